Background: an optimization exercise with open tools, aiming at small area. Do not read the settings as production practice.
Where RTL was checked, it was by simulation tests only, not by an equivalence proof against the original.
Order is by start time. A run may have started before the one above it ended, and the first run may already hold edits.
Not every run is shown, and edits may drop behaviour that the tests do not exercise.
The RTL of runs 1 and 3 was laid out without a check of its function.

--- flow/design.v ---
`timescale 1ns / 1ps
module bcdSubDigit(
    input  [3:0] a,
    input  [3:0] b,
    input  borrowIn,
    output reg [3:0] result,
    output reg     borrowOut
);
    wire [4:0] tempSubBinary = a - b - (borrowIn ? 1'b1 : 1'b0); 
    always @(*) begin
        if (tempSubBinary[4] == 1) begin
            borrowOut = 1;
            result = tempSubBinary + 10; 
        end else begin
            borrowOut = 0;
            result = tempSubBinary[3:0];
        end
    end
endmodule
`timescale 1ns / 1ps
module buttonSyncPulse(
    input  clk,
    input  resetPulse,
    input  button,
    output buttonPulse
);
    parameter DEBOUNCE_CLKS = 240000;
    reg [$clog2(DEBOUNCE_CLKS)-1:0] debounceCounter; 
    reg debouncedButton; 
    always @(posedge clk) begin
        if (~resetPulse) begin 
            debounceCounter <= 0;
            debouncedButton <= 1; 
        end else begin
            if (button != debouncedButton) begin
                if (debounceCounter == (DEBOUNCE_CLKS - 1)) begin
                    debouncedButton <= button; 
                    debounceCounter <= 0; 
                end else begin
                    debounceCounter <= debounceCounter + 1;
                end
            end else begin
                debounceCounter <= 0;
            end
        end
    end
    reg debouncedButtonSync1;
    reg debouncedButtonSync2; 
    always @(posedge clk) begin
        if (~resetPulse) begin 
            debouncedButtonSync1 <= 1;
            debouncedButtonSync2 <= 1;
        end else begin
            debouncedButtonSync1 <= debouncedButton;       
            debouncedButtonSync2 <= debouncedButtonSync1; 
        end
    end
    reg debouncedButtonSync2Delayed; 
    always @(posedge clk) begin
        if (~resetPulse) begin 
            debouncedButtonSync2Delayed <= 1;
        end else begin
            debouncedButtonSync2Delayed <= debouncedButtonSync2; 
        end
    end
    assign buttonPulse = !debouncedButtonSync2 && debouncedButtonSync2Delayed;
endmodule
`timescale 1ns / 1ps
module systemResetHandler(
    input  clk,
    input  reset,
    output resetPulse
);
    parameter DEBOUNCE_CLKS = 240000;
    reg [$clog2(DEBOUNCE_CLKS)-1:0] debounceCounter;
    reg debouncedReset;
    always @(posedge clk) begin 
        if (reset != debouncedReset) begin
            if (debounceCounter == (DEBOUNCE_CLKS - 1)) begin
                debouncedReset <= reset;
                debounceCounter <= 0;
            end else begin
                debounceCounter <= debounceCounter + 1;
            end
        end else begin
            debounceCounter <= 0;
        end
    end
    assign resetPulse = ~debouncedReset; 
endmodule
`timescale 1ns / 1ps
module SevenSegmentALU(
    input clk, 
    input reset,
    input onesBtn, 
    input tensBtn, 
    input hundredsBtn, 
    input sign, 
    input enter, 
    output [6:0] seg,
    output [3:0] anode 
);
    parameter DEBOUNCE_CLKS = 1000;
    wire resetPulse;
    systemResetHandler #(.DEBOUNCE_CLKS(DEBOUNCE_CLKS)) resetHandlerInstance (
        .clk(clk),
        .reset(reset),
        .resetPulse(resetPulse)
    );
    wire onesBtnPulse;
    buttonSyncPulse #(.DEBOUNCE_CLKS(DEBOUNCE_CLKS)) onesBtnGen (
        .clk(clk),
        .resetPulse(resetPulse), 
        .button(onesBtn),
        .buttonPulse(onesBtnPulse)
    );
    wire tensBtnPulse;
    buttonSyncPulse #(.DEBOUNCE_CLKS(DEBOUNCE_CLKS)) tensBtnGen (
        .clk(clk),
        .resetPulse(resetPulse), 
        .button(tensBtn),
        .buttonPulse(tensBtnPulse)
    );
    wire hundredsBtnPulse;
    buttonSyncPulse #(.DEBOUNCE_CLKS(DEBOUNCE_CLKS)) hundredsBtnGen (
        .clk(clk),
        .resetPulse(resetPulse), 
        .button(hundredsBtn),
        .buttonPulse(hundredsBtnPulse)
    );
    wire signPulse;
    buttonSyncPulse #(.DEBOUNCE_CLKS(DEBOUNCE_CLKS)) signBtnGen (
        .clk(clk),
        .resetPulse(resetPulse), 
        .button(sign),
        .buttonPulse(signPulse)
    );
    wire enterPulse;
    buttonSyncPulse #(.DEBOUNCE_CLKS(DEBOUNCE_CLKS)) enterBtnGen (
        .clk(clk),
        .resetPulse(resetPulse), 
        .button(enter),
        .buttonPulse(enterPulse)
    );
    reg [3:0] bcdOnes;
    reg [3:0] bcdTens;
    reg [3:0] bcdHundreds;
    reg [3:0] bcdThousands;
    wire numberOn; 
    wire finished; 
    reg [15:0] firstNumber;
    reg [15:0] secondNumber;
    reg [15:0] sum;
    reg [16:0] carry;
    reg [2:0] state;
    localparam STATE_INPUT_1        = 3'd0;
    localparam STATE_WAIT_1         = 3'd1;
    localparam STATE_INPUT_2        = 3'd2;
    localparam STATE_WAIT_2         = 3'd3;
    localparam STATE_CALC           = 3'd4;
    localparam STATE_UPDATE_DISPLAY = 3'd5;
    localparam STATE_DONE           = 3'd6;
    assign numberOn = (state == STATE_INPUT_2);
    assign finished = (state == STATE_DONE);
    wire [3:0] firstNumberThousandsVal  = firstNumber[15:12];
    wire [3:0] firstNumberHundredsVal = firstNumber[11:8];
    wire [3:0] firstNumberTensVal     = firstNumber[7:4];
    wire [3:0] firstNumberOnesVal     = firstNumber[3:0];
    wire [3:0] secondNumberThousandsVal = secondNumber[15:12];
    wire [3:0] secondNumberHundredsVal  = secondNumber[11:8];
    wire [3:0] secondNumberTensVal      = secondNumber[7:4];
    wire [3:0] secondNumberOnesVal      = secondNumber[3:0];
    reg [3:0] addResultOnes;
    reg [3:0] addResultTens;
    reg [3:0] addResultHundreds;
    reg carryOneAdd;
    reg carryTenAdd;
    reg carryHundredAdd;
    wire [15:0] sameSignCalculatedSum = {firstNumberThousandsVal, addResultHundreds, addResultTens, addResultOnes};
    always @(*) begin 
        if ((firstNumberOnesVal + secondNumberOnesVal) > 9) begin
            addResultOnes = firstNumberOnesVal + secondNumberOnesVal + 6;
            carryOneAdd = 1;
        end else begin
            addResultOnes = firstNumberOnesVal + secondNumberOnesVal;
            carryOneAdd = 0;
        end
        if ((firstNumberTensVal + secondNumberTensVal + carryOneAdd) > 9) begin
            addResultTens = firstNumberTensVal + secondNumberTensVal + carryOneAdd + 6;
            carryTenAdd = 1;
        end else begin
            addResultTens = firstNumberTensVal + secondNumberTensVal + carryOneAdd;
            carryTenAdd = 0;
        end
        if ((firstNumberHundredsVal + secondNumberHundredsVal + carryTenAdd) > 9) begin
            addResultHundreds = firstNumberHundredsVal + secondNumberHundredsVal + carryTenAdd + 6;
            carryHundredAdd = 1;
        end else begin
            addResultHundreds = firstNumberHundredsVal + secondNumberHundredsVal + carryTenAdd;
            carryHundredAdd = 0;
        end
    end
    wire isFirstMagnitudeGreater = (firstNumber[11:0] > secondNumber[11:0]);
    wire areMagnitudesEqual      = (firstNumber[11:0] == secondNumber[11:0]);
    wire [3:0] largerMagnitudeHundreds  = isFirstMagnitudeGreater ? firstNumberHundredsVal : secondNumberHundredsVal;
    wire [3:0] largerMagnitudeTens      = isFirstMagnitudeGreater ? firstNumberTensVal     : secondNumberTensVal;
    wire [3:0] largerMagnitudeOnes      = isFirstMagnitudeGreater ? firstNumberOnesVal     : secondNumberOnesVal;
    wire [3:0] smallerMagnitudeHundreds = isFirstMagnitudeGreater ? secondNumberHundredsVal : firstNumberHundredsVal;
    wire [3:0] smallerMagnitudeTens     = isFirstMagnitudeGreater ? secondNumberTensVal     : firstNumberTensVal;
    wire [3:0] smallerMagnitudeOnes     = isFirstMagnitudeGreater ? secondNumberOnesVal     : firstNumberOnesVal;
    wire [3:0] resultMagnitudeHundreds, resultMagnitudeTens, resultMagnitudeOnes;
    wire borrowOutOnes, borrowOutTens, borrowOutHundreds;
    bcdSubDigit subOnesInstance (
        .a(largerMagnitudeOnes),
        .b(smallerMagnitudeOnes),
        .borrowIn(1'b0),
        .result(resultMagnitudeOnes),
        .borrowOut(borrowOutOnes)
    );
    bcdSubDigit subTensInstance (
        .a(largerMagnitudeTens),
        .b(smallerMagnitudeTens),
        .borrowIn(borrowOutOnes),
        .result(resultMagnitudeTens),
        .borrowOut(borrowOutTens)
    );
    bcdSubDigit subHundredsInstance (
        .a(largerMagnitudeHundreds),
        .b(smallerMagnitudeHundreds),
        .borrowIn(borrowOutTens),
        .result(resultMagnitudeHundreds),
        .borrowOut(borrowOutHundreds)
    );
    wire [3:0] finalSumSign = areMagnitudesEqual ? 15 : (isFirstMagnitudeGreater ? firstNumberThousandsVal : secondNumberThousandsVal);
    wire [15:0] differentSignCalculatedSum = {finalSumSign, resultMagnitudeHundreds, resultMagnitudeTens, resultMagnitudeOnes};
    always @(posedge clk) begin
        if (~resetPulse) begin
            bcdOnes <= 0;
            bcdTens <= 0;
            bcdHundreds <= 0;
            bcdThousands <= 15;
            firstNumber <= 0;
            secondNumber <= 0;
            sum <= 0;
            carry <= 0;
            state <= STATE_INPUT_1;
        end else begin
            case (state)
                STATE_INPUT_1: begin
                    if (enterPulse) begin
                        firstNumber <= {bcdThousands, bcdHundreds, bcdTens, bcdOnes};
                        state <= STATE_WAIT_1;
                    end else begin
                        if (onesBtnPulse) begin
                            if (bcdOnes == 9) begin
                                bcdOnes <= 0;
                            end else begin
                                bcdOnes <= bcdOnes + 1;
                            end
                        end
                        if (tensBtnPulse) begin
                            if (bcdTens == 9) begin
                                bcdTens <= 0;
                            end else begin
                                bcdTens <= bcdTens + 1;
                            end
                        end
                        if (hundredsBtnPulse) begin
                            if (bcdHundreds == 9) begin
                                bcdHundreds <= 0;
                            end else begin
                                bcdHundreds <= bcdHundreds + 1;
                            end
                        end
                        if (signPulse) begin
                            case(bcdThousands)
                                15: bcdThousands <= 14;
                                14: bcdThousands <= 15;
                                default: bcdThousands <= 15;
                            endcase
                        end
                    end
                end
                STATE_WAIT_1: begin
                    if (~enter) begin
                        bcdOnes <= 0;
                        bcdTens <= 0;
                        bcdHundreds <= 0;
                        bcdThousands <= 15;
                        state <= STATE_INPUT_2;
                    end
                end
                STATE_INPUT_2: begin
                    if (enterPulse) begin
                        secondNumber <= {bcdThousands, bcdHundreds, bcdTens, bcdOnes};
                        state <= STATE_WAIT_2;
                    end else begin
                        if (onesBtnPulse) begin
                            if (bcdOnes == 9) begin
                                bcdOnes <= 0;
                            end else begin
                                bcdOnes <= bcdOnes + 1;
                            end
                        end
                        if (tensBtnPulse) begin
                            if (bcdTens == 9) begin
                                bcdTens <= 0;
                            end else begin
                                bcdTens <= bcdTens + 1;
                            end
                        end
                        if (hundredsBtnPulse) begin
                            if (bcdHundreds == 9) begin
                                bcdHundreds <= 0;
                            end else begin
                                bcdHundreds <= bcdHundreds + 1;
                            end
                        end
                        if (signPulse) begin
                            case(bcdThousands)
                                15: bcdThousands <= 14;
                                14: bcdThousands <= 15;
                                default: bcdThousands <= 15;
                            endcase
                        end
                    end
                end
                STATE_WAIT_2: begin
                    if (~enter) begin
                        state <= STATE_CALC;
                    end
                end
                STATE_CALC: begin
                    if (firstNumberThousandsVal == secondNumberThousandsVal) begin
                        sum <= sameSignCalculatedSum;
                        carry[16] <= carryHundredAdd;
                    end else begin 
                        sum <= differentSignCalculatedSum;
                        carry <= 0;
                    end
                    state <= STATE_UPDATE_DISPLAY;
                end
                STATE_UPDATE_DISPLAY: begin
                    bcdOnes <= sum[3:0];
                    bcdTens <= sum[7:4];
                    bcdHundreds <= sum[11:8];
                    bcdThousands <= sum[15:12];
                    state <= STATE_DONE;
                end
                STATE_DONE: begin
                end
            endcase
        end
    end
    parameter MUX_COUNT_MAX = 3000;
    reg [11:0] muxClkCounter;
    reg muxPulse;
    reg [1:0] digitSelector;
    reg [3:0] currentDisplayBcd;
    reg [3:0] anodeOutputReg;
    assign anode = anodeOutputReg;
    always @(posedge clk) begin
        if (~resetPulse) begin
            muxClkCounter <= 0;
            muxPulse <= 0;
            digitSelector <= 0;
            anodeOutputReg <= 4'b1111;
            currentDisplayBcd <= 0;
        end else begin
            if (muxClkCounter == MUX_COUNT_MAX - 1) begin
                muxClkCounter <= 0;
                muxPulse <= 1;
                digitSelector <= digitSelector + 1;
            end else begin
                muxClkCounter <= muxClkCounter + 1;
                muxPulse <= 0;
            end
            if (muxPulse) begin
                case (digitSelector)
                    2'd0: begin
                        anodeOutputReg <= 4'b1110;
                        currentDisplayBcd <= bcdOnes;
                    end
                    2'd1: begin
                        anodeOutputReg <= 4'b1101;
                        currentDisplayBcd <= bcdTens;
                    end
                    2'd2: begin
                        anodeOutputReg <= 4'b1011;
                        currentDisplayBcd <= bcdHundreds;
                    end
                    2'd3: begin
                        anodeOutputReg <= 4'b0111;
                        currentDisplayBcd <= bcdThousands;
                    end
                endcase
            end
        end
    end
    reg [6:0] segOutReg;
    assign seg = segOutReg;
    always @(*) begin
        case(currentDisplayBcd)
            4'b0000: segOutReg = 7'b0111111;
            4'b0001: segOutReg = 7'b0000110;
            4'b0010: segOutReg = 7'b1011011;
            4'b0011: segOutReg = 7'b1001111;
            4'b0100: segOutReg = 7'b1100110;
            4'b0101: segOutReg = 7'b1101101;
            4'b0110: segOutReg = 7'b1111101;
            4'b0111: segOutReg = 7'b0000111;
            4'b1000: segOutReg = 7'b1111111;
            4'b1001: segOutReg = 7'b1101111;
            4'b1110: segOutReg = 7'b1000000;
            4'b1111: segOutReg = 7'b0000000;
            default: segOutReg = 7'b0000000;
        endcase
    end
endmodule
--- flow/run.sh ---
#!/bin/bash
# synth_recipe.tcl (not shown) runs the flow's synth.tcl, then flattens the netlist and writes it again
# the make line also repeats each setting of config.mk as NAME=value (left out here)
make -C /OpenROAD-flow-scripts/flow DESIGN_CONFIG=/design/flow/config.mk WORK_HOME=/design/flow/orfs CLKGATE_MAP_FILE= SYNTH_SCRIPT=/design/flow/synth_recipe.tcl finish
--- flow/config.mk ---
export PLATFORM = sky130hd
export DESIGN_NAME = SevenSegmentALU
export DESIGN_NICKNAME = SevenSegmentALU
export VERILOG_FILES = /design/flow/design.v
export SDC_FILE = /design/flow/constraint.sdc
export NUM_CORES = 4
export LEC_CHECK = 0
export CAP_MARGIN = 20
export CORE_MARGIN = 2
export CORE_UTILIZATION = 40
export SLEW_MARGIN = 20
--- flow/constraint.sdc ---
create_clock -name core_clock -period 10.0 [get_ports {clk}]
set_input_delay 2.0000 -clock core_clock [delete_from_list [all_inputs] [get_ports {clk}]]
set_output_delay 2.0000 -clock core_clock [all_outputs]
set_load 0.01 [all_outputs]
==> run_results.csv, run 1 <==
group,metric,value,unit
die,ioPinCount,18,
placement,gp_congestion,0.873,
critical_path,cp_slowest_stage_delay,0.75,ns
cells_and_area,post_layout_nonfiller_instances,1366,
placement,dp_hpwl,12800,µm
synthesis,ys_seq_elements,178,
die,die_x,154,µm
clocking,clkSinkCount,178,
die,initial_utilization,0.411,
hold_path,min_path_type,"reg -> reg",
sta,finClkSkew,0.0107,ns
synthesis,synth_common_cells,"dfxtp_1, nor2_1, nand2_1, a21oi_1, ha_1",
global_route,antenna_found_initial,0,
clocking,postCtsSetupBuffers,0,
clocking,clock_latency,0.44,ns
route,wl_per_cell,13.7,µm
sta,maxSlewHeadroom,0.397,
clocking,clockBufferDepth,2,
global_route,grt_use_total,0.165,
route,firstDrtPassIters,5,
critical_path,arrival,6.62,ns
critical_path,cp-start-kind,"register",
die,coreArea,0.0220,mm²
critical_path,worstSetupPathType,"reg -> reg",
sta,fin_crit,6.34,ns
global_route,grt_pass1_vias,6487,
route,vias,6913,
sta,rsz0062_at_grt,"false",
clocking,htreeDepth,4,
critical_path,cp_max_fo,15,
synthesis,yosys.area.top_type,"dfxtp_1",
sta,finalHoldViolations,0,
die,die-area,0.0238,mm²
synthesis,synth_cell_types,58,
route,vias_per_cell,5.06,
cells_and_area,fin_nets,1146,
synthesis,synthCells,1069,
critical_path,cpMaxStageDelayCell,"o31ai_4",
sta,period_share,0.634,
cells_and_area,num_antenna_cells,0,
hold_path,min_path_cells,1,
critical_path,crit_path_end_kind,"register",
route,antenna_left,0,
synthesis,synth_nets,1142,
synthesis,synth_top_area_frac,0.393,
route,first_iter_violations,394,
clocking,ctsHoldBuffers,0,
die,die_h,154,µm
global_route,grt_first_pass_wirelength,32000,µm
placement,place_inst,1334,
cells_and_area,utilization,0.459,
flow_run,max_cap_violations,0,
synthesis,syn-cell-area,0.00902,mm²
die,num_rows,54,
critical_path,r2r.worst_path.cells,26,
cells_and_area,area_delta_synth_final,11.6,%
clocking,cts_tree,"built",
route,drcViolationCount,0,
clocking,clockRootBuffer,"clkbuf_16",
synthesis,synth_warnings,4,
critical_path,required,10.29,ns
global_route,gr-total-overflow,0,
synthesis,synth.area.top_cells,"dfxtp_1, ha_1, nor2_1",
clocking,cts_buffers,17,
clocking,clkTransAtPathRegs,0.08,ns
route,routed_wl,18800,µm
sta,finalSetupViolCount,0,
placement,numPortBuffers,17,
global_route,grt_max_degree,74,
synthesis,synth_ff_type,"dfxtp_1",
synthesis,synth_edf_count,1,
sta,final.setup.tns,0,ns
synthesis,synthMostInstantiatedCell,"dfxtp_1",
sta,tightestPinTransition,0.903,ns
cells_and_area,post_route_cells_drive_above_1_share,0.0681,
synthesis,seq_area_frac_synth,0.396,
clocking,ctsResizeCount,0,
sta,maxSlewViolCount,0,
sta,fmax,0.158,GHz
synthesis,async_flop_share,0,
synthesis,avgSynthCellArea,8.44,µm²
outcome,status,"no timing/DRC/antenna violations",
==> layout make-up <==
cell class / count / area [µm²]
repair buffers: 22 / 208
fillers: 2107 / 11900
well taps: 280 / 350
multi-input cells: 805 / 5110
inverters: 49 / 184
clock buffers: 17 / 425
flip-flops and latches: 178 / 3570
clock inverters: 15 / 223
==> critical path, delay by kind of cell, from the launching register on <==
kind	cells	cell delay, ns
XOR/XNOR	2	0.38
AND/OR/NAND/NOR	2	0.30
AO/OA/AOI/OAI	9	2.24
buffers and inverters	4	0.34
flip-flops	1	0.39
adder cells (fa/ha/maj)	6	1.81
multiplexers	3	0.71
==> cells by family after synthesis <==
family / count (synthesis) / synth area share
buf+inv: 86 / 0.0384
simple gates: 437 / 0.224
xor+xnor: 93 / 0.0919
compound gates: 189 / 0.128
fa+ha+maj: 66 / 0.0990
mux: 20 / 0.0227
flops: 178 / 0.396
==> registers in the layout, indices dropped and copies added, names as in the netlist, 7 cells and up <==
| signal | cells |
|---|---|
| resetHandlerInstance.debounceCounter | 10 |
| muxClkCounter | 12 |
| sum | 16 |
| firstNumber | 16 |
| enterBtnGen.debounceCounter | 10 |
| seg | 7 |
| tensBtnGen.debounceCounter | 10 |
| hundredsBtnGen.debounceCounter | 10 |
| secondNumber | 16 |
| signBtnGen.debounceCounter | 10 |
| onesBtnGen.debounceCounter | 10 |
==> layer usage <==
| layer | track usage | share of wire | vias to the layer above |
|---|---|---|---|
| li1 | - | - | 3600 |
| met1 | 0.229 | 0.51 | 3176 |
| met2 | 0.252 | 0.44 | 109 |
| met3 | 0.0347 | 0.036 | 28 |
| met4 | 0.0645 | 0.021 | 0 |
| met5 | 0 | 0 | - |
==> worst paths after layout <==
| path | from | end | slack [ns] |
|---|---|---|---|
| max | secondNumber[9] | sum[10] | 3.66 |
| min | tensBtnGen.debouncedButtonSync1 | tensBtnGen.debouncedButtonSync2 | 0.41 |
| max reg2reg | secondNumber[9] | sum[10] | 3.66 |
| min reg2reg | tensBtnGen.debouncedButtonSync1 | tensBtnGen.debouncedButtonSync2 | 0.41 |
==> placed cells by master, fill, tap and decap left out, types with 5 or more instances in the layout <==
cell,instances
clkbuf_16,17
xnor2_1,49
dfxtp_1,177
buf_4,5
nand3_1,23
mux2i_1,16
nand2_1,139
clkinv_8,6
o21ai_1,5
a21oi_1,89
a211oi_1,11
a211o_1,6
nor3_1,6
ha_1,57
nand4_1,18
or3_1,9
and3_1,22
nor2_1,146
nor3b_1,6
fa_1,9
clkdlybuf4s50_1,17
inv_1,49
o21bai_1,8
and2_1,6
nor2b_1,14
or2_2,23
o21ai_0,34
o22ai_1,5
nand2b_1,17
xor2_1,42
==> metrics by stage <==
| stage | instance area (µm²) | setup WS (ns) | hold WS, ns |
|---|---|---|---|
| 2_1_floorplan | 9020 | 4.54 | 0.389 |
| 6_report | 10100 | 3.66 | 0.412 |
| 3_5_place_dp | 9430 | 3.68 | 0.396 |
| 3_3_place_gp | 9430 | 3.84 | 0.391 |
| 4_1_cts | 10100 | 3.68 | 0.415 |
| 5_1_grt | 10100 | 3.33 | 0.429 |
Power of run 1 is not shown: the default activity estimate is doubtful for this run.
==> run 2: changes to the inputs <==
==> flow/design.v (replaced) <==
`timescale 1ns / 1ps
`timescale 1ns / 1ps
module buttonSyncPulse(
    input  clk,
    input  rst,
    input  button,
    output pulse
);
    localparam [9:0] TERM = 10'b0011011100;
    reg [9:0] cnt;
    reg       db;
    reg [1:0] ph;
    wire differ = button ^ db;
    wire term   = (cnt == TERM);
    wire fall   = differ & term & db;
    always @(posedge clk) begin
        if (rst | ~differ | term)
            cnt <= 10'd0;
        else
            cnt <= {~cnt[8:0], cnt[9] ^ cnt[6]};
        if (rst)
            db <= 1'b1;
        else if (differ & term)
            db <= button;
        ph[0] <= ~ph[1] & (ph[0] | fall);
        ph[1] <= ph[0];
    end
    assign pulse = ph[1] & ~ph[0];
endmodule
`timescale 1ns / 1ps
module systemResetHandler(
    input  clk,
    input  reset,
    output rst
);
    localparam [9:0] SEED = 10'b0101001100;
    reg [9:0] cnt;
    reg       db;
    wire differ = reset ^ db;
    wire hi9    = (cnt[9:1] == 9'b010101010);
    wire term   = hi9 & ~cnt[0];
    always @(posedge clk) begin
        if (~differ | hi9)
            cnt <= SEED;
        else
            cnt <= {~cnt[8:0], cnt[9] ^ cnt[6]};
        if (differ & term)
            db <= reset;
    end
    assign rst = db;
endmodule
`timescale 1ns / 1ps
module SevenSegmentALU(
    input clk,
    input reset,
    input onesBtn,
    input tensBtn,
    input hundredsBtn,
    input sign,
    input enter,
    output [6:0] seg,
    output [3:0] anode
);
    wire rst;
    systemResetHandler resetHandlerInstance (.clk(clk), .reset(reset), .rst(rst));
    wire pOnes, pTens, pHund, pSign, pEnter;
    buttonSyncPulse onesBtnGen     (.clk(clk), .rst(rst), .button(onesBtn),     .pulse(pOnes));
    buttonSyncPulse tensBtnGen     (.clk(clk), .rst(rst), .button(tensBtn),     .pulse(pTens));
    buttonSyncPulse hundredsBtnGen (.clk(clk), .rst(rst), .button(hundredsBtn), .pulse(pHund));
    buttonSyncPulse signBtnGen     (.clk(clk), .rst(rst), .button(sign),        .pulse(pSign));
    buttonSyncPulse enterBtnGen    (.clk(clk), .rst(rst), .button(enter),       .pulse(pEnter));
    localparam [2:0] S_IN1  = 3'd0;
    localparam [2:0] S_W1   = 3'd1;
    localparam [2:0] S_IN2  = 3'd2;
    localparam [2:0] S_W2   = 3'd3;
    localparam [2:0] S_CALC = 3'd4;
    localparam [2:0] S_UPD  = 3'd5;
    localparam [2:0] S_DONE = 3'd6;
    reg [2:0] state;
    reg [3:0] d0, d1, d2;
    reg       neg;
    reg [3:0] a0, a1, a2;
    reg       aneg;
    wire inMode = (state == S_IN1) | (state == S_IN2);
    function [3:0] incDigit(input [3:0] d);
        incDigit = (d == 4'd9) ? 4'd0 : d + 4'd1;
    endfunction
    function [4:0] bcdAdd(input [3:0] x, input [3:0] y, input c);
        reg [4:0] s;
        begin
            s = x + y + c;
            bcdAdd = (s > 9) ? {1'b1, s[3:0] + 4'd6} : {1'b0, s[3:0]};
        end
    endfunction
    function [3:0] nines(input [3:0] x);
        nines = 4'd9 - x;
    endfunction
    wire [11:0] magA = {a2, a1, a0};
    wire [11:0] magB = {d2, d1, d0};
    wire diff = aneg ^ neg;
    wire aGt  = magA > magB;
    wire [11:0] opY = diff ? {nines(d2), nines(d1), nines(d0)} : magB;
    wire [4:0] s0 = bcdAdd(a0, opY[3:0],  diff & aGt);
    wire [4:0] s1 = bcdAdd(a1, opY[7:4],  s0[4]);
    wire [4:0] s2 = bcdAdd(a2, opY[11:8], s1[4]);
    wire [11:0] sumS = {s2[3:0], s1[3:0], s0[3:0]};
    wire [11:0] resMag = (diff & ~aGt) ? {nines(sumS[11:8]), nines(sumS[7:4]), nines(sumS[3:0])} : sumS;
    wire        resNeg = diff ? (aGt ? aneg : (resMag != 12'd0) & neg) : aneg;
    always @(posedge clk) begin
        if (rst) begin
            state <= S_IN1;
            d0 <= 4'd0; d1 <= 4'd0; d2 <= 4'd0; neg <= 1'b0;
        end else begin
            case (state)
                S_IN1, S_IN2: begin
                    if (pEnter) begin
                        state <= state + 3'd1;
                    end else begin
                        if (pOnes) d0 <= incDigit(d0);
                        if (pTens) d1 <= incDigit(d1);
                        if (pHund) d2 <= incDigit(d2);
                        if (pSign) neg <= ~neg;
                    end
                end
                S_W1: begin
                    if (~enter) begin
                        d0 <= 4'd0; d1 <= 4'd0; d2 <= 4'd0; neg <= 1'b0;
                        state <= S_IN2;
                    end
                end
                S_W2: begin
                    if (~enter) state <= S_CALC;
                end
                S_CALC: state <= S_UPD;
                S_UPD: begin
                    {d2, d1, d0} <= resMag;
                    neg <= resNeg;
                    state <= S_DONE;
                end
                default: ;
            endcase
        end
    end
    always @(posedge clk) begin
        if ((state == S_IN1) & pEnter) begin
            {a2, a1, a0} <= {d2, d1, d0};
            aneg <= neg;
        end
    end
    localparam [11:0] MUX_TERM = 12'b101001111100;
    reg [11:0] mcnt;
    reg        mp;
    reg [1:0]  sel;
    reg [3:0]  an;
    reg [3:0]  cd;
    wire mterm = (mcnt == MUX_TERM);
    always @(posedge clk) begin
        mp <= mterm;
        if (rst | mterm)
            mcnt <= 12'd0;
        else
            mcnt <= {~mcnt[10:0], mcnt[11] ^ mcnt[10]};
        if (rst) begin
            sel <= 2'd0;
            an  <= 4'b1111;
            cd  <= 4'd0;
        end else begin
            if (mterm) sel <= sel + 2'd1;
            if (mp) begin
                case (sel)
                    2'd0: begin an <= 4'b1110; cd <= d0; end
                    2'd1: begin an <= 4'b1101; cd <= d1; end
                    2'd2: begin an <= 4'b1011; cd <= d2; end
                    2'd3: begin an <= 4'b0111; cd <= {3'b111, ~neg}; end
                endcase
            end
        end
    end
    assign anode = an;
    reg [6:0] segv;
    always @(*) begin
        case (cd)
            4'd0: segv = 7'b0111111;
            4'd1: segv = 7'b0000110;
            4'd2: segv = 7'b1011011;
            4'd3: segv = 7'b1001111;
            4'd4: segv = 7'b1100110;
            4'd5: segv = 7'b1101101;
            4'd6: segv = 7'b1111101;
            4'd7: segv = 7'b0000111;
            4'd8: segv = 7'b1111111;
            4'd9: segv = 7'b1101111;
            4'd14: segv = 7'b1000000;
            default: segv = 7'b0000000;
        endcase
    end
    assign seg = segv;
endmodule
==> run 2 against run 1 <==
  * Still clean on timing, DRC and antenna
  * Routed wire length down 33%
  * Register-to-register slack got worse by 2.3 ns
  * Area after synthesis is 30% lower
  * Count of clock-buffer cells in the layout rose by 2
  * Final cell count decreased by 34%
  * Sequential share of layout area up 3.4 points
  * Hold slack lost 0.064 ns
  * Critical path depth grew 10
==> run_results.csv, run 2 <==
group,metric,value,unit
outcome,status,"no timing/DRC/antenna violations",
cells_and_area,post_route_cells_drive_above_1_share,0.0860,
sta,tightestPinTransition,0.889,ns
synthesis,async_flop_share,0,
clocking,cts_tree,"built",
sta,final.setup.tns,0,ns
critical_path,cp-start-kind,"register",
cells_and_area,num_antenna_cells,0,
critical_path,cpMaxStageDelayCell,"dfxtp_1",
critical_path,cp_max_fo,6,
critical_path,cpLargestDelayFamily,"adder cells",
cells_and_area,largest_register,"mcnt",
synthesis,syn-cell-area,0.00631,mm²
synthesis,synth_top_area_frac,0.384,
cells_and_area,multi_input_area,0.00322,mm²
die,coreArea,0.0153,mm²
route,wl_per_cell,14.1,µm
critical_path,r2r_setup_slack,1.35,ns
synthesis,synth_nets,721,
synthesis,synthCells,656,
clocking,postCtsSetupBuffers,0,
route,vias_per_cell,5.18,
route,antenna_left,0,
sta,rsz0062_at_grt,"false",
critical_path,required,10.34,ns
cells_and_area,area.sequential,0.00284,mm²
synthesis,ys_seq_elements,135,
sta,maxSlewHeadroom,0.407,
global_route,grt_max_degree,41,
synthesis,synth_compound_area_frac,0.141,
synthesis,synth_fa_ha_area_frac,0.122,
clocking,clockBufferDepth,2,
critical_path,arrival,8.99,ns
clocking,clkSinkCount,135,
clocking,clkTransAtPathRegs,0.06,ns
clocking,ctsResizeCount,0,
clocking,cts_buffers,17,
global_route,grt_first_pass_wirelength,21900,µm
die,initial_utilization,0.412,
synthesis,synth.area.top_cells,"dfxtp_1, ha_1, edfxtp_1",
sta,finalHoldViolations,0,
cells_and_area,mostFrequentLayoutCell,"dfxtp_1",
synthesis,synth_cell_types,68,
synthesis,synth-simple-area-share,0.175,
die,die-area,0.0168,mm²
critical_path,cp_slowest_stage_delay,0.45,ns
route,firstDrtPassIters,5,
synthesis,synth_edf_count,14,
route,first_iter_violations,263,
route,vias,4648,
sta,maxSlewViolCount,0,
synthesis,synth_top_family_by_area,"simple AND/OR/NAND/NOR gates",
cells_and_area,fin_nets,738,
synthesis,avgSynthCellArea,9.62,µm²
synthesis,synthMostInstantiatedCell,"dfxtp_1",
placement,gp_congestion,0.891,
placement,dp_hpwl,9280,µm
critical_path,cp.depth,36,
synthesis,synth_ff_type,"dfxtp_1",
hold_path,min_path_cells,0,
clocking,clockRootBuffer,"clkbuf_16",
cells_and_area,layout_common_cells,"dfxtp_1, nor2_1, ha_1",
critical_path,crit_path_frequent_cell,"fa_1",
die,die_h,130,µm
synthesis,synthMuxAreaShare,0.0220,
cells_and_area,n_fill_cell,1488,
synthesis,yosys.area.top_type,"dfxtp_1",
die,die_x,130,µm
sta,finClkSkew,0.00977,ns
critical_path,crit_path_end_kind,"register",
global_route,grt_use_total,0.166,
synthesis,synth_xor_area_frac,0.0511,
critical_path,r2r.worst_path.cells,36,
sta,fmax,0.116,GHz
critical_path,critPathBufInv,4,
sta,finalSetupViolCount,0,
clocking,htreeDepth,4,
hold_path,min_path_type,"reg -> reg",
synthesis,synth_warnings,3,
flow_run,max_cap_violations,0,
sta,period_share,0.865,
route,drcViolationCount,0,
sta,fin_crit,8.65,ns
clocking,ctsHoldBuffers,0,
global_route,grt_pass1_vias,4683,
global_route,gr-total-overflow,0,
route,routed_wl,12600,µm
critical_path,worstSetupPathType,"reg -> reg",
cells_and_area,area_delta_synth_final,15.8,%
cells_and_area,largest_reg_flops,12,
placement,numPortBuffers,17,
synthesis,seq_area_frac_synth,0.450,
clocking,clock_latency,0.42,ns
die,num_rows,45,
synthesis,synth_common_cells,"dfxtp_1, nor2_1, ha_1, inv_1, nand2_1",
die,ioPinCount,18,
global_route,antenna_found_initial,0,
-- run 2: cell types whose count changed after synthesis, sizes merged, moves of 9 or more --
cell / delta
nand4: -11
a21oi: -57
nand2: -107
o21bai: -9
nand3: -14
dfxtp: -56
nor2: -38
xor2: -31
or2: -21
xnor2: -26
and3: -18
edfxtp: +13
clkbuf: -12
mux2i: -10
-- run 2: logic make-up after synthesis --
family | after synthesis
buffers and inverters | 65
and+or+nand+nor | 227
xor gates and xnor gates | 36
adders and majority gates | 58
muxes | 12
AOI/OAI and AO/OA | 123
DFF | 135
-- run 2: through the flow --
stage                     worst slack (ns)  hold slack (ns)  utilization  std cells  area (µm²)
after floorplan                       2.24            0.331            -        656        6310
after global placement                1.75            0.337        0.436        865        6680
after detailed placement              1.45            0.335        0.436        865        6680
after CTS                             1.38            0.349        0.477        897        7310
after global routing                 0.800            0.354        0.477        897        7310
final                                 1.35            0.348        0.477        897        7310
-- run 2: final timing paths --
| check | startpoint | endpoint |
|---|---|---|
| worst max-delay path | d2[2] | d2[3] |
| worst min-delay path | enterBtnGen.ph[0] | enterBtnGen.ph[1] |
| worst max register to register | d2[2] | d2[3] |
| worst min register to register | enterBtnGen.ph[0] | enterBtnGen.ph[1] |
-- run 2: area by class of cell --
type,instances,share of cell area
Multi-Input combinational cell,456,0.441
Tap cell,211,0.0361
Timing Repair Buffer,18,0.0243
Clock buffer,19,0.0620
Clock inverter,13,0.0245
Sequential cell,135,0.389
Inverter,45,0.0231
-- run 2: worst register-to-register path, delay by kind of cell, from the launching register on --
kind	cells	cell delay, ns
adders and majority gates	11	3.32
AOI/OAI and AO/OA	10	2.24
xor gates and xnor gates	5	1.49
and+or+nand+nor	6	0.78
DFF	1	0.45
buffers and inverters	4	0.28
-- run 2: metal layers --
layer / track usage / vias to the layer above / share of wire
li1: - / 2320 / -
met1: 0.206 / 2207 / 0.46
met2: 0.273 / 94 / 0.47
met3: 0.0339 / 27 / 0.041
met4: 0.0904 / 0 / 0.027
met5: 0 / - / 0
Power of run 2 is not shown: the default activity estimate is doubtful for this run.
==> run 3: changes to the inputs <==
--- a/flow/design.v
+++ b/flow/design.v
@@ -77,35 +77,47 @@
     localparam [2:0] S_UPD  = 3'd5;
     localparam [2:0] S_DONE = 3'd6;
     reg [2:0] state;
+    wire inIn1  = (state == S_IN1);
+    wire inIn2  = (state == S_IN2);
+    wire inW2   = (state == S_W2);
+    wire inCalc = (state == S_CALC);
+    wire inUpd  = (state == S_UPD);
     reg [3:0] d0, d1, d2;
     reg       neg;
     reg [3:0] a0, a1, a2;
     reg       aneg;
-    wire inMode = (state == S_IN1) | (state == S_IN2);
+    reg       aGt;
+    reg       cy;
     function [3:0] incDigit(input [3:0] d);
         incDigit = (d == 4'd9) ? 4'd0 : d + 4'd1;
     endfunction
-    function [4:0] bcdAdd(input [3:0] x, input [3:0] y, input c);
+    function [4:0] dadd(input [3:0] x, input [3:0] y, input c);
         reg [4:0] s;
+        reg       dc;
         begin
             s = x + y + c;
-            bcdAdd = (s > 9) ? {1'b1, s[3:0] + 4'd6} : {1'b0, s[3:0]};
+            dc = s[4] | (s[3] & (s[2] | s[1]));
+            dadd = {dc, s[3:0] + {1'b0, dc, dc, 1'b0}};
         end
     endfunction
-    function [3:0] nines(input [3:0] x);
-        nines = 4'd9 - x;
+    function [3:0] n9(input [3:0] x, input e);
+        n9 = e ? {~(x[3] | x[2] | x[1]), x[2] ^ x[1], x[1], ~x[0]} : x;
     endfunction
-    wire [11:0] magA = {a2, a1, a0};
-    wire [11:0] magB = {d2, d1, d0};
-    wire diff = aneg ^ neg;
-    wire aGt  = magA > magB;
-    wire [11:0] opY = diff ? {nines(d2), nines(d1), nines(d0)} : magB;
-    wire [4:0] s0 = bcdAdd(a0, opY[3:0],  diff & aGt);
-    wire [4:0] s1 = bcdAdd(a1, opY[7:4],  s0[4]);
-    wire [4:0] s2 = bcdAdd(a2, opY[11:8], s1[4]);
-    wire [11:0] sumS = {s2[3:0], s1[3:0], s0[3:0]};
-    wire [11:0] resMag = (diff & ~aGt) ? {nines(sumS[11:8]), nines(sumS[7:4]), nines(sumS[3:0])} : sumS;
-    wire        resNeg = diff ? (aGt ? aneg : (resMag != 12'd0) & neg) : aneg;
+    wire diff   = aneg ^ neg;
+    wire [11:0] cmpA = {a2, a1, a0};
+    wire [11:0] cmpB = {d2, d1, d0};
+    reg  [12:0] gtc;
+    integer gi;
+    always @(*) begin
+        gtc[0] = 1'b0;
+        for (gi = 0; gi < 12; gi = gi + 1)
+            gtc[gi + 1] = (cmpA[gi] & ~cmpB[gi]) | (cmpA[gi] & gtc[gi]) | (~cmpB[gi] & gtc[gi]);
+    end
+    wire gtNow = gtc[12];
+    wire [3:0] bDig = inW2 ? d0 : (inCalc ? d1 : d2);
+    wire [4:0] sd   = dadd(a0, n9(bDig, diff), cy);
+    wire [3:0] rDig = n9(sd[3:0], diff & ~aGt);
+    wire resNeg = (diff & ~aGt) ? (neg & ((rDig != 4'd0) | (a2 != 4'd0) | (a1 != 4'd0))) : aneg;
     always @(posedge clk) begin
         if (rst) begin
             state <= S_IN1;
@@ -133,7 +145,7 @@
                 end
                 S_CALC: state <= S_UPD;
                 S_UPD: begin
-                    {d2, d1, d0} <= resMag;
+                    {d2, d1, d0} <= {rDig, a2, a1};
                     neg <= resNeg;
                     state <= S_DONE;
                 end
@@ -141,19 +153,25 @@
             endcase
         end
     end
-    always @(posedge clk) begin
-        if ((state == S_IN1) & pEnter) begin
+    wire step = (inW2 & ~enter) | inCalc;
+    always @(posedge clk) begin
+        if (inIn1) begin
             {a2, a1, a0} <= {d2, d1, d0};
             aneg <= neg;
-        end
+        end else if (step) begin
+            {a2, a1, a0} <= {rDig, a2, a1};
+        end
+        if (inIn2 | inW2)
+            aGt <= gtNow;
+        cy <= (inIn2 | (inW2 & enter)) ? (diff & gtNow) : sd[4];
     end
     localparam [11:0] MUX_TERM = 12'b101001111100;
     reg [11:0] mcnt;
     reg        mp;
-    reg [1:0]  sel;
     reg [3:0]  an;
     reg [3:0]  cd;
     wire mterm = (mcnt == MUX_TERM);
+    wire an0 = ~an[0] | (&an);    
     always @(posedge clk) begin
         mp <= mterm;
         if (rst | mterm)
@@ -161,19 +179,11 @@
         else
             mcnt <= {~mcnt[10:0], mcnt[11] ^ mcnt[10]};
         if (rst) begin
-            sel <= 2'd0;
             an  <= 4'b1111;
             cd  <= 4'd0;
-        end else begin
-            if (mterm) sel <= sel + 2'd1;
-            if (mp) begin
-                case (sel)
-                    2'd0: begin an <= 4'b1110; cd <= d0; end
-                    2'd1: begin an <= 4'b1101; cd <= d1; end
-                    2'd2: begin an <= 4'b1011; cd <= d2; end
-                    2'd3: begin an <= 4'b0111; cd <= {3'b111, ~neg}; end
-                endcase
-            end
+        end else if (mp) begin
+            an <= an0 ? 4'b1101 : {an[2:0], an[3]};
+            cd <= an0 ? d1 : ~an[1] ? d2 : ~an[2] ? {3'b111, ~neg} : d0;
         end
     end
     assign anode = an;
==> flow/flow/run.sh (new file) <==
#!/bin/bash
# Layout flow: the standard flow, except that synthesis runs ORFS's own
# synth.tcl with three changes (no Kogge-Stone carry-lookahead map, no
# full/half-adder extraction, an area-oriented ABC script in flow/abc_area.scr).
# The standard synthesis is also run, into ref/, and the custom netlist is used
# only if its flip-flops (instance names and cell types) match the standard
# netlist's exactly; otherwise the standard synthesis is used.
# Each tool's output goes to a log file of its own in this folder.
set -uo pipefail
W=$(pwd)
RES=orfs/results/${FLOW_PLATFORM}/SevenSegmentALU/base

sed -e "s#WORK_HOME=[^ ]*orfs#WORK_HOME=$W/ref#" standard.sh > ref.sh
sed -e "s#SYNTH_SCRIPT=[^ ]*synth_recipe.tcl#SYNTH_SCRIPT=$W/my_synth.tcl#" standard.sh > custom.sh

# custom synthesis script
python3 - "$FLOW_HOME/scripts/synth.tcl" "$W/synth_custom.tcl" "$W/flow/abc_area.scr" > patch_synth.log 2>&1 <<'PY'
import sys
src = open(sys.argv[1]).read()
src = src.replace('"-extra-map $::env(FLOW_HOME)/platforms/common/lcu_kogge_stone.v"', '""')
a = src.index('# Technology mapping of adders')
b = src.index('# Technology mapping of latches')
src = src[:a] + src[b:]
old = 'log_cmd abc {*}$abc_args'
assert old in src
src = src.replace(old, 'log_cmd abc -script ' + sys.argv[3] + ' {*}$lib_args {*}$lib_dont_use_args')
assert 'lcu_kogge' not in src and 'extract_fa' not in src
open(sys.argv[2], 'w').write(src)
print("patched synth.tcl")
PY
sed -e "s#source \$::env(SCRIPTS_DIR)/synth.tcl#source $W/synth_custom.tcl#" synth_recipe.tcl > my_synth.tcl

flops() {
  # instance name and cell type (drive strength stripped) of every flip-flop
  awk '/^ *sky130_fd_sc_hd__(df|edf|sdf|dl)[a-z]*_[0-9]+ /{c=$1; sub(/_[0-9]+$/,"",c); n=$2; print n, c}' "$1" | sort
}

use_custom=0
if grep -q "patched" patch_synth.log \
   && bash ref.sh synth > synth_ref.log 2>&1 \
   && bash custom.sh synth > synth_custom.log 2>&1; then
  flops ref/results/${FLOW_PLATFORM}/SevenSegmentALU/base/1_2_yosys.v > flops_ref.txt
  flops $RES/1_2_yosys.v > flops_custom.txt
  if [[ -s flops_ref.txt ]] && cmp -s flops_ref.txt flops_custom.txt; then
    use_custom=1
  fi
fi
echo "use_custom=$use_custom" | tee flow_choice.log
if [[ $use_custom == 0 ]]; then
  rm -rf orfs
  bash standard.sh synth > synth_standard.log 2>&1
fi
bash standard.sh > layout.log 2>&1
==> flow/flow/abc_area.scr (new file) <==
strash
&get -n
&st
&dch -f
&nf -a -R 1000
&put
strash
&get -n
&st
&dch -f
&nf -a -R 1000
&put
topo
==> flow/standard.sh (new file) <==
#!/bin/bash
# synth_recipe.tcl (not shown) runs the flow's synth.tcl, then flattens the netlist and writes it again
# the make line also repeats each setting of config.mk as NAME=value (left out here)
make -C /OpenROAD-flow-scripts/flow DESIGN_CONFIG=/design/flow/config.mk WORK_HOME=/design/flow/orfs CLKGATE_MAP_FILE= SYNTH_SCRIPT=/design/flow/synth_recipe.tcl "${@:-finish}"
removed: flow/run.sh
==> run 3 against run 2 <==
  * Cell area decreased by 18%
  * Largest cell class is now registers
  * Maximum frequency up 89%
  * First-iteration DRC count is 29% lower
  * Die area decreased by 19%
  * Routed wire length down 19%
  * Synthesized cell count shrank 17%
==> run_results.csv, run 3 <==
group,metric,value,unit
outcome,status,"no timing/DRC/antenna violations",
clocking,clkSinkCount,135,
synthesis,async_flop_share,0,
route,antenna_left,0,
critical_path,worstSetupPathType,"reg -> reg",
cells_and_area,n_fill_cell,1195,
hold_path,min_to,"signBtnGen.ph[1]",
sta,maxSlewViolCount,0,
clocking,cts_tree,"built",
hold_path,min_path_type,"reg -> reg",
route,drcViolationCount,0,
sta,fmax,0.218,GHz
critical_path,required,10.33,ns
critical_path,cp-startpoint,"state[2]",
synthesis,seq_area_frac_synth,0.563,
global_route,busiest_layer,"met2",
placement,place_inst,738,
route,vias_per_cell,5.05,
synthesis,synthCells,546,
sta,setup_ws,5.42,ns
synthesis,synth_fa_ha_area_frac,0.0217,
placement,numPortBuffers,17,
critical_path,r2r.worst_path.cells,16,
global_route,grt_use_total,0.167,
placement,gp_congestion,0.872,
route,vias,3881,
sta,maxSlewHeadroom,0.466,
synthesis,synth_compound_area_frac,0.128,
critical_path,rr_endpoint,"neg",
global_route,grt_first_pass_wirelength,17400,µm
synthesis,synth_xor_area_frac,0.0484,
synthesis,synth_warnings,3,
clocking,cts_buffers,17,
die,die-area,0.0136,mm²
global_route,gr-usage-met3,0.0488,
synthesis,yosys.area.top_type,"dfxtp_1",
cells_and_area,post_layout_nonfiller_instances,769,
synthesis,synthMostInstantiatedCell,"nor2_1",
sta,finalHoldViolations,0,
global_route,use_met2,0.266,
flow_run,max_cap_violations,0,
critical_path,crit_chain,"nor3b_1 -> mux2i_1 -> a21oi_1 -> xnor2_1 -> maj3_1 -> maj3_1 -> maj3_1 -> xor2_1 -> nand2_1 -> nand3_1 -> xnor2_1 -> nand2_1 -> xnor2_1 -> a31oi_1 -> o221ai_1 -> a211oi_1",
synthesis,synth_cell_types,40,
die,ioPinCount,18,
critical_path,cp_max_fo,9,
clocking,postCtsSetupBuffers,0,
synthesis,synthMuxAreaShare,0.0170,
synthesis,synth_top_area_frac,0.474,
critical_path,cpMaxStageDelayCell,"nor3b_1",
critical_path,cp_slowest_stage_delay,0.70,ns
clocking,htreeDepth,4,
cells_and_area,utilization,0.483,
die,num_rows,41,
synthesis,synth_top_family_by_area,"simple AND/OR/NAND/NOR gates",
global_route,use_met1,0.212,
clocking,clockRootBuffer,"clkbuf_16",
sta,final.setup.tns,0,ns
cells_and_area,largest_reg_flops,12,
cells_and_area,largest_register,"mcnt",
hold_path,hold_path_startpoint,"signBtnGen.ph[0]",
synthesis,ys_seq_elements,135,
synthesis,synth.area.top_cells,"dfxtp_1, nor2_1, edfxtp_1",
route,firstDrtPassIters,4,
sta,fin_crit,4.58,ns
critical_path,r2r_setup_slack,5.42,ns
sta,finalSetupViolCount,0,
synthesis,avgSynthCellArea,9.28,µm²
cells_and_area,layout_common_cells,"nor2_1, dfxtp_1, a21oi_1",
global_route,antenna_found_initial,0,
cells_and_area,num_antenna_cells,0,
die,die_x,117,µm
sta,rsz0062_at_grt,"false",
global_route,gr-total-overflow,0,
clocking,ctsResizeCount,0,
global_route,grt_max_degree,41,
synthesis,syn-cell-area,0.00506,mm²
die,initial_utilization,0.406,
cells_and_area,fin_nets,592,
clocking,clock_latency,0.42,ns
cells_and_area,post_route_cells_drive_above_1_share,0.0519,
critical_path,r2r_start,"state[2]",
global_route,grt_pass1_vias,3742,
sta,period_share,0.458,
synthesis,synth_nets,553,
clocking,clkTransAtPathRegs,0.05,ns
hold_path,min_path_cells,0,
synthesis,synth-simple-area-share,0.209,
clocking,clockBufferDepth,2,
sta,tightestPinTransition,0.799,ns
synthesis,synth_ff_type,"dfxtp_1",
die,die_h,117,µm
critical_path,crit_path_end_kind,"register",
synthesis,synth_edf_count,15,
placement,pre_cts_ws,5.44,ns
sta,finClkSkew,0.00836,ns
critical_path,arrival,4.91,ns
route,first_iter_violations,187,
die,coreArea,0.0125,mm²
cells_and_area,area_delta_synth_final,19.0,%
clocking,ctsHoldBuffers,0,
critical_path,cp-start-kind,"register",
cells_and_area,mostFrequentLayoutCell,"nor2_1",
route,wl_per_cell,13.4,µm
synthesis,synth_common_cells,"nor2_1, dfxtp_1, a21oi_1, nand2_1, o21ai_0",
route,routed_wl,10300,µm
placement,dp_hpwl,7190,µm
==> run 3: cell count changes after synthesis, sizes merged, moves of 7 or more <==
cell    previous run  this run
a221oi             7         0
nand2             33        42
or4b               7         0
nor2             108       127
clkinv             0        16
inv               45         0
ha                52         0
maj3               0        11
a21oi             32        44
clkbuf            17         0
==> run 3: logic make-up (layout without fill, tap and decap cells) <==
group,Yosys count,in the layout
compound gates,110,110
fa+ha+maj,11,11
buf+inv,16,67
flops,135,135
simple gates,238,238
xor+xnor,28,28
mux,8,8
==> run 3: area by class of cell <==
class	count	area, µm²	area share
flip-flops and latches	135	2850	0.473
multi-input cells	395	2160	0.358
inverters	16	60.1	0.00997
clock inverters	6	41.3	0.00685
well taps	172	215	0.0357
repair buffers	20	193	0.0320
clock buffers	25	507	0.0841
==> run 3: metrics by stage <==
step	instance area [µm²]	hold WS [ns]
after floorplan	5060	0.343
after global placement	5480	0.355
after detailed placement	5480	0.359
after CTS	6030	0.364
after global routing	6030	0.374
final	6030	0.361
==> run 3: per-layer routing <==
layer,up-vias,wire [µm],part of all wire
met3,21,320,0.031
met1,1824,4990,0.49
li1,1985,-,-
met2,51,4750,0.46
met4,0,221,0.022
met5,-,0,0
==> run 3: worst max-delay path by stage <==
stage,to,slack (ns),cells after the start
final,neg,5.42,16
after global routing,neg,5.01,16
after CTS,neg,5.42,16
after detailed placement,neg,5.44,16
after global placement,neg,5.60,16
after floorplan,cy,5.82,16
==> run 3: worst max-delay path: cells and delay by family, from the launching register on <==
family                   cells  cell delay [ns]
AO/OA/AOI/OAI                4             0.63
XOR/XNOR                     4             0.91
adder cells (fa/ha/maj)      3             1.17
flip-flops                   1             0.47
multiplexers                 1             0.26
AND/OR/NAND/NOR              4             1.05
Power of run 3 is not shown: the default activity estimate is doubtful for this run.
==> run 4: changes to the inputs <==
--- a/flow/design.v
+++ b/flow/design.v
@@ -126,7 +126,7 @@
             case (state)
                 S_IN1, S_IN2: begin
                     if (pEnter) begin
-                        state <= state + 3'd1;
+                        state <= inIn1 ? S_W1 : S_W2;
                     end else begin
                         if (pOnes) d0 <= incDigit(d0);
                         if (pTens) d1 <= incDigit(d1);
@@ -165,17 +165,19 @@
             aGt <= gtNow;
         cy <= (inIn2 | (inW2 & enter)) ? (diff & gtNow) : sd[4];
     end
-    localparam [11:0] MUX_TERM = 12'b101001111100;
+    localparam [11:0] MUX_RST  = 12'b101010101010;
+    localparam [11:0] MUX_RUN  = 12'b101010101011;
+    localparam [11:0] MUX_TERM = 12'b010000101110;
     reg [11:0] mcnt;
-    reg        mp;
     reg [3:0]  an;
     reg [3:0]  cd;
-    wire mterm = (mcnt == MUX_TERM);
+    wire mp = (mcnt == MUX_TERM);
     wire an0 = ~an[0] | (&an);    
     always @(posedge clk) begin
-        mp <= mterm;
-        if (rst | mterm)
-            mcnt <= 12'd0;
+        if (rst)
+            mcnt <= MUX_RST;
+        else if (mp)
+            mcnt <= MUX_RUN;
         else
             mcnt <= {~mcnt[10:0], mcnt[11] ^ mcnt[10]};
         if (rst) begin
@@ -187,22 +189,17 @@
         end
     end
     assign anode = an;
-    reg [6:0] segv;
-    always @(*) begin
-        case (cd)
-            4'd0: segv = 7'b0111111;
-            4'd1: segv = 7'b0000110;
-            4'd2: segv = 7'b1011011;
-            4'd3: segv = 7'b1001111;
-            4'd4: segv = 7'b1100110;
-            4'd5: segv = 7'b1101101;
-            4'd6: segv = 7'b1111101;
-            4'd7: segv = 7'b0000111;
-            4'd8: segv = 7'b1111111;
-            4'd9: segv = 7'b1101111;
-            4'd14: segv = 7'b1000000;
-            default: segv = 7'b0000000;
-        endcase
-    end
+    wire [6:0] segv =
+        (cd == 4'd0)  ? 7'b0111111 :
+        (cd == 4'd1)  ? 7'b0000110 :
+        (cd == 4'd2)  ? 7'b1011011 :
+        (cd == 4'd3)  ? 7'b1001111 :
+        (cd == 4'd4)  ? 7'b1100110 :
+        (cd == 4'd5)  ? 7'b1101101 :
+        (cd == 4'd6)  ? 7'b1111101 :
+        (cd == 4'd7)  ? 7'b0000111 :
+        (cd == 4'd8)  ? 7'b1111111 :
+        (cd == 4'd9)  ? 7'b1101111 :
+        (cd == 4'd14) ? 7'b1000000 : 7'b0000000;
     assign seg = segv;
 endmodule
--- a/flow/flow/run.sh
+++ b/flow/flow/run.sh
@@ -5,6 +5,8 @@
 # The standard synthesis is also run, into ref/, and the custom netlist is used
 # only if its flip-flops (instance names and cell types) match the standard
 # netlist's exactly; otherwise the standard synthesis is used.
+# Placement buffers the ports with buf_1 and CTS builds the clock tree from
+# clkbuf_4 without dummy loads.
 # Each tool's output goes to a log file of its own in this folder.
 set -uo pipefail
 W=$(pwd)
@@ -50,4 +52,7 @@
   rm -rf orfs
   bash standard.sh synth > synth_standard.log 2>&1
 fi
-bash standard.sh > layout.log 2>&1
+# clock tree of clkbuf_4 without dummy loads; port buffers of buf_1
+EXTRA=("CTS_ARGS=-sink_clustering_enable -repair_clock_nets -dont_use_dummy_load -buf_list sky130_fd_sc_hd__clkbuf_4"
+       "BUFFER_PORTS_ARGS=-buffer_cell sky130_fd_sc_hd__buf_1")
+bash standard.sh "${EXTRA[@]}" finish > layout.log 2>&1
==> run 4 against run 3 <==
  * First-iteration DRC count is 25% higher
  * Count of clock-buffer cells in the layout is 8 lower
  * Non-clock buffer count stayed put
  * Critical path type unchanged
  * Critical endpoint is now cy
  * Highest routed layer unchanged
==> run_results.csv, run 4 <==
group,metric,value,unit
cells_and_area,largest_reg_flops,12,
die,coreArea,0.0120,mm²
synthesis,synth_warnings,3,
synthesis,synthMostInstantiatedCell,"nor2_1",
hold_path,hold_path_startpoint,"tensBtnGen.ph[0]",
route,vias_per_cell,5.33,
sta,tightestPinTransition,0.977,ns
route,first_iter_violations,234,
die,die_x,115,µm
global_route,grt_max_degree,36,
clocking,clkTransAtPathRegs,0.09,ns
sta,maxSlewViolCount,0,
global_route,grt_use_total,0.165,
critical_path,cp-start-kind,"register",
global_route,antenna_found_initial,0,
synthesis,synth.area.top_cells,"dfxtp_1, edfxtp_1, nor2_1",
global_route,grt_first_pass_wirelength,17000,µm
route,routed_wl,9950,µm
clocking,cts_tree,"built",
synthesis,synth_nets,541,
clocking,clock_latency,0.53,ns
sta,fmax,0.221,GHz
cells_and_area,area.sequential,0.00269,mm²
clocking,ctsHoldBuffers,0,
cells_and_area,fin_nets,580,
flow_run,max_cap_violations,0,
sta,final.setup.tns,0,ns
critical_path,required,10.43,ns
clocking,clockBufferDepth,2,
cells_and_area,multi_input_area,0.00217,mm²
clocking,cts_buffers,17,
sta,worst_hold_slack,0.347,ns
sta,finClkSkew,0.0373,ns
synthesis,seq_area_frac_synth,0.547,
route,firstDrtPassIters,4,
clocking,htreeDepth,4,
sta,finalHoldViolations,0,
cells_and_area,n_fill_cell,1170,
synthesis,async_flop_share,0,
synthesis,avgSynthCellArea,9.22,µm²
die,die_h,115,µm
cells_and_area,mostFrequentLayoutCell,"nor2_1",
critical_path,cp_max_fo,10,
route,antenna_left,0,
cells_and_area,post_route_cells_drive_above_1_share,0.0350,
die,die-area,0.0132,mm²
synthesis,synth_edf_count,15,
cells_and_area,num_antenna_cells,0,
outcome,status,"no timing/DRC/antenna violations",
cells_and_area,area_delta_synth_final,8.08,%
critical_path,arrival,4.95,ns
critical_path,rr_endpoint,"cy",
clocking,ctsResizeCount,0,
synthesis,ys_seq_elements,127,
sta,finalSetupViolCount,0,
clocking,clkSinkCount,127,
critical_path,worstSetupPathType,"reg -> reg",
sta,period_share,0.452,
hold_path,min_to,"tensBtnGen.ph[1]",
die,ioPinCount,18,
critical_path,r2r_start,"d0[0]",
critical_path,crit_path_end_kind,"register",
hold_path,min_path_type,"reg -> reg",
clocking,clockRootBuffer,"clkbuf_4",
placement,dp_hpwl,7110,µm
global_route,grt_pass1_vias,3664,
synthesis,synth_top_area_frac,0.455,
cells_and_area,largest_register,"mcnt",
critical_path,r2r_setup_slack,5.48,ns
synthesis,synth_ff_type,"dfxtp_1",
synthesis,synthCells,534,
global_route,gr-total-overflow,0,
route,vias,3825,
sta,maxSlewHeadroom,0.346,
placement,gp_congestion,0.884,
die,initial_utilization,0.410,
route,wl_per_cell,13.9,µm
synthesis,synth_common_cells,"nor2_1, dfxtp_1, nand2_1, o21ai_0, a21oi_1",
sta,rsz0062_at_grt,"false",
hold_path,min_path_cells,0,
synthesis,yosys.area.top_type,"dfxtp_1",
critical_path,r2r.worst_path.cells,16,
die,num_rows,40,
cells_and_area,layout_common_cells,"nor2_1, dfxtp_1, nand2_1",
synthesis,syn-cell-area,0.00493,mm²
synthesis,synth_cell_types,44,
clocking,postCtsSetupBuffers,0,
placement,numPortBuffers,17,
sta,fin_crit,4.52,ns
route,drcViolationCount,0,
[run 4: worst max-delay path by stage]
stage,startpoint,end,slack (ns)
CTS,d0[0],cy,5.49
detailed placement,d0[0],cy,5.54
floorplan,d0[0],cy,5.74
global route,state[2],neg,5.15
finish,d0[0],cy,5.48
global placement,d0[0],cy,5.57
[run 4: per-layer routing]
metal	track usage	part of all wire	wire, µm
met1	0.205	0.47	4710
met2	0.259	0.46	4600
met3	0.0538	0.049	484
met4	0.0771	0.016	159
met5	0	0	0
[run 4: per-stage QoR]
stage | cells | worst slack (ns) | instance area, µm² | utilization
global placement | 701 | 5.57 | 5200 | 0.433
finish | 718 | 5.48 | 5320 | 0.443
CTS | 718 | 5.49 | 5320 | 0.443
floorplan | 534 | 5.74 | 4930 | -
detailed placement | 701 | 5.54 | 5200 | 0.433
global route | 718 | 5.15 | 5320 | 0.443
[run 4: critical path, stage by stage (launching register included)]
cell and delay (ns):
dfxtp_1 0.40, nand2b_1 0.19, maj3_1 0.35, o21ai_0 0.07, o21ai_0 0.10, maj3_1 0.37, maj3_1 0.36, maj3_1 0.36
maj3_1 0.36, maj3_1 0.36, maj3_1 0.36, maj3_1 0.36, maj3_1 0.37, nand2_1 0.08, nand2_1 0.05, o21ai_0 0.10
a41o_1 0.21
[run 4: kinds of logic (layout without fill, tap and decap cells)]
family | Yosys count | in the layout | share of synthesized area
AND/OR/NAND/NOR | 229 | 229 | 0.212
flip-flops | 127 | 127 | 0.547
AO/OA/AOI/OAI | 115 | 115 | 0.142
XOR/XNOR | 33 | 33 | 0.0587
buffers and inverters | 16 | 53 | 0.0122
adder cells (fa/ha/maj) | 12 | 12 | 0.0244
multiplexers | 2 | 2 | 0.00432
[run 4: area by class of cell]
| cell class | count | share of cell area |
|---|---|---|
| Clock buffer | 17 | 0.0240 |
| Inverter | 16 | 0.0113 |
| Multi-Input combinational cell | 391 | 0.408 |
| Sequential cell | 127 | 0.506 |
| Tap cell | 147 | 0.0345 |
| Timing Repair Buffer | 20 | 0.0162 |
Power of run 4 is not shown: the default activity estimate is doubtful for this run.
==> run 5: changes to the inputs <==
--- a/flow/design.v
+++ b/flow/design.v
@@ -84,7 +84,8 @@
     wire inUpd  = (state == S_UPD);
     reg [3:0] d0, d1, d2;
     reg       neg;
-    reg [3:0] a0, a1, a2;
+    reg [3:0] na0, na1, na2;
+    wire [3:0] a0 = ~na0, a1 = ~na1, a2 = ~na2;
     reg       aneg;
     reg       aGt;
     reg       cy;
@@ -156,10 +157,10 @@
     wire step = (inW2 & ~enter) | inCalc;
     always @(posedge clk) begin
         if (inIn1) begin
-            {a2, a1, a0} <= {d2, d1, d0};
+            {na2, na1, na0} <= ~{d2, d1, d0};
             aneg <= neg;
         end else if (step) begin
-            {a2, a1, a0} <= {rDig, a2, a1};
+            {na2, na1, na0} <= ~{rDig, a2, a1};
         end
         if (inIn2 | inW2)
             aGt <= gtNow;
==> flow/flow/abc_area.scr (replaced) <==
strash
&get -n
&st
&deepsyn -T 60
&dch -f
&nf -a -R 1000
&put
strash
&get -n
&st
&dch -f
&nf -a -R 1000
&put
topo
==> run 5 against run 4 <==
  * Still clean on timing, DRC and antenna
  * Utilization fell by 0.19 points
  * Sequential share of layout area rose by 3.1 points
  * Hold slack improved by 0.0073 ns
  * Global-route usage barely moved
  * Routed wire length fell by 6.7%
  * Die area fell by 6.0%
  * Register-to-register slack improved by 0.09 ns
  * Count of clock-buffer cells in the layout did not move
  * Cell area fell by 5.8%
  * Synthesized cell count fell by 9.2%
  * Area after synthesis fell by 6.2%
  * Largest cell class unchanged
==> run_results.csv, run 5 <==
group,metric,value,unit
outcome,status,"no timing/DRC/antenna violations",
synthesis,synth_fa_ha_area_frac,0,
sta,worst_hold_slack,0.354,ns
clocking,htreeDepth,4,
clocking,clkTransAtPathRegs,0.12,ns
placement,dp_hpwl,6670,µm
synthesis,async_flop_share,0,
hold_path,min_path_type,"reg -> reg",
critical_path,cpLargestDelayFamily,"simple AND/OR/NAND/NOR gates",
critical_path,critPathBufInv,0,
critical_path,cp.depth,18,
critical_path,worstSetupPathType,"reg -> reg",
synthesis,yosys.area.top_type,"dfxtp_1",
global_route,grt_use_total,0.165,
critical_path,cp_max_fo,8,
synthesis,synth_xor_area_frac,0.0606,
critical_path,cp_slowest_stage_delay,0.50,ns
sta,finClkSkew,0.0433,ns
synthesis,synth.area.top_cells,"dfxtp_1, nor2_1, edfxtp_1",
die,die_h,111,µm
cells_and_area,post_layout_nonfiller_instances,664,
clocking,cts_buffers,17,
synthesis,synth_nets,492,
global_route,gr-total-overflow,0,
sta,rsz0062_at_grt,"false",
clocking,postCtsSetupBuffers,0,
cells_and_area,n_fill_cell,1121,
sta,period_share,0.443,
synthesis,synth_top_family_by_area,"simple AND/OR/NAND/NOR gates",
cells_and_area,post_route_cells_drive_above_1_share,0.0403,
cells_and_area,layout_common_cells,"nor2_1, dfxtp_1, nand2_1",
critical_path,r2r_setup_slack,5.57,ns
synthesis,synth_compound_area_frac,0.133,
route,wl_per_cell,14.0,µm
sta,finalSetupViolCount,0,
sta,maxSlewHeadroom,0.418,
global_route,grt_max_degree,26,
cells_and_area,utilization,0.441,
critical_path,required,10.25,ns
critical_path,crit_chain,"nor2b_1 -> nand2_1 -> o22a_1 -> o21ai_0 -> xor2_1 -> nor2_1 -> o21ai_0 -> a21oi_1 -> xnor2_1 -> nand2_1 -> a21o_1 -> or2_0 -> a21boi_0 -> and2_0 -> or3b_1 -> mux2_1 -> nor2_1 -> a21oi_1",
synthesis,synth_top_area_frac,0.485,
synthesis,syn-cell-area,0.00462,mm²
route,first_iter_violations,189,
placement,gp_congestion,0.852,
synthesis,synth-simple-area-share,0.209,
die,die-area,0.0124,mm²
cells_and_area,largest_register,"mcnt",
sta,fmax,0.226,GHz
cells_and_area,fin_nets,530,
synthesis,synthCells,485,
critical_path,cpMaxStageDelayCell,"dfxtp_1",
synthesis,synth_common_cells,"nor2_1, dfxtp_1, nand2_1, a21oi_1, xnor2_1",
cells_and_area,largest_reg_flops,12,
critical_path,cp-start-kind,"register",
sta,final.setup.tns,0,ns
clocking,ctsHoldBuffers,0,
placement,place_inst,647,
clocking,cts_tree,"built",
critical_path,crit_path_end_kind,"register",
synthesis,seq_area_frac_synth,0.583,
cells_and_area,mostFrequentLayoutCell,"nor2_1",
critical_path,arrival,4.68,ns
die,die_x,111,µm
die,coreArea,0.0114,mm²
clocking,clkSinkCount,127,
sta,fin_crit,4.43,ns
critical_path,r2r.worst_path.cells,18,
synthesis,ys_seq_elements,127,
synthesis,synth_edf_count,15,
hold_path,min_path_cells,0,
synthesis,synthMuxAreaShare,0.00677,
synthesis,synth_ff_type,"dfxtp_1",
global_route,antenna_found_initial,0,
cells_and_area,num_antenna_cells,0,
route,antenna_left,0,
die,ioPinCount,18,
route,vias_per_cell,5.36,
clocking,clock_latency,0.53,ns
clocking,clockRootBuffer,"clkbuf_4",
sta,tightestPinTransition,0.868,ns
clocking,ctsResizeCount,0,
synthesis,synth_warnings,3,
cells_and_area,area_delta_synth_final,8.55,%
sta,maxSlewViolCount,0,
synthesis,synthMostInstantiatedCell,"nor2_1",
die,num_rows,39,
route,firstDrtPassIters,5,
global_route,grt_pass1_vias,3401,
placement,numPortBuffers,17,
route,routed_wl,9290,µm
flow_run,max_cap_violations,0,
route,drcViolationCount,0,
global_route,grt_first_pass_wirelength,16200,µm
synthesis,synth_cell_types,44,
clocking,clockBufferDepth,2,
route,vias,3557,
die,initial_utilization,0.407,
synthesis,avgSynthCellArea,9.53,µm²
sta,finalHoldViolations,0,
==> run 5: metrics by stage <==
| stage | instance area, µm² | setup WS (ns) |
|---|---|---|
| floorplan | 4620 | 6.03 |
| global placement | 4890 | 5.82 |
| CTS | 5020 | 5.62 |
| finish | 5020 | 5.57 |
| detailed placement | 4890 | 5.67 |
| global route | 5020 | 5.14 |
==> run 5: worst register-to-register path: stages (launching register included) <==
cell      delay (ns)
dfxtp_1         0.50
nor2b_1         0.26
nand2_1         0.20
o22a_1          0.25
o21ai_0         0.15
xor2_1          0.22
nor2_1          0.05
o21ai_0         0.24
a21oi_1         0.14
xnor2_1         0.30
nand2_1         0.14
a21o_1          0.20
or2_0           0.27
a21boi_0        0.17
and2_0          0.21
or3b_1          0.40
mux2_1          0.32
nor2_1          0.09
a21oi_1         0.04
==> run 5: layout make-up <==
class / instances / area [µm²] / area share
flip-flops and latches: 127 / 2690 / 0.537
multi-input cells: 348 / 1900 / 0.379
well taps: 143 / 179 / 0.0357
clock buffers: 17 / 128 / 0.0254
repair buffers: 19 / 78.8 / 0.0157
inverters: 10 / 37.5 / 0.00748
==> run 5: final timing paths <==
kind	from	endpoint
max	state[1]	na2[3]
min	enterBtnGen.ph[0]	enterBtnGen.ph[1]
max reg2reg	state[1]	na2[3]
min reg2reg	enterBtnGen.ph[0]	enterBtnGen.ph[1]
==> run 5: per-layer routing <==
layer / global-route usage / wire length (µm) / part of all wire / up-vias
met5: 0 / 0 / 0 / -
met4: 0.0774 / 153 / 0.016 / 0
met3: 0.0572 / 469 / 0.050 / 12
met2: 0.252 / 4270 / 0.46 / 68
met1: 0.210 / 4400 / 0.47 / 1684
li1: - / - / - / 1793
==> run 5: logic make-up (layout without fill, tap and decap cells) <==
| kind of cell | after synthesis | count (layout) |
|---|---|---|
| muxes | 3 | 3 |
| buffers and inverters | 10 | 46 |
| DFF | 127 | 127 |
| and+or+nand+nor | 215 | 215 |
| xor gates and xnor gates | 32 | 32 |
| AOI/OAI and AO/OA | 98 | 98 |
Power of run 5 is not shown: the default activity estimate is doubtful for this run.
==> run 6: changes to the inputs <==
==> flow/flow/run.sh (replaced) <==
#!/bin/bash
# Layout flow: the standard flow, except for synthesis and two settings.
#
# Synthesis runs ORFS's own synth.tcl with three changes: no Kogge-Stone
# carry-lookahead map, no full/half-adder extraction, and an area-oriented ABC
# script. It is run with several ABC scripts (flow/abc_*.scr, and &deepsyn
# with seeds 1-5) and the netlist with the smallest cell area is kept. The
# standard synthesis is also run, into ref/; a custom netlist is used only if
# its flip-flops (instance names and cell types) match the standard netlist's
# exactly, otherwise the standard synthesis is used.
# Placement buffers the ports with buf_1, and CTS builds the clock tree from
# clkbuf_4 without dummy loads.
# Each tool's output goes to a log file of its own in this folder.
set -uo pipefail
W=$(pwd)
RESREL=results/${FLOW_PLATFORM}/SevenSegmentALU/base

sed -e "s#WORK_HOME=[^ ]*orfs#WORK_HOME=$W/ref#" standard.sh > ref.sh

python3 - "$FLOW_HOME/scripts/synth.tcl" "$W/synth_custom.tcl" > patch_synth.log 2>&1 <<'PY'
import sys
src = open(sys.argv[1]).read()
src = src.replace('"-extra-map $::env(FLOW_HOME)/platforms/common/lcu_kogge_stone.v"', '""')
a = src.index('# Technology mapping of adders')
b = src.index('# Technology mapping of latches')
src = src[:a] + src[b:]
old = 'log_cmd abc {*}$abc_args'
assert old in src
src = src.replace(old, 'log_cmd abc -script $::env(CUSTOM_ABC_SCRIPT) {*}$lib_args {*}$lib_dont_use_args')
assert 'lcu_kogge' not in src and 'extract_fa' not in src
open(sys.argv[2], 'w').write(src)
print("patched synth.tcl")
PY
sed -e "s#source \$::env(SCRIPTS_DIR)/synth.tcl#source $W/synth_custom.tcl#" synth_recipe.tcl > my_synth.tcl

# candidate ABC scripts
mkdir -p abc
cp flow/abc_*.scr abc/
for s in 1 2 3 4 5; do
  sed -e "s/&deepsyn -T 60/\&deepsyn -T 60 -S $s/" flow/abc_deepsyn.scr > abc/abc_deepsyn_s$s.scr
done

flops() {
  # instance name and cell type (drive strength stripped) of every flip-flop
  awk '/^ *sky130_fd_sc_hd__(df|edf|sdf|dl)[a-z]*_[0-9]+ /{c=$1; sub(/_[0-9]+$/,"",c); n=$2; print n, c}' "$1" | sort
}
area() {
  awk '/Chip area for module/{print $NF}' "$1/reports/${FLOW_PLATFORM}/SevenSegmentALU/base/synth_stat.txt" 2>/dev/null
}

bash ref.sh synth > synth_ref.log 2>&1
flops ref/$RESREL/1_2_yosys.v > flops_ref.txt

best=""; best_area=""
if grep -q "patched" patch_synth.log && [[ -s flops_ref.txt ]]; then
  names=()
  for f in abc/*.scr; do names+=("$(basename "$f" .scr)"); done
  run_one() {
    local n=$1
    sed -e "s#WORK_HOME=[^ ]*orfs#WORK_HOME=$W/cand_$n#" \
        -e "s#SYNTH_SCRIPT=[^ ]*synth_recipe.tcl#SYNTH_SCRIPT=$W/my_synth.tcl#" standard.sh > cand_$n.sh
    CUSTOM_ABC_SCRIPT=$W/abc/$n.scr bash cand_$n.sh synth > synth_$n.log 2>&1
  }
  i=0
  for n in "${names[@]}"; do
    run_one "$n" &
    i=$((i+1))
    if (( i % 4 == 0 )); then wait; fi
  done
  wait
  for n in "${names[@]}"; do
    a=$(area cand_$n)
    [[ -n "$a" ]] || continue
    flops cand_$n/$RESREL/1_2_yosys.v > flops_$n.txt
    if cmp -s flops_ref.txt flops_$n.txt; then
      echo "$n $a" >> candidates.log
      if [[ -z "$best" ]] || awk -v a="$a" -v b="$best_area" 'BEGIN{exit !(a<b)}'; then
        best=$n; best_area=$a
      fi
    else
      echo "$n $a flip-flops differ from the standard synthesis" >> candidates.log
    fi
  done
fi

rm -rf orfs
if [[ -n "$best" ]]; then
  echo "synthesis: custom $best, area $best_area" | tee flow_choice.log
  mv cand_$best orfs
else
  echo "synthesis: standard" | tee flow_choice.log
  bash standard.sh synth > synth_standard.log 2>&1
fi
for n in cand_*; do [[ -d "$n" ]] && rm -rf "$n"; done

EXTRA=("CTS_ARGS=-sink_clustering_enable -repair_clock_nets -dont_use_dummy_load -buf_list sky130_fd_sc_hd__clkbuf_4"
       "BUFFER_PORTS_ARGS=-buffer_cell sky130_fd_sc_hd__buf_1")
bash standard.sh "${EXTRA[@]}" finish > layout.log 2>&1
==> flow/flow/abc_deepsyn.scr (new file) <==
strash
&get -n
&st
&deepsyn -T 60
&dch -f
&nf -a -R 1000
&put
strash
&get -n
&st
&dch -f
&nf -a -R 1000
&put
topo
==> flow/flow/abc_nf.scr (new file) <==
strash
&get -n
&st
&dch -f
&nf -a -R 1000
&put
strash
&get -n
&st
&dch -f
&nf -a -R 1000
&put
topo
removed: flow/flow/abc_area.scr
==> run 6 against run 5 <==
  * Final cell count up 1.8%
  * Cell area up 1.1%
  * Routed wire length up 3.2%
  * Critical path type is now reg -> out
==> run_results.csv, run 6 <==
group,metric,value,unit
placement,dp_hpwl,6900,µm
route,vias,3645,
global_route,grt_first_pass_wirelength,16000,µm
sta,finClkSkew,0.0256,ns
sta,maxSlewHeadroom,0.566,
synthesis,synth_common_cells,"nor2_1, dfxtp_1, nand2_1, a21oi_1, xnor2_1",
placement,numPortBuffers,17,
cells_and_area,post_route_cells_drive_above_1_share,0.0395,
route,met3WireLength,595,µm
sta,maxSlewViolCount,0,
synthesis,synthCells,495,
synthesis,yosys.area.top_type,"dfxtp_1",
die,coreArea,0.0114,mm²
critical_path,crit_chain,"o21a_1 -> a21oi_1 -> o21ai_0 -> a31oi_1 -> a21oi_1 -> buf_1",
synthesis,synth_nets,502,
outcome,status,"no timing/DRC/antenna violations",
clocking,ctsHoldBuffers,0,
synthesis,syn-cell-area,0.00467,mm²
critical_path,cp_slowest_stage_delay,0.39,ns
route,routed_wl,9590,µm
sta,fmax,0.254,GHz
synthesis,synth.area.top_cells,"dfxtp_1, edfxtp_1, nor2_1",
route,drcViolationCount,0,
synthesis,synth_ff_type,"dfxtp_1",
die,num_rows,39,
critical_path,worstSetupPathType,"reg -> out",
global_route,grt_use_total,0.160,
sta,fin_crit,3.93,ns
global_route,gr-total-overflow,0,
cells_and_area,mostFrequentLayoutCell,"nor2_1",
sta,finalSetupViolCount,0,
clocking,clock_latency,0.50,ns
route,antenna_left,0,
synthesis,synthMostInstantiatedCell,"nor2_1",
cells_and_area,layout_common_cells,"nor2_1, dfxtp_1, nand2_1",
die,die_h,112,µm
cells_and_area,n_fill_cell,1140,
synthesis,synth_top_area_frac,0.480,
synthesis,async_flop_share,0,
critical_path,cp_max_fo,8,
global_route,antenna_found_initial,1,
critical_path,required,8.00,ns
route,highest_layer,"met4",
synthesis,synth_cell_types,42,
clocking,ctsResizeCount,0,
sta,finalHoldViolations,0,
sta,final.setup.tns,0,ns
clocking,clkTransAtPathRegs,0.10,ns
die,die-area,0.0126,mm²
cells_and_area,utilization,0.444,
cells_and_area,post_layout_nonfiller_instances,676,
route,firstDrtPassIters,4,
critical_path,cp-start-kind,"register",
critical_path,crit_path_end_kind,"output port",
synthesis,synth_edf_count,15,
placement,gp_congestion,0.843,
critical_path,crit_path_frequent_cell,"a21oi_1",
cells_and_area,area_delta_synth_final,8.57,%
route,first_iter_violations,225,
clocking,cts_buffers,17,
critical_path,arrival,1.93,ns
cells_and_area,largest_register,"mcnt",
sta,period_share,0.393,
synthesis,ys_seq_elements,127,
synthesis,avgSynthCellArea,9.44,µm²
sta,rsz0062_at_grt,"false",
sta,worst_hold_slack,0.354,ns
die,ioPinCount,18,
route,wl_per_cell,14.2,µm
global_route,grt_max_degree,26,
clocking,clockRootBuffer,"clkbuf_4",
synthesis,seq_area_frac_synth,0.576,
route,met2_length,4380,µm
cells_and_area,fin_nets,541,
sta,tightestPinTransition,0.651,ns
clocking,cts_tree,"built",
flow_run,max_cap_violations,0,
die,initial_utilization,0.409,
clocking,postCtsSetupBuffers,0,
placement,place_inst,658,
route,vias_per_cell,5.39,
cells_and_area,largest_reg_flops,12,
clocking,clockBufferDepth,2,
clocking,htreeDepth,4,
hold_path,min_path_type,"reg -> reg",
die,die_x,112,µm
route,wl_met1,4360,µm
clocking,clkSinkCount,127,
critical_path,cpMaxStageDelayCell,"dfxtp_1",
global_route,grt_pass1_vias,3469,
synthesis,synth_warnings,3,
==> run 6: cell count changes in the layout (fill, tap and decap cells not counted), sizes merged, moves of 3 or more <==
cell,before,now
a21oi,31,34
nand2,33,40
nand2b,1,4
nor2,123,114
o21a,1,4
xnor2,25,22
==> run 6: logic make-up (layout without fill, tap and decap cells) <==
kind of cell / Yosys count / in the layout / share of synthesized area
buffers and inverters: 10 / 47 / 0.00803
DFF: 127 / 127 / 0.576
and+or+nand+nor: 220 / 220 / 0.214
AOI/OAI and AO/OA: 107 / 107 / 0.143
adders and majority gates: 1 / 1 / 0.00214
other: 0 / 1 / 0
xor gates and xnor gates: 30 / 30 / 0.0562
==> run 6: per-layer routing <==
metal | vias up | GRT usage
li1 | 1846 | -
met1 | 1674 | 0.199
met2 | 105 | 0.251
met3 | 20 | 0.0508
met4 | 0 | 0.0797
met5 | - | 0
==> run 6: final timing paths <==
path                     startpoint                 to  slack [ns]  depth (start not counted)
setup / recovery              cd[1]             seg[1]        6.07                          6
hold / removal    enterBtnGen.ph[0]  enterBtnGen.ph[1]        0.35                          0
setup reg to reg           state[1]             na2[3]        6.23                         16
hold reg to reg   enterBtnGen.ph[0]  enterBtnGen.ph[1]        0.35                          0
==> run 6: worst max-delay path, delay by kind of cell, from the launching register on <==
kind                   cells  cell delay (ns)
AOI/OAI and AO/OA          5             0.90
buffers and inverters      1             0.14
DFF                        1             0.39
==> run 6: cell type report <==
cell class / instances / area (µm²) / area share
Sequential cell: 127 / 2690 / 0.531
Multi-Input combinational cell: 358 / 1950 / 0.384
Tap cell: 143 / 179 / 0.0353
Clock buffer: 17 / 128 / 0.0251
Timing Repair Buffer: 20 / 86.3 / 0.0170
Inverter: 10 / 37.5 / 0.00740
Antenna cell: 1 / 2.50 / 0.000493
==> run 6: per-stage QoR <==
stage | instance area [µm²] | setup slack (ns)
after floorplan | 4670 | 6.58
after global placement | 4940 | 6.40
after detailed placement | 4940 | 6.25
after CTS | 5070 | 6.01
after global routing | 5070 | 5.85
final | 5070 | 6.07
Power of run 6 is not shown: the default activity estimate is doubtful for this run.
==> run 7: changes to the inputs <==
--- a/flow/design.v
+++ b/flow/design.v
@@ -172,7 +172,8 @@
     reg [11:0] mcnt;
     reg [3:0]  an;
     reg [3:0]  cd;
-    wire mp = (mcnt == MUX_TERM);
+    localparam [11:0] MUX_MASK = 12'b111110110111;
+    wire mp = ((mcnt & MUX_MASK) == (MUX_TERM & MUX_MASK));
     wire an0 = ~an[0] | (&an);    
     always @(posedge clk) begin
         if (rst)
--- a/flow/flow/run.sh
+++ b/flow/flow/run.sh
@@ -4,7 +4,7 @@
 # Synthesis runs ORFS's own synth.tcl with three changes: no Kogge-Stone
 # carry-lookahead map, no full/half-adder extraction, and an area-oriented ABC
 # script. It is run with several ABC scripts (flow/abc_*.scr, and &deepsyn
-# with seeds 1-5) and the netlist with the smallest cell area is kept. The
+# with seeds 1-11) and the netlist with the smallest cell area is kept. The
 # standard synthesis is also run, into ref/; a custom netlist is used only if
 # its flip-flops (instance names and cell types) match the standard netlist's
 # exactly, otherwise the standard synthesis is used.
@@ -36,7 +36,7 @@
 # candidate ABC scripts
 mkdir -p abc
 cp flow/abc_*.scr abc/
-for s in 1 2 3 4 5; do
+for s in 1 2 3 4 5 6 7 8 9 10 11; do
   sed -e "s/&deepsyn -T 60/\&deepsyn -T 60 -S $s/" flow/abc_deepsyn.scr > abc/abc_deepsyn_s$s.scr
 done
 
==> run 7 against run 6 <==
  * Cell area up 0.42%
  * Area after synthesis grew 0.35%
  * Utilization increased by 0.19 points
  * Clock skew up 0.026 ns
  * Non-clock buffer count increased by 1
  * Critical path depth rose by 17
  * Sequential share of layout area decreased by 0.22 points
  * First-iteration DRC count is 28% lower
  * Hold slack gained 0.013 ns
  * Count of clock-buffer cells in the layout stayed put
  * Critical path type is now reg -> reg
  * Largest cell class unchanged
  * Highest routed layer unchanged
==> run_results.csv, run 7 <==
group,metric,value,unit
sta,finalHoldViolations,0,
hold_path,min_path_type,"reg -> reg",
sta,final.setup.tns,0,ns
critical_path,r2r.worst_path.cells,23,
cells_and_area,post_route_cells_drive_above_1_share,0.0411,
global_route,antenna_found_initial,0,
cells_and_area,area_delta_synth_final,8.64,%
synthesis,async_flop_share,0,
route,routed_wl,9480,µm
die,coreArea,0.0114,mm²
synthesis,synth_warnings,3,
sta,maxSlewViolCount,0,
cells_and_area,largest_reg_flops,12,
sta,maxSlewHeadroom,0.601,
global_route,use_met1,0.203,
route,drcViolationCount,0,
clocking,clockRootBuffer,"clkbuf_4",
route,wl_per_cell,14.0,µm
cells_and_area,largest_register,"mcnt",
hold_path,hold_path_startpoint,"hundredsBtnGen.ph[0]",
critical_path,cp-start-kind,"register",
die,initial_utilization,0.411,
critical_path,crit_path_end_kind,"register",
die,ioPinCount,18,
sta,tightestPinTransition,0.590,ns
placement,gp_congestion,0.882,
synthesis,yosys.area.top_type,"dfxtp_1",
clocking,clkTransAtPathRegs,0.10,ns
outcome,status,"no timing/DRC/antenna violations",
critical_path,rr_endpoint,"neg",
die,die_h,112,µm
global_route,busiest_layer,"met2",
route,firstDrtPassIters,5,
hold_path,min_path_cells,0,
global_route,grt_first_pass_wirelength,16300,µm
clocking,htreeDepth,4,
clocking,cts_buffers,17,
synthesis,synth.area.top_cells,"dfxtp_1, edfxtp_1, nor2_1",
sta,fmax,0.226,GHz
cells_and_area,utilization,0.446,
synthesis,avgSynthCellArea,9.44,µm²
synthesis,synth_common_cells,"dfxtp_1, nor2_1, a21oi_1, nand2_1, o21ai_0",
sta,fin_crit,4.43,ns
flow_run,max_cap_violations,0,
route,vias,3698,
critical_path,r2r_setup_slack,5.57,ns
synthesis,synth_nets,504,
die,die-area,0.0126,mm²
synthesis,synth_edf_count,15,
sta,period_share,0.443,
synthesis,synth_ff_type,"dfxtp_1",
global_route,grt_use_total,0.162,
clocking,ctsResizeCount,0,
global_route,gr-usage-met3,0.0540,
synthesis,seq_area_frac_synth,0.574,
critical_path,arrival,4.80,ns
route,vias_per_cell,5.45,
global_route,grt_pass1_vias,3552,
synthesis,synthCells,497,
placement,dp_hpwl,6710,µm
synthesis,syn-cell-area,0.00469,mm²
route,antenna_left,0,
die,num_rows,39,
global_route,grt_max_degree,25,
sta,finClkSkew,0.0513,ns
placement,numPortBuffers,17,
critical_path,r2r_start,"state[2]",
global_route,use_met2,0.257,
clocking,clkSinkCount,127,
cells_and_area,num_antenna_cells,0,
clocking,cts_tree,"built",
synthesis,synth_cell_types,42,
global_route,gr-total-overflow,0,
clocking,clock_latency,0.51,ns
cells_and_area,fin_nets,544,
synthesis,synth_top_area_frac,0.478,
sta,finalSetupViolCount,0,
critical_path,cp_max_fo,13,
cells_and_area,layout_common_cells,"dfxtp_1, nor2_1, a21oi_1",
die,die_x,112,µm
cells_and_area,mostFrequentLayoutCell,"dfxtp_1",
clocking,postCtsSetupBuffers,0,
clocking,clockBufferDepth,2,
synthesis,synthMostInstantiatedCell,"dfxtp_1",
sta,rsz0062_at_grt,"false",
critical_path,worstSetupPathType,"reg -> reg",
route,first_iter_violations,161,
clocking,ctsHoldBuffers,0,
synthesis,ys_seq_elements,127,
critical_path,required,10.37,ns
hold_path,min_to,"hundredsBtnGen.ph[1]",
-- run 7: changes by cell type after synthesis, moves of 3 or more --
cell	delta
a21oi_1	+8
or3_1	+3
nor2_1	-13
nand4_1	-5
nor3b_1	-3
a22oi_1	+3
xor2_1	-3
nand2_1	-4
clkinv_1	+3
o21ai_0	+10
and2_0	+4
a22o_1	-3
-- run 7: worst max-delay path by stage --
| stage | start | slack (ns) | end |
|---|---|---|---|
| final | state[2] | 5.57 | neg |
| after global routing | state[2] | 5.01 | neg |
| after CTS | state[2] | 5.60 | neg |
| after detailed placement | state[2] | 5.61 | neg |
| after global placement | state[2] | 5.83 | neg |
| after floorplan | state[2] | 6.19 | neg |
-- run 7: cell families (layout without fill, tap and decap cells) --
family | after synthesis | count (layout) | synth area share
adders and majority gates | 1 | 1 | 0.00213
buffers and inverters | 13 | 51 | 0.0104
muxes | 1 | 1 | 0.00213
xor gates and xnor gates | 28 | 28 | 0.0523
DFF | 127 | 127 | 0.574
and+or+nand+nor | 203 | 203 | 0.199
AOI/OAI and AO/OA | 124 | 124 | 0.160
-- run 7: per-stage QoR --
stage	hold WS (ns)	cells	area (µm²)	setup slack, ns
after detailed placement	0.347	661	4970	5.61
after floorplan	0.338	497	4690	6.19
after CTS	0.365	678	5100	5.60
after global routing	0.375	678	5100	5.01
final	0.367	678	5100	5.57
after global placement	0.343	661	4970	5.83
-- run 7: per-layer routing --
layer,wire (µm),up-vias
li1,-,1854
met1,4270,1719
met2,4350,105
met3,646,20
met4,211,0
met5,0,-
-- run 7: final cells by class --
cell class / instances / area, µm²
fill: 1136 / 6320
inverter: 13 / 48.8
multi-input combinational: 357 / 1950
tap: 143 / 179
timing repair buffer: 21 / 93.8
clock buffer: 17 / 128
sequential: 127 / 2690
-- run 7: worst max-delay path, stage by stage (launching register included) --
cell and delay, ns:
dfxtp_1 0.59, nor2b_1 0.14, and2_0 0.24, a21oi_1 0.29, nand2_1 0.09, nand2_1 0.11
xnor2_1 0.14, nand2_1 0.07, nand2_1 0.06, o21ai_0 0.13, maj3_1 0.42, a21o_1 0.18
o21ai_0 0.12, or2_0 0.22, nor2_1 0.07, o21ai_0 0.26, and2_0 0.22, nand3_1 0.09
o21a_1 0.15, a41oi_1 0.22, o21ai_0 0.10, a21oi_1 0.22, a21oi_1 0.09, o21a_1 0.10
Power of run 7 is not shown: the default activity estimate is doubtful for this run.
==> run 8: changes to the inputs <==
--- a/flow/design.v
+++ b/flow/design.v
@@ -90,7 +90,7 @@
     reg       aGt;
     reg       cy;
     function [3:0] incDigit(input [3:0] d);
-        incDigit = (d == 4'd9) ? 4'd0 : d + 4'd1;
+        incDigit = (d[3] & d[0]) ? 4'd0 : d + 4'd1;
     endfunction
     function [4:0] dadd(input [3:0] x, input [3:0] y, input c);
         reg [4:0] s;
@@ -191,17 +191,11 @@
         end
     end
     assign anode = an;
-    wire [6:0] segv =
-        (cd == 4'd0)  ? 7'b0111111 :
-        (cd == 4'd1)  ? 7'b0000110 :
-        (cd == 4'd2)  ? 7'b1011011 :
-        (cd == 4'd3)  ? 7'b1001111 :
-        (cd == 4'd4)  ? 7'b1100110 :
-        (cd == 4'd5)  ? 7'b1101101 :
-        (cd == 4'd6)  ? 7'b1111101 :
-        (cd == 4'd7)  ? 7'b0000111 :
-        (cd == 4'd8)  ? 7'b1111111 :
-        (cd == 4'd9)  ? 7'b1101111 :
-        (cd == 4'd14) ? 7'b1000000 : 7'b0000000;
-    assign seg = segv;
+    assign seg[0] = (~cd[0] & ~cd[2]) | (cd[0] & ~cd[1] & cd[2]) | (cd[1] & ~cd[3]) | (~cd[1] & cd[3]);
+    assign seg[1] = (~cd[0] & ~cd[1]) | (~cd[2]) | (cd[0] & cd[1] & ~cd[3]);
+    assign seg[2] = (~cd[1]) | (cd[0] & ~cd[2]) | (cd[2] & ~cd[3]);
+    assign seg[3] = (~cd[0] & ~cd[2]) | (cd[1] & ~cd[2]) | (cd[0] & ~cd[1] & cd[2]) | (~cd[1] & cd[3]) | (~cd[0] & cd[1] & ~cd[3]);
+    assign seg[4] = (~cd[0] & ~cd[2]) | (~cd[0] & cd[1] & ~cd[3]);
+    assign seg[5] = (~cd[0] & ~cd[1]) | (~cd[1] & cd[2]) | (~cd[1] & cd[3]) | (~cd[0] & cd[2] & ~cd[3]);
+    assign seg[6] = (~cd[0] & cd[1]) | (cd[1] & ~cd[2]) | (~cd[1] & cd[2]) | (~cd[1] & cd[3]);
 endmodule
--- a/flow/flow/run.sh
+++ b/flow/flow/run.sh
@@ -4,7 +4,7 @@
 # Synthesis runs ORFS's own synth.tcl with three changes: no Kogge-Stone
 # carry-lookahead map, no full/half-adder extraction, and an area-oriented ABC
 # script. It is run with several ABC scripts (flow/abc_*.scr, and &deepsyn
-# with seeds 1-11) and the netlist with the smallest cell area is kept. The
+# with seeds 1-23) and the netlist with the smallest cell area is kept. The
 # standard synthesis is also run, into ref/; a custom netlist is used only if
 # its flip-flops (instance names and cell types) match the standard netlist's
 # exactly, otherwise the standard synthesis is used.
@@ -36,8 +36,8 @@
 # candidate ABC scripts
 mkdir -p abc
 cp flow/abc_*.scr abc/
-for s in 1 2 3 4 5 6 7 8 9 10 11; do
-  sed -e "s/&deepsyn -T 60/\&deepsyn -T 60 -S $s/" flow/abc_deepsyn.scr > abc/abc_deepsyn_s$s.scr
+for s in $(seq 1 23); do
+  sed -e "s/&deepsyn -J 50 -T 600/\&deepsyn -J 50 -T 600 -S $s/" flow/abc_deepsyn.scr > abc/abc_deepsyn_s$s.scr
 done
 
 flops() {
==> flow/flow/abc_deepsyn.scr (replaced) <==
strash
&get -n
&st
&deepsyn -J 50 -T 600
&dch -f
&nf -a -R 1000
&put
strash
&get -n
&st
&dch -f
&nf -a -R 1000
&put
topo
==> run 8 against run 7 <==
  * Die area fell by 0.67%
  * Cell area fell by 0.79%
  * Non-clock buffer count fell by 1
  * Global-route usage fell by 0.15 points
  * Utilization fell by 0.16 points
  * Count of clock-buffer cells in the layout did not move
  * Sequential share of layout area rose by 0.42 points
  * Critical path depth fell by 5
  * Critical endpoint unchanged
==> run_results.csv, run 8 <==
group,metric,value,unit
global_route,grt_max_degree,30,
synthesis,syn-cell-area,0.00466,mm²
placement,gp_congestion,0.861,
die,die_h,112,µm
route,first_iter_violations,182,
synthesis,synth_common_cells,"nor2_1, dfxtp_1, nand2_1, a21oi_1, xnor2_1",
synthesis,synth_ff_type,"dfxtp_1",
global_route,grt_pass1_vias,3454,
route,wl_per_cell,13.8,µm
synthesis,avgSynthCellArea,9.32,µm²
sta,finalHoldViolations,0,
global_route,grt_use_total,0.160,
cells_and_area,post_route_cells_drive_above_1_share,0.0391,
clocking,clockRootBuffer,"clkbuf_4",
clocking,clock_latency,0.52,ns
synthesis,yosys.area.top_type,"dfxtp_1",
sta,fin_crit,4.01,ns
clocking,cts_tree,"built",
outcome,status,"no timing/DRC/antenna violations",
sta,tightestPinTransition,0.840,ns
cells_and_area,fin_nets,546,
clocking,htreeDepth,4,
synthesis,synth_warnings,3,
clocking,ctsHoldBuffers,0,
synthesis,ys_seq_elements,127,
die,coreArea,0.0114,mm²
flow_run,max_cap_violations,0,
global_route,antenna_found_initial,0,
sta,rsz0062_at_grt,"false",
cells_and_area,layout_common_cells,"nor2_1, dfxtp_1, nand2_1",
clocking,cts_buffers,17,
synthesis,async_flop_share,0,
route,antenna_left,0,
synthesis,synth.area.top_cells,"dfxtp_1, edfxtp_1, nor2_1",
clocking,ctsResizeCount,0,
global_route,grt_first_pass_wirelength,16000,µm
cells_and_area,utilization,0.445,
die,ioPinCount,18,
cells_and_area,mostFrequentLayoutCell,"nor2_1",
critical_path,r2r_setup_slack,5.99,ns
critical_path,r2r.worst_path.cells,18,
global_route,gr-total-overflow,0,
critical_path,worstSetupPathType,"reg -> reg",
die,initial_utilization,0.410,
synthesis,synth_edf_count,15,
route,vias,3629,
route,vias_per_cell,5.34,
hold_path,min_path_cells,0,
route,firstDrtPassIters,4,
sta,setup_ws,5.99,ns
synthesis,seq_area_frac_synth,0.578,
cells_and_area,largest_reg_flops,12,
cells_and_area,num_antenna_cells,0,
placement,pre_cts_ws,6.04,ns
synthesis,synthCells,500,
route,routed_wl,9350,µm
synthesis,synthMostInstantiatedCell,"nor2_1",
cells_and_area,area_delta_synth_final,8.54,%
sta,maxSlewViolCount,0,
die,num_rows,39,
critical_path,crit_path_end_kind,"register",
clocking,clkTransAtPathRegs,0.10,ns
synthesis,synth_top_area_frac,0.481,
sta,final.setup.tns,0,ns
placement,dp_hpwl,6690,µm
critical_path,required,10.40,ns
sta,fmax,0.249,GHz
route,drcViolationCount,0,
clocking,clockBufferDepth,2,
hold_path,min_path_type,"reg -> reg",
critical_path,cp-start-kind,"register",
synthesis,synth_cell_types,39,
die,die-area,0.0125,mm²
critical_path,cp_max_fo,9,
sta,worst_hold_slack,0.359,ns
clocking,clkSinkCount,127,
cells_and_area,largest_register,"mcnt",
sta,finClkSkew,0.0311,ns
die,die_x,112,µm
sta,finalSetupViolCount,0,
sta,period_share,0.401,
sta,maxSlewHeadroom,0.438,
placement,numPortBuffers,17,
clocking,postCtsSetupBuffers,0,
critical_path,arrival,4.41,ns
synthesis,synth_nets,507,
[run 8: cell types whose count changed in the layout (fill, tap and decap cells not counted), sizes merged, moves of 5 or more]
| cell | before | now |
|---|---|---|
| a21oi | 42 | 31 |
| and2 | 6 | 1 |
| clkinv | 13 | 3 |
| nand2 | 36 | 54 |
| nor2 | 101 | 120 |
| nor4 | 2 | 7 |
| o21ai | 25 | 18 |
| or3 | 6 | 1 |
| or4 | 5 | 0 |
[run 8: worst paths after layout]
kind | from | endpoint
max | state[1] | neg
min | enterBtnGen.ph[0] | enterBtnGen.ph[1]
max reg2reg | state[1] | neg
min reg2reg | enterBtnGen.ph[0] | enterBtnGen.ph[1]
[run 8: logic make-up (layout without fill, tap and decap cells)]
family,Yosys count,after routing,share of synthesized area
AND/OR/NAND/NOR,238,238,0.227
XOR/XNOR,25,25,0.0470
flip-flops,127,127,0.578
multiplexers,1,1,0.00215
buffers and inverters,3,40,0.00242
AO/OA/AOI/OAI,106,106,0.143
[run 8: through the flow]
| step | std cells | area [µm²] |
|---|---|---|
| final | 680 | 5060 |
| after global routing | 680 | 5060 |
| after CTS | 680 | 5060 |
| after detailed placement | 663 | 4930 |
| after global placement | 663 | 4930 |
| after floorplan | 500 | 4660 |
[run 8: layout make-up]
class                   count  area (µm²)
well taps                 143         179
inverters                   3        11.3
repair buffers             20        86.3
fillers                  1139        6310
multi-input cells         370        1960
flip-flops and latches    127        2690
clock buffers              17         128
[run 8: metal layers]
metal,vias to the layer above,wire length [µm],global-route usage
li1,1845,-,-
met1,1694,4410,0.201
met2,82,4360,0.253
met3,8,485,0.0539
met4,0,102,0.0675
met5,-,0,0
[run 8: worst max-delay path, stage by stage, from the launching register on]
cell and delay (ns):
dfxtp_1 0.49, nor2b_1 0.32, nand2_1 0.22, a31oi_1 0.31, xor2_1 0.24, nand2_1 0.08, a21oi_1 0.25, nand2_1 0.08
a21oi_1 0.18, or2_0 0.17, clkinv_1 0.06, o21ai_0 0.33, o21ai_0 0.19, a21oi_1 0.20, o22ai_1 0.09, a22oi_1 0.29
a31oi_1 0.14, o22ai_1 0.14, o22ai_1 0.09
Power of run 8 is not shown: the default activity estimate is doubtful for this run.
==> run 9: changes to the inputs <==
--- a/flow/design.v
+++ b/flow/design.v
@@ -79,9 +79,9 @@
     reg [2:0] state;
     wire inIn1  = (state == S_IN1);
     wire inIn2  = (state == S_IN2);
-    wire inW2   = (state == S_W2);
+    wire inW2   = state[1] & state[0];
     wire inCalc = (state == S_CALC);
-    wire inUpd  = (state == S_UPD);
+    wire inUpd  = state[2] & state[0];
     reg [3:0] d0, d1, d2;
     reg       neg;
     reg [3:0] na0, na1, na2;
@@ -174,7 +174,7 @@
     reg [3:0]  cd;
     localparam [11:0] MUX_MASK = 12'b111110110111;
     wire mp = ((mcnt & MUX_MASK) == (MUX_TERM & MUX_MASK));
-    wire an0 = ~an[0] | (&an);    
+    wire an0 = ~an[0] | (&an[3:1]);    
     always @(posedge clk) begin
         if (rst)
             mcnt <= MUX_RST;
==> run 9 against run 8 <==
  * Final cell count shrank 0.59%
  * Die area fell by 0.57%
  * Area after synthesis is 0.59% lower
  * First-iteration DRC count up 2.2%
  * Global-route usage decreased by 0.50 points
  * Largest cell class unchanged
  * Still clean
==> run_results.csv, run 9 <==
group,metric,value,unit
outcome,status,"no timing/DRC/antenna violations",
synthesis,synth_cell_types,37,
critical_path,arrival,3.83,ns
sta,period_share,0.360,
clocking,postCtsSetupBuffers,0,
sta,rsz0062_at_grt,"false",
die,die_x,112,µm
synthesis,synthMostInstantiatedCell,"dfxtp_1",
synthesis,async_flop_share,0,
route,wl_per_cell,13.2,µm
global_route,grt_first_pass_wirelength,15400,µm
synthesis,synth_ff_type,"dfxtp_1",
cells_and_area,post_route_cells_drive_above_1_share,0.0375,
placement,gp_congestion,0.831,
critical_path,r2r.worst_path.cells,16,
sta,tightestPinTransition,0.927,ns
critical_path,r2r_start,"state[1]",
sta,maxSlewViolCount,0,
clocking,clockRootBuffer,"clkbuf_4",
synthesis,yosys.area.top_type,"dfxtp_1",
sta,fmax,0.278,GHz
cells_and_area,area.sequential,0.00269,mm²
synthesis,ys_seq_elements,127,
clocking,clkSinkCount,127,
global_route,grt_pass1_vias,3404,
synthesis,synthCells,497,
die,num_rows,39,
critical_path,crit_path_frequent_cell,"o21ai_0",
sta,finalHoldViolations,0,
critical_path,cpMaxStageDelayCell,"dfxtp_1",
clocking,cts_tree,"built",
synthesis,synth_nets,504,
hold_path,min_path_type,"reg -> reg",
sta,setup_ws,6.40,ns
route,routed_wl,8940,µm
cells_and_area,largest_register,"mcnt",
sta,maxSlewHeadroom,0.379,
route,vias_per_cell,5.31,
clocking,htreeDepth,4,
route,antenna_left,0,
cells_and_area,layout_common_cells,"dfxtp_1, nor2_1, nand2_1",
global_route,antenna_found_initial,0,
critical_path,required,10.23,ns
clocking,cts_buffers,17,
synthesis,synth_edf_count,15,
critical_path,rr_endpoint,"na2[2]",
sta,finalSetupViolCount,0,
flow_run,max_cap_violations,0,
synthesis,syn-cell-area,0.00463,mm²
hold_path,min_path_cells,0,
clocking,clockBufferDepth,2,
critical_path,cp-start-kind,"register",
sta,final.setup.tns,0,ns
placement,numPortBuffers,17,
hold_path,min_to,"enterBtnGen.ph[1]",
die,die_h,112,µm
cells_and_area,post_layout_nonfiller_instances,676,
route,drcViolationCount,0,
clocking,clkTransAtPathRegs,0.09,ns
critical_path,worstSetupPathType,"reg -> reg",
route,firstDrtPassIters,4,
critical_path,crit_path_end_kind,"register",
synthesis,avgSynthCellArea,9.32,µm²
cells_and_area,utilization,0.442,
cells_and_area,area_delta_synth_final,8.43,%
die,ioPinCount,18,
global_route,grt_use_total,0.155,
route,first_iter_violations,186,
global_route,gr-total-overflow,0,
critical_path,r2r_setup_slack,6.40,ns
synthesis,synth.area.top_cells,"dfxtp_1, edfxtp_1, nor2_1",
placement,dp_hpwl,6450,µm
placement,pre_cts_ws,6.44,ns
die,coreArea,0.0114,mm²
critical_path,cp_max_fo,9,
die,initial_utilization,0.407,
synthesis,synth_warnings,3,
hold_path,hold_path_startpoint,"enterBtnGen.ph[0]",
critical_path,cp_slowest_stage_delay,0.49,ns
critical_path,crit_chain,"nor2_1 -> nand2_1 -> nand2_1 -> o21ai_0 -> xor2_1 -> a21o_1 -> o21ai_0 -> maj3_1 -> o22ai_1 -> nor2_1 -> o21ai_0 -> nor2b_1 -> o21ai_0 -> xor2_1 -> nor2_1 -> a21oi_1",
placement,place_inst,659,
sta,fin_crit,3.60,ns
route,vias,3592,
die,die-area,0.0125,mm²
cells_and_area,mostFrequentLayoutCell,"dfxtp_1",
cells_and_area,n_fill_cell,1122,
sta,finClkSkew,0.0407,ns
synthesis,seq_area_frac_synth,0.581,
global_route,grt_max_degree,28,
cells_and_area,fin_nets,542,
synthesis,synth_common_cells,"dfxtp_1, nor2_1, nand2_1, o21ai_0, a21oi_1",
synthesis,synth_top_area_frac,0.484,
cells_and_area,multi_input_area,0.00188,mm²
clocking,clock_latency,0.52,ns
clocking,ctsHoldBuffers,0,
cells_and_area,largest_reg_flops,12,
clocking,ctsResizeCount,0,
cells_and_area,num_antenna_cells,0,
## run 9: metal layers
metal,part of all wire,track usage,wire (µm),up-vias
li1,-,-,-,1835
met1,0.47,0.187,4190,1665
met2,0.46,0.244,4080,76
met3,0.051,0.0544,460,16
met4,0.022,0.0831,199,0
met5,0,0,0,-
## run 9: how the worst max path moves through the flow
stage                     startpoint     end  slack (ns)  cells after the start
final                       state[1]  na2[2]        6.40                     16
after global routing        state[1]  na2[2]        5.98                     16
after CTS                      cd[0]  seg[0]        6.38                      5
after detailed placement    state[1]  na2[2]        6.44                     16
after global placement      state[1]  na2[2]        6.60                     16
after floorplan             state[1]  na2[2]        6.81                     16
## run 9: layout make-up
class	count	share of cell area
Multi-Input combinational cell	353	0.374
Sequential cell	127	0.536
Timing Repair Buffer	19	0.0157
Tap cell	143	0.0356
Clock buffer	17	0.0254
Inverter	17	0.0127
## run 9: kinds of logic after synthesis
family,after synthesis,share of synthesized area
AOI/OAI and AO/OA,116,0.150
xor gates and xnor gates,24,0.0454
adders and majority gates,1,0.00216
buffers and inverters,17,0.0138
DFF,127,0.581
muxes,3,0.00648
and+or+nand+nor,209,0.201
## run 9: worst max-delay path: cells and delay by family (launching register included)
| kind | cells | cell delay [ns] |
|---|---|---|
| XOR/XNOR | 2 | 0.39 |
| adder cells (fa/ha/maj) | 1 | 0.41 |
| flip-flops | 1 | 0.49 |
| AND/OR/NAND/NOR | 6 | 0.89 |
| AO/OA/AOI/OAI | 7 | 1.17 |
## run 9: through the flow
stage               hold WS, ns  area (µm²)
floorplan                 0.343        4630
global placement          0.349        4890
detailed placement        0.364        4890
CTS                       0.364        5020
global route              0.353        5020
finish                    0.352        5020
Power of run 9 is not shown: the default activity estimate is doubtful for this run.
==> run 10: changes to the inputs <==
--- a/flow/flow/run.sh
+++ b/flow/flow/run.sh
@@ -4,10 +4,10 @@
 # Synthesis runs ORFS's own synth.tcl with three changes: no Kogge-Stone
 # carry-lookahead map, no full/half-adder extraction, and an area-oriented ABC
 # script. It is run with several ABC scripts (flow/abc_*.scr, and &deepsyn
-# with seeds 1-23) and the netlist with the smallest cell area is kept. The
-# standard synthesis is also run, into ref/; a custom netlist is used only if
-# its flip-flops (instance names and cell types) match the standard netlist's
-# exactly, otherwise the standard synthesis is used.
+# with several seeds and step limits) and the netlist with the smallest cell
+# area is kept. The standard synthesis is also run, into ref/; a custom
+# netlist is used only if its flip-flops (instance names and cell types) match
+# the standard netlist's exactly, otherwise the standard synthesis is used.
 # Placement buffers the ports with buf_1, and CTS builds the clock tree from
 # clkbuf_4 without dummy loads.
 # Each tool's output goes to a log file of its own in this folder.
@@ -36,8 +36,14 @@
 # candidate ABC scripts
 mkdir -p abc
 cp flow/abc_*.scr abc/
-for s in $(seq 1 23); do
+for s in $(seq 1 31); do
   sed -e "s/&deepsyn -J 50 -T 600/\&deepsyn -J 50 -T 600 -S $s/" flow/abc_deepsyn.scr > abc/abc_deepsyn_s$s.scr
+done
+for s in $(seq 1 16); do
+  sed -e "s/&deepsyn -J 50 -T 600/\&deepsyn -J 20 -T 600 -S $s/" flow/abc_deepsyn.scr > abc/abc_deepsyn_j20_s$s.scr
+done
+for s in $(seq 1 4); do
+  sed -e "s/&deepsyn -J 50 -T 600/\&deepsyn -J 150 -T 600 -S $s/" flow/abc_deepsyn.scr > abc/abc_deepsyn_j150_s$s.scr
 done
 
 flops() {
==> run 10 against run 9 <==
  * Routed wire length rose by 2.8%
  * Clock skew is 0.011 ns lower
  * Area after synthesis decreased by 0.32%
  * Critical endpoint is now seg[5]
  * Register-to-register slack gained 0.07 ns
  * Cell area down 0.15%
  * Critical path depth shrank 11
  * Maximum frequency is 3.2% lower
  * Global-route usage grew 0.22 points
  * Final cell count is 1.0% higher
  * Count of clock-buffer cells in the layout stayed put
  * Die area down 0.31%
  * Synthesized cell count is 1.2% higher
==> run_results.csv, run 10 <==
group,metric,value,unit
cells_and_area,num_antenna_cells,0,
route,vias,3554,
clocking,postCtsSetupBuffers,0,
synthesis,seq_area_frac_synth,0.583,
route,routed_wl,9190,µm
cells_and_area,mostFrequentLayoutCell,"nor2_1",
synthesis,synth_top_area_frac,0.486,
sta,rsz0062_at_grt,"false",
hold_path,min_path_type,"reg -> reg",
die,coreArea,0.0113,mm²
global_route,grt_max_degree,26,
route,wl_per_cell,13.5,µm
synthesis,synth_cell_types,35,
sta,period_share,0.371,
critical_path,cp_slowest_stage_delay,0.51,ns
global_route,grt_use_total,0.157,
sta,worst_hold_slack,0.362,ns
clocking,ctsHoldBuffers,0,
synthesis,avgSynthCellArea,9.18,µm²
route,drcViolationCount,0,
sta,tightestPinTransition,0.874,ns
global_route,grt_first_pass_wirelength,15800,µm
synthesis,async_flop_share,0,
synthesis,synth_fa_ha_area_frac,0,
placement,dp_hpwl,6560,µm
cells_and_area,largest_register,"mcnt",
critical_path,crit_chain,"a21oi_1 -> o221ai_1 -> nand2_1 -> a21oi_1 -> buf_1",
synthesis,synthMostInstantiatedCell,"nor2_1",
global_route,grt_pass1_vias,3412,
clocking,clkSinkCount,127,
global_route,use_met2,0.250,
die,die_h,111,µm
critical_path,crit_path_end_kind,"output port",
synthesis,synth_compound_area_frac,0.145,
critical_path,worstSetupPathType,"reg -> out",
cells_and_area,layout_common_cells,"nor2_1, dfxtp_1, nand2_1",
synthesis,synth_nets,510,
sta,maxSlewViolCount,0,
sta,finClkSkew,0.0298,ns
sta,finalSetupViolCount,0,
die,ioPinCount,18,
synthesis,syn-cell-area,0.00462,mm²
critical_path,required,8.00,ns
sta,fmax,0.269,GHz
critical_path,crit_path_frequent_cell,"a21oi_1",
clocking,cts_buffers,17,
critical_path,cp_max_fo,11,
sta,fin_crit,3.71,ns
global_route,gr-usage-met3,0.0555,
clocking,clock_latency,0.48,ns
synthesis,synth.area.top_cells,"dfxtp_1, nor2_1, edfxtp_1",
clocking,clkTransAtPathRegs,0.12,ns
synthesis,synth_edf_count,15,
sta,maxSlewHeadroom,0.415,
clocking,clockBufferDepth,2,
cells_and_area,area_delta_synth_final,8.62,%
route,vias_per_cell,5.20,
synthesis,synth_ff_type,"dfxtp_1",
sta,finalHoldViolations,0,
global_route,use_met1,0.205,
die,num_rows,39,
flow_run,max_cap_violations,0,
route,antenna_left,0,
route,firstDrtPassIters,5,
clocking,ctsResizeCount,0,
cells_and_area,largest_reg_flops,12,
synthesis,yosys.area.top_type,"dfxtp_1",
synthesis,synthCells,503,
clocking,htreeDepth,4,
synthesis,synth_warnings,3,
clocking,clockRootBuffer,"clkbuf_4",
global_route,antenna_found_initial,0,
clocking,cts_tree,"built",
die,initial_utilization,0.408,
synthesis,synth-simple-area-share,0.217,
global_route,gr-total-overflow,0,
synthesis,synth_top_family_by_area,"simple AND/OR/NAND/NOR gates",
critical_path,cpLargestDelayFamily,"flip-flops",
critical_path,arrival,1.71,ns
global_route,busiest_layer,"met2",
die,die_x,111,µm
cells_and_area,fin_nets,549,
synthesis,synth_xor_area_frac,0.0455,
critical_path,critPathBufInv,1,
die,die-area,0.0124,mm²
route,first_iter_violations,206,
sta,final.setup.tns,0,ns
critical_path,cpMaxStageDelayCell,"dfxtp_1",
cells_and_area,post_route_cells_drive_above_1_share,0.0389,
placement,numPortBuffers,17,
outcome,status,"no timing/DRC/antenna violations",
placement,gp_congestion,0.812,
synthesis,ys_seq_elements,127,
synthesis,synth_common_cells,"nor2_1, dfxtp_1, nand2_1, a21oi_1, o21ai_0",
synthesis,synthMuxAreaShare,0,
critical_path,cp-start-kind,"register",
-- run 10: worst paths after layout --
check / slack, ns / depth (start not counted) / start / to
min reg2reg: 0.36 / 1 / mcnt[3] / mcnt[4]
max reg2reg: 6.47 / 17 / state[2] / na2[2]
min: 0.36 / 1 / mcnt[3] / mcnt[4]
max: 6.29 / 5 / cd[2] / seg[5]
-- run 10: layer usage --
metal | part of all wire | wire, µm
met5 | 0 | 0
met4 | 0.0040 | 37
met3 | 0.047 | 430
met2 | 0.47 | 4330
met1 | 0.48 | 4390
-- run 10: worst register-to-register path, stage by stage, from the launching register on --
cell and delay (ns):
dfxtp_1 0.42, clkinv_1 0.16, or3_1 0.47, nand2_1 0.15, o21ai_0 0.15, xnor2_1 0.22
nand2_1 0.08, a21oi_1 0.22, o21ai_0 0.16, a21oi_1 0.24, nor2_1 0.10, nor2_1 0.26
nand2_1 0.12, nand2_1 0.12, nand2_1 0.07, xor2_1 0.18, nor2_1 0.11, a21oi_1 0.04
-- run 10: cells by family after synthesis --
logic type,count (synthesis)
and+or+nand+nor,229
DFF,127
AOI/OAI and AO/OA,112
xor gates and xnor gates,24
buffers and inverters,11
-- run 10: metrics by stage --
stage	area (µm²)	worst slack, ns	utilization	std cells
2_1_floorplan	4620	6.82	-	503
3_3_place_gp	4890	6.50	0.432	666
3_5_place_dp	4890	6.45	0.432	666
4_1_cts	5010	6.20	0.443	683
5_1_grt	5010	6.03	0.443	683
6_report	5010	6.29	0.443	683
-- run 10: cell type report --
cell class	instances	area (µm²)
flip-flops and latches	127	2690
fillers	1122	6310
well taps	143	179
repair buffers	20	86.3
clock buffers	17	128
multi-input cells	365	1890
inverters	11	41.3
Power of run 10 is not shown: the default activity estimate is doubtful for this run.
==> run 11: changes to the inputs <==
--- a/flow/design.v
+++ b/flow/design.v
@@ -156,7 +156,10 @@
     end
     wire step = (inW2 & ~enter) | inCalc;
     always @(posedge clk) begin
-        if (inIn1) begin
+        if (rst) begin
+            {na2, na1, na0} <= 12'hfff;
+            aneg <= 1'b0;
+        end else if (inIn1) begin
             {na2, na1, na0} <= ~{d2, d1, d0};
             aneg <= neg;
         end else if (step) begin
==> run 11 against run 10 <==
  * Die area is 1.5% lower
  * Sequential share of layout area is 1.8 points lower
  * Register-to-register slack worse by 0.36 ns
  * Via count is 1.4% higher
  * Count of clock-buffer cells in the layout stayed put
  * First-iteration DRC count is 0.49% higher
  * Cell area is 1.6% lower
  * Critical path depth is 11 higher
  * Synthesized cell count is 3.0% lower
  * Routed wire length is 4.0% higher
==> run_results.csv, run 11 <==
group,metric,value,unit
cells_and_area,utilization,0.449,
sta,period_share,0.389,
synthesis,avgSynthCellArea,9.31,µm²
placement,dp_hpwl,6740,µm
cells_and_area,multi_input_area,0.00192,mm²
critical_path,arrival,4.24,ns
synthesis,synth_cell_types,49,
clocking,clockBufferDepth,2,
die,initial_utilization,0.414,
synthesis,syn-cell-area,0.00455,mm²
sta,finalHoldViolations,0,
die,coreArea,0.0110,mm²
clocking,postCtsSetupBuffers,0,
global_route,grt_first_pass_wirelength,16500,µm
sta,setup_ws,6.11,ns
cells_and_area,area.sequential,0.00256,mm²
route,antenna_left,0,
critical_path,cpMaxStageDelayCell,"dfxtp_1",
placement,gp_congestion,0.837,
critical_path,cp_slowest_stage_delay,0.63,ns
route,routed_wl,9550,µm
sta,tightestPinTransition,0.844,ns
cells_and_area,largest_register,"mcnt",
global_route,grt_max_degree,18,
global_route,grt_use_total,0.163,
synthesis,yosys.area.top_type,"dfxtp_1",
global_route,antenna_found_initial,0,
global_route,grt_pass1_vias,3559,
clocking,ctsResizeCount,0,
critical_path,crit_chain,"nand2b_1 -> nor2_1 -> a32o_1 -> a21oi_1 -> o22ai_1 -> a21oi_1 -> a21oi_1 -> maj3_1 -> o22ai_1 -> o21ai_0 -> a21oi_1 -> nor4_1 -> a311oi_1 -> a31oi_1 -> o22ai_1 -> o22ai_1",
synthesis,synth_common_cells,"dfxtp_1, nor2_1, nand2_1, a21oi_1, o22ai_1",
sta,finalSetupViolCount,0,
clocking,clkSinkCount,127,
critical_path,cp_max_fo,14,
clocking,htreeDepth,4,
cells_and_area,area_delta_synth_final,8.56,%
hold_path,min_path_type,"reg -> reg",
die,die-area,0.0122,mm²
cells_and_area,mostFrequentLayoutCell,"dfxtp_1",
sta,fin_crit,3.89,ns
die,die_x,111,µm
cells_and_area,layout_common_cells,"dfxtp_1, nor2_1, nand2_1",
outcome,status,"no timing/DRC/antenna violations",
synthesis,synth_edf_count,2,
synthesis,async_flop_share,0,
synthesis,synth_nets,495,
clocking,clkTransAtPathRegs,0.10,ns
critical_path,required,10.35,ns
synthesis,synth_ff_type,"dfxtp_1",
clocking,cts_tree,"built",
cells_and_area,fin_nets,534,
clocking,ctsHoldBuffers,0,
global_route,gr-total-overflow,0,
die,num_rows,38,
cells_and_area,largest_reg_flops,12,
clocking,cts_buffers,17,
clocking,clock_latency,0.50,ns
route,firstDrtPassIters,5,
sta,final.setup.tns,0,ns
placement,pre_cts_ws,6.04,ns
synthesis,ys_seq_elements,127,
route,vias,3605,
synthesis,synthMostInstantiatedCell,"dfxtp_1",
die,die_h,111,µm
flow_run,max_cap_violations,0,
synthesis,synth_warnings,3,
sta,maxSlewHeadroom,0.435,
die,ioPinCount,18,
sta,maxSlewViolCount,0,
synthesis,synthCells,488,
cells_and_area,num_antenna_cells,0,
sta,finClkSkew,0.0360,ns
critical_path,cp-start-kind,"register",
route,drcViolationCount,0,
synthesis,synth.area.top_cells,"dfxtp_1, nor2_1, xnor2_1",
route,first_iter_violations,207,
cells_and_area,n_fill_cell,1063,
route,vias_per_cell,5.42,
sta,fmax,0.257,GHz
cells_and_area,post_route_cells_drive_above_1_share,0.0381,
sta,rsz0062_at_grt,"false",
critical_path,crit_path_end_kind,"register",
synthesis,synth_top_area_frac,0.551,
route,wl_per_cell,14.4,µm
placement,numPortBuffers,17,
critical_path,worstSetupPathType,"reg -> reg",
synthesis,seq_area_frac_synth,0.564,
clocking,clockRootBuffer,"clkbuf_4",
-- run 11: changes by cell type in the layout (fill, tap and decap cells not counted), sizes merged, moves of 13 or more --
cell	previous run	this run
dfxtp	112	125
edfxtp	15	2
nand2	50	37
nor2	122	88
-- run 11: critical path, delay by kind of cell (launching register included) --
| family | cells | cell delay, ns |
|---|---|---|
| flip-flops | 1 | 0.63 |
| adder cells (fa/ha/maj) | 1 | 0.40 |
| AO/OA/AOI/OAI | 12 | 2.27 |
| AND/OR/NAND/NOR | 3 | 0.43 |
-- run 11: cells by family (layout without fill, tap and decap cells) --
family	Yosys count	after routing	synth area share
simple gates	181	181	0.180
compound gates	132	132	0.182
flops	127	127	0.564
xor+xnor	29	29	0.0559
buf+inv	17	54	0.0140
fa+ha+maj	1	1	0.00220
mux	1	1	0.00220
-- run 11: path summary, 6_finish.rpt --
| kind | to | cells past startpoint | slack (ns) | startpoint |
|---|---|---|---|---|
| worst max-delay path | neg | 16 | 6.11 | state[0] |
| worst min-delay path | tensBtnGen.ph[1] | 0 | 0.36 | tensBtnGen.ph[0] |
| worst max register to register | neg | 16 | 6.11 | state[0] |
| worst min register to register | tensBtnGen.ph[1] | 0 | 0.36 | tensBtnGen.ph[0] |
-- run 11: per-stage QoR --
stage / area, µm² / hold WS [ns] / cells
floorplan: 4550 / 0.338 / 488
global placement: 4810 / 0.344 / 648
detailed placement: 4810 / 0.352 / 648
CTS: 4930 / 0.354 / 665
global route: 4930 / 0.364 / 665
finish: 4930 / 0.357 / 665
-- run 11: area by class of cell --
class | instances | area share
timing repair buffer | 20 | 0.0175
sequential | 127 | 0.519
clock buffer | 17 | 0.0259
tap | 140 | 0.0355
inverter | 17 | 0.0129
multi-input combinational | 344 | 0.389
-- run 11: layer usage --
metal,track usage,wire length (µm),up-vias
met3,0.0472,580,20
met5,0,0,-
li1,-,-,1833
met2,0.253,4430,109
met4,0.0800,200,0
met1,0.207,4340,1643
Power of run 11 is not shown: the default activity estimate is doubtful for this run.
==> run 12: changes to the inputs <==
--- a/flow/flow/run.sh
+++ b/flow/flow/run.sh
@@ -9,7 +9,8 @@
 # netlist is used only if its flip-flops (instance names and cell types) match
 # the standard netlist's exactly, otherwise the standard synthesis is used.
 # Placement buffers the ports with buf_1, and CTS builds the clock tree from
-# clkbuf_4 without dummy loads.
+# clkbuf_4 without dummy loads (clkbuf_8 if the clock-pin slew of the clkbuf_4
+# tree is over 124 ps as measured here).
 # Each tool's output goes to a log file of its own in this folder.
 set -uo pipefail
 W=$(pwd)
@@ -39,7 +40,7 @@
 for s in $(seq 1 31); do
   sed -e "s/&deepsyn -J 50 -T 600/\&deepsyn -J 50 -T 600 -S $s/" flow/abc_deepsyn.scr > abc/abc_deepsyn_s$s.scr
 done
-for s in $(seq 1 16); do
+for s in $(seq 1 32); do
   sed -e "s/&deepsyn -J 50 -T 600/\&deepsyn -J 20 -T 600 -S $s/" flow/abc_deepsyn.scr > abc/abc_deepsyn_j20_s$s.scr
 done
 for s in $(seq 1 4); do
@@ -102,3 +103,14 @@
 EXTRA=("CTS_ARGS=-sink_clustering_enable -repair_clock_nets -dont_use_dummy_load -buf_list sky130_fd_sc_hd__clkbuf_4"
        "BUFFER_PORTS_ARGS=-buffer_cell sky130_fd_sc_hd__buf_1")
 bash standard.sh "${EXTRA[@]}" finish > layout.log 2>&1
+
+RES=$W/orfs/$RESREL PLATFORM_DIR=$FLOW_HOME/platforms/$FLOW_PLATFORM \
+  openroad -no_init -exit flow/clkslew.tcl > clkslew.log 2>&1
+slew=$(awk '/^CLKSLEW/{print $2}' clkslew.log)
+echo "clock pin slew: ${slew:-unknown} ns" | tee -a flow_choice.log
+if [[ -z "$slew" ]] || awk -v s="$slew" 'BEGIN{exit !(s > 0.124)}'; then
+  rm -f orfs/$RESREL/4_* orfs/$RESREL/5_* orfs/$RESREL/6_* out/final.def
+  EXTRA[0]="CTS_ARGS=-sink_clustering_enable -repair_clock_nets -dont_use_dummy_load -buf_list sky130_fd_sc_hd__clkbuf_8"
+  echo "clock tree made again with clkbuf_8" | tee -a flow_choice.log
+  bash standard.sh "${EXTRA[@]}" finish > layout_clkbuf8.log 2>&1
+fi
==> flow/flow/clkslew.tcl (new file) <==
# Largest flip-flop clock-pin slew (ns) of the final layout, with its extracted parasitics.
set plat $::env(PLATFORM_DIR)
read_lef $plat/lef/sky130_fd_sc_hd.tlef
read_lef $plat/lef/sky130_fd_sc_hd_merged.lef
read_liberty $plat/lib/sky130_fd_sc_hd__tt_025C_1v80.lib
read_db $::env(RES)/6_final.odb
read_sdc $::env(RES)/6_final.sdc
read_spef $::env(RES)/6_final.spef
set mx 0
foreach p [get_pins -hierarchical */CLK] {
  foreach t {slew_max_rise slew_max_fall} {
    catch { set v [get_property $p $t]; if {$v > $mx} {set mx $v} }
  }
}
puts "CLKSLEW $mx"
==> run 12 against run 11 <==
  * Still clean on timing, DRC and antenna
  * Synthesized cell count is the same
  * Count of clock-buffer cells in the layout is the same
  * Non-clock buffer count is the same
  * Critical path depth is the same
  * Via count is the same
  * Register-to-register slack is essentially flat
  * Clock skew is the same
  * First-iteration DRC count is the same
  * Critical path type unchanged
  * Critical endpoint unchanged
  * Largest cell class unchanged
==> run_results.csv, run 12 <==
group,metric,value,unit
synthesis,synthCells,488,
clocking,htreeDepth,4,
sta,finalSetupViolCount,0,
clocking,clkSinkCount,127,
cells_and_area,largest_register,"mcnt",
cells_and_area,n_fill_cell,1063,
clocking,ctsResizeCount,0,
route,firstDrtPassIters,5,
flow_run,max_cap_violations,0,
sta,fmax,0.257,GHz
sta,tightestPinTransition,0.844,ns
die,num_rows,38,
placement,gp_congestion,0.837,
route,routed_wl,9550,µm
cells_and_area,num_antenna_cells,0,
sta,maxSlewViolCount,0,
critical_path,cpMaxStageDelayCell,"dfxtp_1",
clocking,cts_tree,"built",
critical_path,cp_slowest_stage_delay,0.63,ns
cells_and_area,mostFrequentLayoutCell,"dfxtp_1",
sta,period_share,0.389,
synthesis,synth_cell_types,49,
critical_path,critPathBufInv,0,
synthesis,yosys.area.top_type,"dfxtp_1",
die,ioPinCount,18,
cells_and_area,utilization,0.449,
critical_path,arrival,4.24,ns
global_route,grt_use_total,0.163,
critical_path,cp_max_fo,14,
global_route,grt_first_pass_wirelength,16500,µm
critical_path,crit_path_end_kind,"register",
synthesis,syn-cell-area,0.00455,mm²
die,die-area,0.0122,mm²
synthesis,synth.area.top_cells,"dfxtp_1, nor2_1, xnor2_1",
cells_and_area,layout_common_cells,"dfxtp_1, nor2_1, nand2_1",
route,wl_per_cell,14.4,µm
clocking,clockRootBuffer,"clkbuf_4",
clocking,cts_buffers,17,
clocking,postCtsSetupBuffers,0,
synthesis,synthMostInstantiatedCell,"dfxtp_1",
hold_path,min_path_type,"reg -> reg",
global_route,antenna_found_initial,0,
die,die_x,111,µm
die,initial_utilization,0.414,
die,die_h,111,µm
clocking,clkTransAtPathRegs,0.10,ns
die,coreArea,0.0110,mm²
cells_and_area,fin_nets,534,
global_route,grt_pass1_vias,3559,
synthesis,ys_seq_elements,127,
synthesis,seq_area_frac_synth,0.564,
cells_and_area,post_route_cells_drive_above_1_share,0.0381,
placement,numPortBuffers,17,
global_route,grt_max_degree,18,
synthesis,synth_ff_type,"dfxtp_1",
sta,final.setup.tns,0,ns
critical_path,cpLargestDelayFamily,"compound AO/OA/AOI/OAI gates",
critical_path,required,10.35,ns
critical_path,crit_chain,"nand2b_1 -> nor2_1 -> a32o_1 -> a21oi_1 -> o22ai_1 -> a21oi_1 -> a21oi_1 -> maj3_1 -> o22ai_1 -> o21ai_0 -> a21oi_1 -> nor4_1 -> a311oi_1 -> a31oi_1 -> o22ai_1 -> o22ai_1",
clocking,clockBufferDepth,2,
route,drcViolationCount,0,
sta,finalHoldViolations,0,
synthesis,synth_warnings,3,
outcome,status,"no timing/DRC/antenna violations",
critical_path,worstSetupPathType,"reg -> reg",
cells_and_area,area_delta_synth_final,8.56,%
route,vias,3605,
synthesis,avgSynthCellArea,9.31,µm²
route,vias_per_cell,5.42,
synthesis,async_flop_share,0,
clocking,clock_latency,0.50,ns
sta,fin_crit,3.89,ns
synthesis,synth_top_area_frac,0.551,
synthesis,synth_common_cells,"dfxtp_1, nor2_1, nand2_1, a21oi_1, o22ai_1",
global_route,gr-total-overflow,0,
synthesis,synth_nets,495,
route,first_iter_violations,207,
cells_and_area,largest_reg_flops,12,
synthesis,synth_edf_count,2,
sta,maxSlewHeadroom,0.435,
critical_path,cp-start-kind,"register",
placement,dp_hpwl,6740,µm
route,antenna_left,0,
sta,finClkSkew,0.0360,ns
sta,rsz0062_at_grt,"false",
clocking,ctsHoldBuffers,0,
run 12: cell counts after synthesis:
No cell type changed its count.
run 12: cell type report:
class                      instances  area, µm²  share of cell area
clock buffer                      17        128              0.0259
inverter                          17       63.8              0.0129
multi-input combinational        344       1920               0.389
sequential                       127       2560               0.519
tap                              140        175              0.0355
timing repair buffer              20       86.3              0.0175
run 12: routing by layer:
metal,vias up,global-route usage,part of all wire,wire length [µm]
met5,-,0,0,0
met4,0,0.0800,0.021,200
met3,20,0.0472,0.061,580
met2,109,0.253,0.46,4430
met1,1643,0.207,0.45,4340
li1,1833,-,-,-
run 12: cells by family after synthesis:
| family | share of synthesized area |
|---|---|
| AO/OA/AOI/OAI | 0.182 |
| XOR/XNOR | 0.0559 |
| adder cells (fa/ha/maj) | 0.00220 |
| buffers and inverters | 0.0140 |
| flip-flops | 0.564 |
| multiplexers | 0.00220 |
| AND/OR/NAND/NOR | 0.180 |
run 12: final timing paths:
| check | startpoint | end | slack, ns | cells past startpoint |
|---|---|---|---|---|
| setup / recovery | state[0] | neg | 6.11 | 16 |
| hold / removal | tensBtnGen.ph[0] | tensBtnGen.ph[1] | 0.36 | 0 |
| setup reg to reg | state[0] | neg | 6.11 | 16 |
| hold reg to reg | tensBtnGen.ph[0] | tensBtnGen.ph[1] | 0.36 | 0 |
run 12: metrics by stage:
| stage | worst slack [ns] | cells | hold WS [ns] | cell area, µm² |
|---|---|---|---|---|
| floorplan | 6.41 | 488 | 0.338 | 4550 |
| global placement | 6.10 | 648 | 0.344 | 4810 |
| detailed placement | 6.04 | 648 | 0.352 | 4810 |
| CTS | 6.10 | 665 | 0.354 | 4930 |
| global route | 5.82 | 665 | 0.364 | 4930 |
| finish | 6.11 | 665 | 0.357 | 4930 |
Power of run 12 is not shown: the default activity estimate is doubtful for this run.

==> separate check: timing with driven ports <==
Ports are ideal in the flow. The routed layouts listed here were re-timed in OpenROAD.
Step 1: set_driving_cell puts a clkbuf_16 on clk and a buf_2 on each other input, an assumption about the parent block.
Step 2, shift: input delay + t, output delay - t, t = (earliest + latest rising clock arrival at the registers) / 2. This alone moves slack from input paths to output paths.
Slacks: ideal ports / drivers / drivers and shift; pairs: ideal ports / drivers.
run | shift t [ns] | slack for setup (ns) | worst setup path at the end | latest minus earliest clock arrival (ns) | worst data-port slew with drivers (ns)
run 1 | 0.476 | 3.665 / 3.665 / 3.665 | register to register | 0.014 / 0.015 | 0.04
run 2 | 0.460 | 1.354 / 1.354 / 1.354 | register to register | 0.011 / 0.010 | 0.03
run 3 | 0.450 | 5.421 / 5.421 / 5.421 | register to register | 0.008 / 0.008 | 0.03
run 4 | 0.541 | 5.483 / 5.483 / 5.483 | register to register | 0.042 / 0.043 | 0.04
run 5 | 0.540 | 5.574 / 5.574 / 5.574 | register to register | 0.043 / 0.043 | 0.04
run 6 | 0.523 | 6.066 / 6.032 / 6.226 | register to register | 0.028 / 0.028 | 0.04
run 7 | 0.516 | 5.575 / 5.575 / 5.575 | register to register | 0.052 / 0.051 | 0.04
run 8 | 0.532 | 5.991 / 5.991 / 5.991 | register to register | 0.031 / 0.031 | 0.03
run 9 | 0.527 | 6.405 / 6.405 / 6.405 | register to register | 0.040 / 0.040 | 0.04
run 10 | 0.507 | 6.286 / 6.253 / 6.437 | input to register | 0.052 / 0.052 | 0.04
run 11 | 0.509 | 6.105 / 6.089 / 6.011 | input to register | 0.051 / 0.052 | 0.03
run 12 | 0.509 | 6.105 / 6.089 / 6.011 | input to register | 0.051 / 0.052 | 0.03
After both steps every run listed still meets setup and hold.
